From an optimization exercise on the open Yosys and OpenROAD flow, aimed at small area; shortcuts taken in it are not production practice.
The RTL was checked by simulation tests, not by an equivalence proof against the original design.
The runs stand in the order in which they began. Some may have run side by side, so a run need not build on the results above it, and the first need not be the original design.
The series may have gaps, and a smaller design here may also do less where the tests do not look.
No activity file was given, so power comes from the tool's default toggle rates.

### design/flow/design.v
module AluMux (z,x,y,mux_ctrl);
output reg [31:0] z;
input [31:0] x,y;
input mux_ctrl; 
always@ (x or y or mux_ctrl)
begin
if (mux_ctrl ==0)
begin z=x; end 
else if (mux_ctrl ==1)
begin z=y; end 
else 
begin z= 32'bx; end 
end
endmodule
module RegisterFile ( rd1, rd2, rr1, rr2, wr, wd, we, clk);
output reg [31:0] rd1,rd2;
input [4:0] rr1,rr2,wr;
input we,clk;
input [31:0] wd;
reg [31:0] rf [7:0];
always@ (posedge clk)
begin
if (we && wr[4:3] == 2'b00)
begin
rf[wr[2:0]] <= wd;
end
rd1 <= (rr1[4:3] == 2'b00) ? rf[rr1[2:0]] : 32'd0;
rd2 <= (rr2[4:3] == 2'b00) ? rf[rr2[2:0]] : 32'd0;
end
endmodule
module Alu( Result, A, B, op, shamount,sign);
output wire [31:0] Result;
input wire sign;
input wire [31:0] A,B;
input wire [3:0] op;
input wire [3:0] shamount;
assign Result = 
 (op == 4'b 0000) ? A+B 
:(op == 4'b 0001) ? A-B 
:(op == 4'b 0010) ? A&B
:(op == 4'b 0011) ? A|B
:(op == 4'b 0100) ? A<<shamount
:(op == 4'b 0101) ? A>>shamount
:(op == 4'b 0110) ? $signed($signed(A) >>> shamount)
:(op == 4'b 0111 && sign == 0) ? ((A>B)? 1:0)
:(op == 4'b 0111 && sign == 1) ? ((A>B)? 0:1)
:(op == 4'b 1000 && sign == 0) ? ((A<B)? 1:0)
:(op == 4'b 1000 && sign == 1) ? ((A<B)? 0:1)
: 32'b0000 ;
endmodule
module alu_datapath (
    input  wire        clk,
    input  wire        we,
    input  wire        mux_ctrl,
    input  wire [4:0]  rr1,
    input  wire [4:0]  rr2,
    input  wire [4:0]  wr,
    input  wire [31:0] write_data,
    input  wire [3:0]  op,
    input  wire [3:0]  shamount,
    input  wire        sign,
    output wire [31:0] result
);
wire [31:0] rd1, rd2, wd;
Alu          myAlu (result, rd1, rd2, op, shamount, sign);
AluMux       muxx  (wd, write_data, result, mux_ctrl);
RegisterFile RF    (rd1, rd2, rr1, rr2, wr, wd, we, clk);
endmodule
### design/flow/run.sh
#!/bin/bash
# synth_recipe.tcl (not shown) runs the flow's synth.tcl, then flattens the netlist and writes it again
# the make line also repeats each setting of config.mk as NAME=value (left out here)
make -C /OpenROAD-flow-scripts/flow DESIGN_CONFIG=/design/flow/config.mk WORK_HOME=/design/flow/orfs CLKGATE_MAP_FILE= SYNTH_SCRIPT=/design/flow/synth_recipe.tcl finish
### design/flow/config.mk
export PLATFORM = sky130hd
export DESIGN_NAME = alu_datapath
export DESIGN_NICKNAME = alu_datapath
export VERILOG_FILES = /design/flow/design.v
export SDC_FILE = /design/flow/constraint.sdc
export NUM_CORES = 4
export LEC_CHECK = 0
export CAP_MARGIN = 20
export CORE_MARGIN = 2
export CORE_UTILIZATION = 40
export SLEW_MARGIN = 20
### design/flow/constraint.sdc
create_clock -name core_clock -period 10.0 [get_ports {clk}]
set_input_delay 2.0000 -clock core_clock [delete_from_list [all_inputs] [get_ports {clk}]]
set_output_delay 2.0000 -clock core_clock [all_outputs]
set_load 0.01 [all_outputs]
==> results of run 1 <==
==> cells in the mapped netlist, drive strengths merged, types with 21 or more instances <==
cell type | n | share of area [%]
a211oi | 25 | 0.88
a21o | 21 | 0.72
a21oi | 125 | 2.9
buf | 53 | 1.1
clkbuf | 91 | 1.6
dfxtp | 64 | 5.9
edfxtp | 256 | 35
ha | 96 | 5.5
inv | 107 | 1.8
mux2 | 36 | 1.9
mux2i | 120 | 5.5
mux4 | 164 | 17
nand2 | 93 | 1.6
nand2b | 23 | 0.66
nand3 | 22 | 0.50
nor2 | 211 | 3.6
nor3 | 34 | 0.78
o21ai | 132 | 3.0
==> cell type report <==
cell class | count | area (um2) | share of cell area (%)
Tap cell | 696 | 871 | 3.61
Sequential cell | 320 | 8970 | 37.1
Multi-Input combinational cell | 1370 | 11900 | 49.3
Timing Repair Buffer | 121 | 1080 | 4.47
Clock buffer | 31 | 691 | 2.86
Inverter | 108 | 405 | 1.68
Clock inverter | 18 | 224 | 0.927
==> metal layers <==
layer  vias to the layer above  share of wire (%)  GRT usage (%)
met4                         0                2.7           6.73
li1                       7479                  -              -
met1                      8570                 43           36.0
met3                       121                7.4           2.45
met2                       791                 47           40.3
met5                         -                  0              0
==> cell usage in the layout (no fill, tap or decap), drive strengths merged, types with 9 or more instances in the layout <==
cell type,synthesis,layout
buf,53,42
nor2b,9,9
dfxtp,64,64
a31oi,15,15
clkbuf,91,32
mux4,164,164
mux2,36,36
nand3,22,22
ha,96,96
a22oi,13,13
a221o,15,15
nor4,12,12
clkdlybuf4s50,0,78
nor2,211,211
nand2b,23,23
nand2,93,93
a211o,11,11
o22ai,16,16
o21a,10,10
a211oi,25,25
clkinv,1,10
a21o,21,21
inv,107,108
edfxtp,256,256
or3,10,10
a21oi,125,125
o21bai,13,13
o221ai,14,14
o21ai,132,132
nor3,34,34
a221oi,11,11
o211ai,16,16
mux2i,120,120
==> flip-flops by register name (all words and copies together), names as in the netlist <==
signal / flops
RF.rd2: 32
RF.rd1: 32
RF.rf: 256
==> path summary, 6_finish.rpt <==
path	slack, ns	cells past startpoint	end
worst max-delay path	1.82	11	result[0]
worst min register to register	0.72	3	RF.rd2[23]$_SDFF_PP0_
worst min-delay path	0.72	3	RF.rd2[23]$_SDFF_PP0_
worst max register to register	5.40	12	RF.rf[6][23]$_DFFE_PP_
==> through the flow <==
step / utilization [%] / setup slack, ns / instances / cell area, um2
after floorplan: - / 3.88 / 1942 / 21800
after global placement: 43.2 / 1.69 / 2614 / 23200
after detailed placement: 43.2 / 1.76 / 2614 / 23200
after CTS: 44.9 / 1.74 / 2663 / 24100
after global routing: 44.9 / 1.75 / 2664 / 24200
final: 44.9 / 1.82 / 2664 / 24200
==> worst max-delay path: cells and delay by family <==
family | cells | cell delay (ns)
compound gates | 3 | 0.94
simple gates | 6 | 1.74
buf+inv | 2 | 1.48
==> kinds of logic after synthesis <==
| kind of cell | after synthesis |
|---|---|
| buffers and inverters | 252 |
| and+or+nand+nor | 451 |
| DFF | 320 |
| adders and majority gates | 98 |
| muxes | 320 |
| AOI/OAI and AO/OA | 496 |
| xor gates and xnor gates | 5 |
==> where the power goes <==
group / internal [mW] / switching, mW / total [mW]
logic: 0.277 / 0.427 / 0.704
registers: 1.48 / 0.0315 / 1.51
clock network: 0.626 / 0.465 / 1.09
==> results.ini, run 1 <==
[status]
status = no timing/DRC/antenna violations

[routing]
vias = 17000
drt_first_pass_iters = 7
post_drt_via_cell_ratio = 6.37
drtAntennaViolNets = 0
drtIter0Drc = 2013
drt-total-wl_mm = 71.3
drt-wirelength-per-cell_um = 26.8
drcViolationCount = 0

[synth]
ys_seq_elements = 320
yosys.cell_types.count = 83
ys_async_sr_fraction_pct = 0
syn_avg_cell_area_um2 = 11.2
synth_top_family_by_area = multiplexers
syn-cell-area_um2 = 21800
synth_edf_count = 256
synthMuxAreaShare_pct = 24.3
synth_xor_area_share_pct = 0.201
synth_ff_type = edfxtp_1
yosysWarnings = 2
synthAdderAreaFrac_pct = 5.69
yosys.area_share.simple_pct = 9.26
synth_seq_area_share_pct = 41.1
synthesis.nets = 2099
synth_compound_area_share_pct = 14.8
synthCells = 1942

[finish]
diodes = 0
fillCellCount = 4968
syn2layout_area_growth_pct = 10.8
nets = 2105
drive_gt1_share_pct = 16.3

[cts]
cts_buffer_depth = 3
postCtsSetupRepairBufs = 0
cts-root-buf = clkbuf_16
ctsResizeCount = 0
path_clk_slew_ns = 0.07
clkLatencyLatePin_ns = 0.55
hold_buffers = 0
clock-sinks = 320
cts_tree = built
cts_made_buffers = 27
htreeDepth = 1

[placed_design]
dp_hpwl_mm = 51.1
portBuffers = 90
gp_congestion = 0.969

[critical_path]
worst-path-max-fanout = 20
crit_chain = clkdlybuf4s50_1 > or4b_2 > nor2_1 > nand3_1 > nand2_1 > nor2_1 > nand2_1 > a221oi_1 > a211oi_1 > a2bb2oi_1 > clkdlybuf4s50_1
critPathCaptureType = output pin
critPathLaunchType = primary input
cp_slowest_stage_delay_ns = 1.00
slowest_stage = or4b_2
crit_start = op[1]
crit_arrival_ns = 6.18
reg2reg_from = RF.rd1[10]$_SDFF_PP0_
cp.required_ns = 8.00
worstSetupPathType = in2out

[timing]
slew_headroom_pct = 30.9
fmax_mhz = 122
maxSlewViolCount = 0
hold_viol = 0
finalCriticalPeriod_ns = 8.18
setup_viol = 0
setup_tns_ns = 0
min_period_over_period_pct = 81.8
finClkSkew_ns = 0.0114
grt_setup_unrepaired = false
tightest_slew_ns = 1.03
holdWs_ns = 0.719

[power]
finalPower_mw = 3.30
leakagePower_nw = 8.52
power_per_cell_area_nw_per_um2 = 137
vdd_drop_max_uv = 124

[global_routing]
grtUsageTotal_pct = 24.9
grt-ovfl-total = 0
grt_pass1_vias = 16400
antenna_found_initial = 0
grt_max_degree = 93
grt_pass1_wl_mm = 106

[die]
die_area_um2 = 56400
rows = 85
placeableCoreArea_um2 = 53800
die_h_um = 237
die_x_um = 237
io_pins = 91
start_util_pct = 40.5

[min_path]
min_path_type = reg2reg
min-delay-start = RF.rf[2][23]$_DFFE_PP_

[flow_run]
drv_cap = 0

==> inputs of run 2 (changes only) <==
==> design/flow/design.v (replaced) <==
module AluMux (z, x, y, mux_ctrl);
output wire [31:0] z;
input  wire [31:0] x, y;
input  wire mux_ctrl;
assign z = mux_ctrl ? y : x;
endmodule
module RegisterFile (rd1, rd2, rr1, rr2, wr, wd, we, clk);
output wire [31:0] rd1, rd2;
input  wire [4:0]  rr1, rr2, wr;
input  wire        we, clk;
input  wire [31:0] wd;
reg [31:0] rf [7:0];
reg [7:0]  s1, s2;              
reg [2:0]  wa;                  
reg        wv;                  
reg [31:0] wbuf;                
always @(posedge clk) begin
    if (wv)
        rf[wa] <= wbuf;
    wbuf <= wd;
    wa   <= wr[2:0];
    wv   <= we && wr[4:3] == 2'b00;
    s1   <= (rr1[4:3] == 2'b00) ? (8'd1 << rr1[2:0]) : 8'd0;
    s2   <= (rr2[4:3] == 2'b00) ? (8'd1 << rr2[2:0]) : 8'd0;
end
assign rd1 = ({32{s1[0]}} & rf[0]) | ({32{s1[1]}} & rf[1]) |
             ({32{s1[2]}} & rf[2]) | ({32{s1[3]}} & rf[3]) |
             ({32{s1[4]}} & rf[4]) | ({32{s1[5]}} & rf[5]) |
             ({32{s1[6]}} & rf[6]) | ({32{s1[7]}} & rf[7]);
assign rd2 = ({32{s2[0]}} & rf[0]) | ({32{s2[1]}} & rf[1]) |
             ({32{s2[2]}} & rf[2]) | ({32{s2[3]}} & rf[3]) |
             ({32{s2[4]}} & rf[4]) | ({32{s2[5]}} & rf[5]) |
             ({32{s2[6]}} & rf[6]) | ({32{s2[7]}} & rf[7]);
endmodule
module Alu (Result, A, B, op, shamount, sign);
output wire [31:0] Result; input wire sign; input wire [31:0] A, B; input wire [3:0] op; input wire [3:0] shamount;
wire inv = (op != 4'd0);
wire cin = (op == 4'd1) || (op == 4'd8);
wire [31:0] bx = B ^ {32{inv}};
wire [31:0] p = A ^ bx;
wire [31:0] g = A & bx;
wire n1 = g[0] | (p[0] & cin);
wire n2 = g[1] | (p[1] & n1);
wire n3 = g[3] | (p[3] & g[2]);
wire n4 = p[3] & p[2];
wire n5 = g[5] | (p[5] & g[4]);
wire n6 = p[5] & p[4];
wire n7 = g[7] | (p[7] & g[6]);
wire n8 = p[7] & p[6];
wire n9 = g[9] | (p[9] & g[8]);
wire n10 = p[9] & p[8];
wire n11 = g[11] | (p[11] & g[10]);
wire n12 = p[11] & p[10];
wire n13 = g[13] | (p[13] & g[12]);
wire n14 = p[13] & p[12];
wire n15 = g[15] | (p[15] & g[14]);
wire n16 = p[15] & p[14];
wire n17 = g[17] | (p[17] & g[16]);
wire n18 = p[17] & p[16];
wire n19 = g[19] | (p[19] & g[18]);
wire n20 = p[19] & p[18];
wire n21 = g[21] | (p[21] & g[20]);
wire n22 = p[21] & p[20];
wire n23 = g[23] | (p[23] & g[22]);
wire n24 = p[23] & p[22];
wire n25 = g[25] | (p[25] & g[24]);
wire n26 = p[25] & p[24];
wire n27 = g[27] | (p[27] & g[26]);
wire n28 = p[27] & p[26];
wire n29 = g[29] | (p[29] & g[28]);
wire n30 = p[29] & p[28];
wire n31 = g[31] | (p[31] & g[30]);
wire n32 = p[31] & p[30];
wire n33 = g[2] | (p[2] & n2);
wire n34 = n3 | (n4 & n2);
wire n35 = g[6] | (p[6] & n5);
wire n36 = p[6] & n6;
wire n37 = n7 | (n8 & n5);
wire n38 = n8 & n6;
wire n39 = g[10] | (p[10] & n9);
wire n40 = p[10] & n10;
wire n41 = n11 | (n12 & n9);
wire n42 = n12 & n10;
wire n43 = g[14] | (p[14] & n13);
wire n44 = p[14] & n14;
wire n45 = n15 | (n16 & n13);
wire n46 = n16 & n14;
wire n47 = g[18] | (p[18] & n17);
wire n48 = p[18] & n18;
wire n49 = n19 | (n20 & n17);
wire n50 = n20 & n18;
wire n51 = g[22] | (p[22] & n21);
wire n52 = p[22] & n22;
wire n53 = n23 | (n24 & n21);
wire n54 = n24 & n22;
wire n55 = g[26] | (p[26] & n25);
wire n56 = p[26] & n26;
wire n57 = n27 | (n28 & n25);
wire n58 = n28 & n26;
wire n59 = g[30] | (p[30] & n29);
wire n60 = p[30] & n30;
wire n61 = n31 | (n32 & n29);
wire n62 = n32 & n30;
wire n63 = g[4] | (p[4] & n34);
wire n64 = n5 | (n6 & n34);
wire n65 = n35 | (n36 & n34);
wire n66 = n37 | (n38 & n34);
wire n67 = g[12] | (p[12] & n41);
wire n68 = p[12] & n42;
wire n69 = n13 | (n14 & n41);
wire n70 = n14 & n42;
wire n71 = n43 | (n44 & n41);
wire n72 = n44 & n42;
wire n73 = n45 | (n46 & n41);
wire n74 = n46 & n42;
wire n75 = g[20] | (p[20] & n49);
wire n76 = p[20] & n50;
wire n77 = n21 | (n22 & n49);
wire n78 = n22 & n50;
wire n79 = n51 | (n52 & n49);
wire n80 = n52 & n50;
wire n81 = n53 | (n54 & n49);
wire n82 = n54 & n50;
wire n83 = g[28] | (p[28] & n57);
wire n84 = p[28] & n58;
wire n85 = n29 | (n30 & n57);
wire n86 = n30 & n58;
wire n87 = n59 | (n60 & n57);
wire n88 = n60 & n58;
wire n89 = n61 | (n62 & n57);
wire n90 = n62 & n58;
wire n91 = g[8] | (p[8] & n66);
wire n92 = n9 | (n10 & n66);
wire n93 = n39 | (n40 & n66);
wire n94 = n41 | (n42 & n66);
wire n95 = n67 | (n68 & n66);
wire n96 = n69 | (n70 & n66);
wire n97 = n71 | (n72 & n66);
wire n98 = n73 | (n74 & n66);
wire n99 = g[24] | (p[24] & n81);
wire n100 = p[24] & n82;
wire n101 = n25 | (n26 & n81);
wire n102 = n26 & n82;
wire n103 = n55 | (n56 & n81);
wire n104 = n56 & n82;
wire n105 = n57 | (n58 & n81);
wire n106 = n58 & n82;
wire n107 = n83 | (n84 & n81);
wire n108 = n84 & n82;
wire n109 = n85 | (n86 & n81);
wire n110 = n86 & n82;
wire n111 = n87 | (n88 & n81);
wire n112 = n88 & n82;
wire n113 = n89 | (n90 & n81);
wire n114 = n90 & n82;
wire n115 = g[16] | (p[16] & n98);
wire n116 = n17 | (n18 & n98);
wire n117 = n47 | (n48 & n98);
wire n118 = n49 | (n50 & n98);
wire n119 = n75 | (n76 & n98);
wire n120 = n77 | (n78 & n98);
wire n121 = n79 | (n80 & n98);
wire n122 = n81 | (n82 & n98);
wire n123 = n99 | (n100 & n98);
wire n124 = n101 | (n102 & n98);
wire n125 = n103 | (n104 & n98);
wire n126 = n105 | (n106 & n98);
wire n127 = n107 | (n108 & n98);
wire n128 = n109 | (n110 & n98);
wire n129 = n111 | (n112 & n98);
wire n130 = n113 | (n114 & n98);
wire [32:0] c = {n130, n129, n128, n127, n126, n125, n124, n123, n122, n121, n120, n119, n118, n117, n116, n115, n98, n97, n96, n95, n94, n93, n92, n91, n66, n65, n64, n63, n34, n33, n2, n1, cin};
wire [31:0] sum = p ^ c[31:0];
wire cmp = c[32] ^ sign ^ op[3];
wire        left = (op[1:0] == 2'b00);
wire        fill = op[1] & A[31];
wire [46:0] x = left ? {A, 15'd0} : {{15{fill}}, A};
wire [3:0]  t = shamount ^ {4{left}};
wire [46:0] y = x >> t;
wire [31:0] sh = y[31:0];
wire s_add = (op == 4'd0) || (op == 4'd1);
wire s_and = (op == 4'd2);
wire s_or  = (op == 4'd3);
wire s_sh  = (op == 4'd4) || (op == 4'd5) || (op == 4'd6);
wire s_cmp = (op == 4'd7) || (op == 4'd8);
assign Result = ({32{s_add}} & sum) | ({32{s_and}} & (A & B)) | ({32{s_or}}  & (A | B)) | ({32{s_sh}}  & sh) | {31'd0, s_cmp & cmp};
endmodule
module alu_datapath (
    input  wire        clk,
    input  wire        we,
    input  wire        mux_ctrl,
    input  wire [4:0]  rr1,
    input  wire [4:0]  rr2,
    input  wire [4:0]  wr,
    input  wire [31:0] write_data,
    input  wire [3:0]  op,
    input  wire [3:0]  shamount,
    input  wire        sign,
    output wire [31:0] result
);
wire [31:0] rd1, rd2, wd;
Alu          myAlu (result, rd1, rd2, op, shamount, sign);
AluMux       muxx  (wd, write_data, result, mux_ctrl);
RegisterFile RF    (rd1, rd2, rr1, rr2, wr, wd, we, clk);
endmodule
==> results.ini, run 2 <==
[timing]
slew_headroom_pct = 22.3
maxSlewViolCount = 0
hold_viol = 0
tightest_slew_ns = 1.15
grt_setup_unrepaired = false
setup_viol = 0
finClkSkew_ns = 0.0190
setup_tns_ns = 0
fmax_mhz = 108
finalCriticalPeriod_ns = 9.28
min_period_over_period_pct = 92.8

[die]
placeableCoreArea_um2 = 42100
io_pins = 91
rows = 75
start_util_pct = 40.6
die_area_um2 = 44500
die_h_um = 211
die_x_um = 211

[placed_design]
portBuffers = 90
gp_congestion = 1.03
dp_hpwl_mm = 44.5

[cts]
postCtsSetupRepairBufs = 0
cts_buffer_depth = 3
cts_made_buffers = 34
cts_tree = built
htreeDepth = 2
clkLatencyLatePin_ns = 0.56
hold_buffers = 0
ctsResizeCount = 0
path_clk_slew_ns = 0.06
cts-root-buf = clkbuf_16
clock-sinks = 308

[global_routing]
antenna_found_initial = 3
grtUsageTotal_pct = 29.9
grt-ovfl-total = 0
grt_max_degree = 48
grt_pass1_vias = 14400
grt_pass1_wl_mm = 96.6

[routing]
drtAntennaViolNets = 0
met1_length_mm = 27.6
drt_first_pass_iters = 6
drcViolationCount = 0
post_drt_via_cell_ratio = 6.79
routed-wl-met2_mm = 29.3
drtIter0Drc = 1979
vias = 14600
highest_layer = met4
met3_length_mm = 7.28
drt-wirelength-per-cell_um = 31.0
drt-total-wl_mm = 66.6

[critical_path]
cp.required_ns = 8.00
r2r_slack_ns = 4.93
worst-path-max-fanout = 31
reg2reg_from = RF.s1[3]$_SDFF_PP0_
r2r_end = RF.wbuf[30]$_DFF_P_
critPathCaptureType = output pin
crit_arrival_ns = 7.28
critPathLaunchType = primary input
worstSetupPathType = in2out
r2r_cells = 16

[power]
clkPwrFrac_pct = 40.1
switching_share_pct = 26.8
intPower_mw = 2.47
finalPower_mw = 3.38
p_sw_uw = 906
leakagePower_nw = 6.52
vdd_drop_max_uv = 90.5
power_per_cell_area_nw_per_um2 = 170
p_seq_share_pct = 43.4
p_comb_share_pct = 16.6

[finish]
syn2layout_area_growth_pct = 16.0
layout_common_cells = 258 x a22oi_1, 256 x edfxtp_1, 91 x nor2_1, 87 x clkdlybuf4s50_1, 86 x nand2_1
final_common_cell = a22oi_1
nets = 1680
drive_gt1_share_pct = 11.8
diodes = 0
fillCellCount = 3790
largest_reg_flops = 256

[synth]
synth_ff_type = edfxtp_1
synthCells = 1515
ys_seq_elements = 308
yosys.area.top_type = edfxtp_1
synth_seq_area_share_pct = 51.0
synthTopCellsByCount = 258 x a22oi_1, 256 x edfxtp_1, 99 x nor2_1
yosysWarnings = 1
ys_async_sr_fraction_pct = 0
synth_area_leaders = edfxtp_1 45%, a22oi_1 11%, dfxtp_1 6.1%
synthesis.nets = 1610
syn-cell-area_um2 = 17100
yosys.cell_types.count = 74
synth_top_area_share_pct = 44.9
yosys.cell_count.top_type = a22oi_1
syn_avg_cell_area_um2 = 11.3
synth_edf_count = 256

[min_path]
min_to = RF.rf[0][13]$_DFFE_PP_
worstHoldPathCells = 0
min_path_type = reg2reg
min-delay-start = RF.wbuf[13]$_DFF_P_

[flow_run]
drv_cap = 0

[status]
status = no timing/DRC/antenna violations

run 2: cell count changes after synthesis, sizes merged, moves of 62 or more:
cell / previous run / this run
mux2i: 120 / 20
mux4: 164 / 28
nor2: 211 / 99
ha: 96 / 30
a22oi: 13 / 262
a21oi: 125 / 63
o21ai: 132 / 58
run 2: final cells by class:
type | instances | area, um2 | area share [%]
multi-input combinational | 1056 | 7810 | 39.3
clock inverter | 16 | 254 | 1.28
inverter | 48 | 180 | 0.907
clock buffer | 45 | 983 | 4.95
timing repair buffer | 137 | 1240 | 6.23
tap | 539 | 674 | 3.39
sequential | 308 | 8730 | 43.9
run 2: critical path: stages:
cell and delay, ns:
clkdlybuf4s50_1 0.54, or2_2 0.47, nor2_4 0.16, buf_4 0.49, xor2_1 0.17, fa_1 0.49, nand2b_1 0.19, a21oi_1 0.28
o211ai_1 0.23, o21ai_1 0.21, buf_4 0.17, inv_1 0.18, nor3_1 0.37, o21ai_0 0.41, mux2i_1 0.31, nand2_1 0.10
clkdlybuf4s50_1 0.49
run 2: cell families after synthesis:
family,after synthesis,share of synthesized area [%]
adders and majority gates,61,4.35
xor gates and xnor gates,51,2.61
AOI/OAI and AO/OA,525,21.8
and+or+nand+nor,353,10.4
buffers and inverters,151,3.82
DFF,308,51.0
muxes,66,6.08
run 2: worst max-delay path by stage:
stage,from,to,slack (ns),cells past startpoint
after floorplan,op[1],result[17],1.74,19
final,op[3],result[0],0.72,17
after global routing,op[3],result[0],0.50,17
after CTS,op[3],result[17],0.73,18
after global placement,op[3],result[17],0.80,18
after detailed placement,op[3],result[17],0.74,18
run 2: routing by layer:
layer  GRT usage (%)  vias to the layer above
met2            45.5                     1007
met5               0                        -
met4            10.9                        0
met1            42.5                     7190
li1                -                     6207
met3            5.62                      178
run 2: per-stage QoR:
| step | setup slack [ns] | cells | utilization, % | hold slack [ns] | cell area, um2 |
|---|---|---|---|---|---|
| after floorplan | 1.74 | 1515 | - | 0.507 | 17100 |
| after global placement | 0.801 | 2088 | 44.2 | 0.537 | 18600 |
| after detailed placement | 0.742 | 2088 | 44.2 | 0.541 | 18600 |
| after CTS | 0.733 | 2149 | 47.2 | 0.541 | 19900 |
| after global routing | 0.500 | 2149 | 47.2 | 0.569 | 19900 |
| final | 0.721 | 2149 | 47.2 | 0.539 | 19900 |
run 2: power by group through the flow:
stage,sequential [mW],clock (mW),combinational (mW)
after floorplan,1.48,0,0.333
after global placement,1.49,0,0.544
after detailed placement,1.49,0,0.542
after CTS,1.46,1.37,0.545
after global routing,1.47,1.42,0.593
final,1.46,1.35,0.561
==> inputs of run 3 (changes only) <==
--- a/design/flow/config.mk
+++ b/design/flow/config.mk
@@ -7,5 +7,7 @@
 export LEC_CHECK = 0
 export CAP_MARGIN = 20
 export CORE_MARGIN = 2
-export CORE_UTILIZATION = 40
+export CORE_UTILIZATION = 60
+export CTS_BUF_LIST = sky130_fd_sc_hd__clkbuf_4 sky130_fd_sc_hd__clkbuf_8
+export PLACE_DENSITY = 0.75
 export SLEW_MARGIN = 20
==> results.ini, run 3 <==
[status]
status = no timing/DRC/antenna violations

[critical_path]
cp.required_ns = 8.00
critPathCaptureType = output pin
reg2reg_from = RF.s1[1]$_SDFF_PP0_
crit_chain = clkdlybuf4s50_1 > or2_2 > nor2_4 > buf_4 > xor2_1 > fa_1 > nand2b_1 > a21oi_1 > o211ai_1 > o21ai_1 > inv_1 > fa_1 > xor2_1 > nand2_1 > o21ai_0 > o22ai_2 > clkdlybuf4s50_1
critPathLaunchType = primary input
r2r_end = RF.wbuf[30]$_DFF_P_
r2r_slack_ns = 4.48
cp.depth = 17
crit_buf_inv = 4
worstSetupPathType = in2out
worst-path-max-fanout = 31
crit_arrival_ns = 7.54
cp_slowest_stage_delay_ns = 0.58
slowest_stage = clkdlybuf4s50_1
cpLargestDelayFamily = buffers and inverters
r2r_cells = 15

[timing]
hold_viol = 0
setup_viol = 0
holdWs_ns = 0.536
setup_tns_ns = 0
grt_setup_unrepaired = false
slew_headroom_pct = 27.9
min_period_over_period_pct = 95.4
finalCriticalPeriod_ns = 9.54
tightest_slew_ns = 1.07
finClkSkew_ns = 0.0603
fmax_mhz = 105
maxSlewViolCount = 0

[synth]
synth_seq_area_share_pct = 51.0
synthesis.nets = 1610
ys_async_sr_fraction_pct = 0
syn-cell-area_um2 = 17100
syn_avg_cell_area_um2 = 11.3
yosysWarnings = 1
synthTopCellsByCount = 258 x a22oi_1, 256 x edfxtp_1, 99 x nor2_1
yosys.area.top_type = edfxtp_1
synth_top_area_share_pct = 44.9
yosys.cell_count.top_type = a22oi_1
synth_edf_count = 256
yosys.cell_types.count = 74
synth_ff_type = edfxtp_1
synth_area_leaders = edfxtp_1 45%, a22oi_1 11%, dfxtp_1 6.1%
synthCells = 1515
ys_seq_elements = 308

[die]
die_h_um = 173
rows = 61
placeableCoreArea_um2 = 27900
start_util_pct = 61.3
die_x_um = 173
die_area_um2 = 29900
io_pins = 91

[global_routing]
grt_pass1_vias = 14900
grt_max_degree = 47
grtUsageTotal_pct = 42.5
grt_pass1_wl_mm = 94.8
antenna_found_initial = 2
grt-ovfl-total = 0

[routing]
drt-wirelength-per-cell_um = 32.0
drtAntennaViolNets = 0
vias = 15200
drt-total-wl_mm = 64.3
drcViolationCount = 0
drtIter0Drc = 2734
post_drt_via_cell_ratio = 7.55
drt_first_pass_iters = 7

[finish]
fillCellCount = 2062
drive_gt1_share_pct = 13.1
largest_reg_flops = 256
nets = 1690
final_common_cell = a22oi_1
syn2layout_area_growth_pct = 13.3
layout_common_cells = 258 x a22oi_1, 256 x edfxtp_1, 90 x nor2_1, 87 x clkdlybuf4s50_1, 86 x nand2_1

[placed_design]
gp_congestion = 1.07
portBuffers = 90
dp_hpwl_mm = 42.6

[cts]
postCtsSetupRepairBufs = 0
cts-root-buf = clkbuf_8
clock-sinks = 308
cts_tree = built
cts_made_buffers = 48
ctsResizeCount = 0
path_clk_slew_ns = 0.06
cts_buffer_depth = 3
htreeDepth = 2
clkLatencyLatePin_ns = 0.63
hold_buffers = 0

[power]
vdd_drop_max_uv = 170
leakagePower_nw = 6.42
power_per_cell_area_nw_per_um2 = 161

[min_path]
worstHoldPathCells = 0
min-delay-start = RF.wbuf[13]$_DFF_P_
min_path_type = reg2reg
min_to = RF.rf[2][13]$_DFFE_PP_

[flow_run]
drv_cap = 0

[run 3: cell type report]
type | count | area [um2] | share of cell area (%)
sequential | 308 | 8730 | 45.0
multi-input combinational | 1056 | 7810 | 40.2
timing repair buffer | 133 | 1210 | 6.23
clock buffer | 76 | 896 | 4.62
tap | 378 | 473 | 2.44
inverter | 48 | 180 | 0.928
clock inverter | 12 | 105 | 0.542
antenna | 2 | 5.00 | 0.0258
[run 3: worst max-delay path by stage]
stage	start	end	slack, ns
6_report	op[3]	result[17]	0.46
4_1_cts	op[3]	result[17]	0.61
2_1_floorplan	op[1]	result[17]	1.74
5_1_grt	op[3]	result[17]	0.30
3_5_place_dp	op[3]	result[17]	0.62
3_3_place_gp	op[3]	result[17]	0.67
[run 3: logic make-up (layout without fill, tap and decap cells)]
kind of cell,after synthesis,count (layout),share of synthesized area (%)
mux,66,66,6.08
other cells,0,2,0
compound gates,525,525,21.8
flops,308,308,51.0
xor+xnor,51,51,2.61
buf+inv,151,269,3.82
fa+ha+maj,61,61,4.35
simple gates,353,353,10.4
[run 3: per-layer routing]
metal / global-route usage, % / vias to the layer above / part of all wire (%)
met4: 23.2 / 2 / 5.8
met3: 14.4 / 301 / 17
met5: 0 / - / 0.016
met1: 57.2 / 7221 / 35
met2: 60.9 / 1436 / 42
li1: - / 6240 / -
[run 3: per-stage QoR]
step / setup WS [ns] / cells / power, mW / utilization, % / instance area [um2]
5_1_grt: 0.295 / 2011 / 3.21 / 69.5 / 19400
6_report: 0.460 / 2013 / 3.12 / 69.5 / 19400
4_1_cts: 0.609 / 2011 / 3.09 / 69.5 / 19400
3_3_place_gp: 0.666 / 1923 / 2.01 / 65.9 / 18400
2_1_floorplan: 1.74 / 1515 / 1.81 / - / 17100
3_5_place_dp: 0.623 / 1923 / 2.02 / 65.9 / 18400
[run 3: report_power, final]
group	total, mW	internal [mW]	switching [mW]	leakage (nW)
combinational	0.553	0.207	0.345	3.14
sequential	1.46	1.43	0.0326	2.76
clock	1.10	0.598	0.501	0.528
==> inputs of run 4 (changes only) <==
==> design/flow/config.mk (replaced) <==
export PLATFORM = sky130hd
export DESIGN_NAME = alu_datapath
export DESIGN_NICKNAME = alu_datapath
export VERILOG_FILES = /design/flow/design.v
export SDC_FILE = /design/flow/constraint.sdc
export NUM_CORES = 4
export LEC_CHECK = 0
export CAP_MARGIN = 5
export CORE_MARGIN = 2
export CORE_UTILIZATION = 40
export CTS_BUF_LIST = sky130_fd_sc_hd__clkbuf_8
export CTS_CLUSTER_SIZE = 30
export SLEW_MARGIN = 5
==> results.ini, run 4 <==
[placed_design]
dp_hpwl_mm = 44.5
portBuffers = 90
pre_cts_slack_ns = 0.742
gp_congestion = 1.03

[power]
leakagePower_nw = 6.52
power_per_cell_area_nw_per_um2 = 162
vdd_drop_max_uv = 73.8

[synth]
synth_ff_type = edfxtp_1
yosysWarnings = 1
synth_top_area_share_pct = 44.9
ys_async_sr_fraction_pct = 0
synth_seq_area_share_pct = 51.0
synthCells = 1515
syn-cell-area_um2 = 17100
syn_avg_cell_area_um2 = 11.3
yosys.cell_count.top_type = a22oi_1
synthTopCellsByCount = 258 x a22oi_1, 256 x edfxtp_1, 99 x nor2_1
yosys.cell_types.count = 74
synth_area_leaders = edfxtp_1 45%, a22oi_1 11%, dfxtp_1 6.1%
yosys.area.top_type = edfxtp_1
synthesis.nets = 1610
ys_seq_elements = 308
synth_edf_count = 256

[cts]
htreeDepth = 2
postCtsSetupRepairBufs = 0
path_clk_slew_ns = 0.07
cts_buffer_depth = 3
cts-root-buf = clkbuf_8
clock-sinks = 308
clkLatencyLatePin_ns = 0.64
hold_buffers = 0
cts_made_buffers = 50
cts_tree = built
ctsResizeCount = 0

[min_path]
worstHoldPathCells = 0
min_path_type = reg2reg

[timing]
tightest_slew_ns = 1.09
finalCriticalPeriod_ns = 9.32
min_period_over_period_pct = 93.2
grt_setup_unrepaired = false
setup_slack_ns = 0.680
setup_tns_ns = 0
fmax_mhz = 107
slew_headroom_pct = 26.8
setup_viol = 0
finClkSkew_ns = 0.0341
hold_viol = 0
maxSlewViolCount = 0

[critical_path]
r2r_slack_ns = 4.88
r2r_cells = 15
worst-path-max-fanout = 31
worstSetupPathType = in2out
cp.required_ns = 8.00
critPathLaunchType = primary input
crit_arrival_ns = 7.32
critPathCaptureType = output pin

[routing]
drt_first_pass_iters = 5
drtAntennaViolNets = 0
drtIter0Drc = 1922
drt-wirelength-per-cell_um = 30.4
drcViolationCount = 0
post_drt_via_cell_ratio = 6.71
drt-total-wl_mm = 66.5
vias = 14700

[finish]
drive_gt1_share_pct = 12.7
largest_reg_flops = 256
nets = 1696
final_common_cell = a22oi_1
utilization_pct = 46.8
syn2layout_area_growth_pct = 15.1
layout_common_cells = 258 x a22oi_1, 256 x edfxtp_1, 91 x nor2_1, 87 x clkdlybuf4s50_1, 86 x nand2_1

[global_routing]
grt_pass1_wl_mm = 96.4
grt_pass1_vias = 14400
grtUsageTotal_pct = 29.8
antenna_found_initial = 3
grt_max_degree = 48
grt-ovfl-total = 0

[die]
die_h_um = 211
rows = 75
placeableCoreArea_um2 = 42100
start_util_pct = 40.6
die_area_um2 = 44500
die_x_um = 211
io_pins = 91

[status]
status = no timing/DRC/antenna violations

[flow_run]
drv_cap = 0

## run 4: metal layers
layer | share of wire, % | GRT usage, % | wire length, um
met5 | 0 | 0 | 0
met1 | 41 | 41.6 | 27300
met4 | 3.9 | 12.7 | 2590
met3 | 11 | 6.13 | 7620
met2 | 44 | 45.0 | 29000
## run 4: where the power goes
part | total (mW) | switching, mW | leakage (nW) | internal (mW)
sequential | 1.47 | 0.0329 | 2.76 | 1.43
clock | 1.16 | 0.516 | 0.606 | 0.645
combinational | 0.560 | 0.351 | 3.16 | 0.209
## run 4: final cells by class
type,instances,area [um2]
fillers,3840,22400
flip-flops and latches,308,8730
multi-input cells,1056,7810
repair buffers,137,1240
clock buffers,55,757
well taps,539,674
clock inverters,39,324
inverters,48,180
diodes,1,2.50
## run 4: worst max-delay path, cell delays in order
cell	delay [ns]
clkdlybuf4s50_1	0.54
or2_2	0.48
nor2_4	0.16
buf_4	0.48
xor2_1	0.17
fa_1	0.49
nand2b_1	0.19
a21oi_1	0.29
o211ai_1	0.24
o21ai_1	0.22
buf_4	0.17
inv_1	0.18
nor3_1	0.36
o21ai_0	0.42
mux2i_1	0.32
nand2_1	0.10
clkdlybuf4s50_1	0.50
## run 4: path summary, 6_finish.rpt
kind	from	end
worst max-delay path	op[3]	result[0]
worst min-delay path	RF.wbuf[22]$_DFF_P_	RF.rf[7][22]$_DFFE_PP_
worst max register to register	RF.s1[3]$_SDFF_PP0_	RF.wbuf[30]$_DFF_P_
worst min register to register	RF.wbuf[22]$_DFF_P_	RF.rf[7][22]$_DFFE_PP_
## run 4: logic make-up (layout without fill, tap and decap cells)
kind of cell | Yosys count | after routing | synth area share, %
AO/OA/AOI/OAI | 525 | 525 | 21.8
AND/OR/NAND/NOR | 353 | 353 | 10.4
flip-flops | 308 | 308 | 51.0
buffers and inverters | 151 | 279 | 3.82
multiplexers | 66 | 66 | 6.08
adder cells (fa/ha/maj) | 61 | 61 | 4.35
XOR/XNOR | 51 | 51 | 2.61
other | 0 | 1 | 0
## run 4: through the flow
| stage | cells | hold WS [ns] | area, um2 | power (mW) |
|---|---|---|---|---|
| after floorplan | 1515 | 0.507 | 17100 | 1.81 |
| after global placement | 2088 | 0.537 | 18600 | 2.04 |
| after detailed placement | 2088 | 0.541 | 18600 | 2.03 |
| after CTS | 2182 | 0.540 | 19700 | 3.19 |
| after global routing | 2182 | 0.541 | 19700 | 3.30 |
| final | 2183 | 0.539 | 19700 | 3.19 |
==> inputs of run 5 (changes only) <==
==> design/flow/flow/run.sh (new file) <==
#!/bin/bash
# Standard layout, except that ABC maps the logic with an area-oriented
# script (flow/area.abc) instead of ORFS's speed script. Everything else,
# registers included, comes from the standard synthesis and flow.
set -euo pipefail
W=$(pwd)
cat > "$W/own_synth.tcl" <<EOT
proc own_abc_script {n1 n2 op} {
  global abc_args
  set i [lsearch -exact \$abc_args -script]
  if {\$i >= 0} { lset abc_args [expr {\$i + 1}] {$W/flow/area.abc} }
}
trace add variable ::abc_args write own_abc_script
source {$W/synth_recipe.tcl}
EOT
bash "$W/standard.sh" "SYNTH_SCRIPT=$W/own_synth.tcl" finish > "$W/flow.log" 2>&1
==> design/flow/flow/area.abc (new file) <==
strash
&get -n
&dch -f
&nf -R 1000
&put
==> design/flow/standard.sh (new file) <==
#!/bin/bash
# synth_recipe.tcl (not shown) runs the flow's synth.tcl, then flattens the netlist and writes it again
# the make line also repeats each setting of config.mk as NAME=value (left out here)
make -C /OpenROAD-flow-scripts/flow DESIGN_CONFIG=/design/flow/config.mk WORK_HOME=/design/flow/orfs CLKGATE_MAP_FILE= SYNTH_SCRIPT=/design/flow/synth_recipe.tcl "${@:-finish}"
==> design/flow/config.mk (replaced) <==
export PLATFORM = sky130hd
export DESIGN_NAME = alu_datapath
export DESIGN_NICKNAME = alu_datapath
export VERILOG_FILES = /design/flow/design.v
export SDC_FILE = /design/flow/constraint.sdc
export NUM_CORES = 4
export LEC_CHECK = 0
export CAP_MARGIN = 20
export CORE_MARGIN = 2
export CORE_UTILIZATION = 40
export SLEW_MARGIN = 20
removed: design/flow/run.sh
==> results.ini, run 5 <==
[status]
status = no timing/DRC/antenna violations

[min_path]
worstHoldPathCells = 0
min_path_type = reg2reg
min-delay-start = RF.wbuf[4]$_DFF_P_
min_to = RF.rf[4][4]$_DFFE_PP_

[synth]
synth_edf_count = 256
ys_async_sr_fraction_pct = 0
synthTopCellsByCount = 256 x edfxtp_1, 156 x nand2_1, 125 x o21ai_0
syn_avg_cell_area_um2 = 11.3
yosys.cell_count.top_type = edfxtp_1
synth_ff_type = edfxtp_1
yosysWarnings = 1
ys_seq_elements = 308
synth_seq_area_share_pct = 56.1
yosys.area.top_type = edfxtp_1
synth_area_leaders = edfxtp_1 49%, a222oi_1 7.2%, dfxtp_1 6.7%
synthCells = 1380
yosys.cell_types.count = 48
syn-cell-area_um2 = 15600
synthesis.nets = 1475
synth_top_area_share_pct = 49.4

[critical_path]
reg2reg_from = RF.s2[1]$_SDFF_PP0_
slowest_stage = clkdlybuf4s50_1
worst-path-max-fanout = 31
r2r_slack_ns = 4.25
cp.required_ns = 8.00
cpLargestDelayFamily = compound AO/OA/AOI/OAI gates
critPathLaunchType = primary input
r2r_cells = 22
worstSetupPathType = in2out
cp_slowest_stage_delay_ns = 0.61
crit_arrival_ns = 7.59
crit_chain = clkdlybuf4s50_1 > nor2_2 > nand2_1 > nor2_4 > buf_6 > xnor2_1 > ha_1 > nand2_1 > nor2_1 > a211oi_1 > o21ai_1 > nand3_1 > and3b_1 > o31ai_1 > buf_4 > a21oi_1 > o41ai_1 > buf_4 > and3_1 > a211oi_1 > xor2_1 > o211ai_1 > clkdlybuf4s50_1
crit_buf_inv = 5
critPathCaptureType = output pin
r2r_end = RF.wbuf[28]$_DFF_P_

[routing]
drt_first_pass_iters = 7
drt-total-wl_mm = 54.1
drtAntennaViolNets = 0
drt-wirelength-per-cell_um = 25.7
drtIter0Drc = 2115
post_drt_via_cell_ratio = 6.45
drcViolationCount = 0
vias = 13600

[placed_design]
dpl_cell_area_um2 = 17600
dp_cells = 2043
portBuffers = 90
pre_cts_slack_ns = 0.175
dp_hpwl_mm = 35.8
gp_congestion = 1.00

[cts]
path_clk_slew_ns = 0.06
clkLatencyLatePin_ns = 0.54
cts-root-buf = clkbuf_16
htreeDepth = 2
clock-sinks = 308
postCtsSetupRepairBufs = 0
cts_tree = built
hold_buffers = 0
cts_buffer_depth = 3
cts_made_buffers = 34
ctsResizeCount = 0

[finish]
syn2layout_area_growth_pct = 20.9
layout_common_cells = 256 x edfxtp_1, 156 x nand2_1, 124 x o21ai_0, 113 x a21oi_1, 113 x nor2_1
final_common_cell = edfxtp_1
diodes = 0
fin_area_um2 = 18800
largest_reg_flops = 256
layoutNonFillerInstCount = 2104
nets = 1656
drive_gt1_share_pct = 8.20
utilization_pct = 48.9

[global_routing]
grt-ovfl-total = 0
grt_pass1_vias = 12900
grt_max_degree = 47
antenna_found_initial = 0
grt_pass1_wl_mm = 80.1
grtUsageTotal_pct = 26.2

[die]
die_area_um2 = 40500
die_x_um = 201
die_h_um = 201
start_util_pct = 40.4
io_pins = 91
placeableCoreArea_um2 = 38500
rows = 72

[timing]
setup_tns_ns = 0
hold_viol = 0
finalCriticalPeriod_ns = 9.59
setup_slack_ns = 0.406
holdWs_ns = 0.546
maxSlewViolCount = 0
finClkSkew_ns = 0.0223
fmax_mhz = 104
min_period_over_period_pct = 95.9
grt_setup_unrepaired = false
setup_viol = 0
tightest_slew_ns = 1.10
slew_headroom_pct = 26.5

[power]
power_per_cell_area_nw_per_um2 = 173
leakagePower_nw = 6.34
vdd_drop_max_uv = 117
finalPower_mw = 3.25

[flow_run]
drv_cap = 0

-- run 5: how the worst max path moves through the flow --
stage               startpoint          to  slack (ns)  depth (start not counted)
finish                   op[3]  result[29]        0.41                         23
global route             op[3]  result[28]        0.06                         23
CTS                      op[3]  result[29]        0.17                         23
detailed placement       op[3]  result[29]        0.18                         23
global placement         op[3]  result[29]        0.26                         23
floorplan                op[2]  result[28]        0.23                         19
-- run 5: cells by family (layout without fill, tap and decap cells) --
| family | count (synthesis) | in the layout | share of synthesized area (%) |
|---|---|---|---|
| and+or+nand+nor | 422 | 422 | 11.9 |
| muxes | 50 | 50 | 3.47 |
| buffers and inverters | 21 | 227 | 0.507 |
| xor gates and xnor gates | 53 | 53 | 2.98 |
| adders and majority gates | 36 | 36 | 3.19 |
| AOI/OAI and AO/OA | 490 | 490 | 21.8 |
| DFF | 308 | 308 | 56.1 |
-- run 5: where the power goes --
part / internal (mW) / switching [mW]
logic: 0.192 / 0.298
registers: 1.44 / 0.0345
clock network: 0.780 / 0.506
total: 2.41 / 0.839
-- run 5: metal layers --
layer	vias to the layer above	global-route usage (%)	wire length (um)
li1	6017	-	-
met1	6654	36.7	22500
met2	806	40.8	24700
met3	100	4.37	5380
met4	0	10.1	1530
met5	-	0	0
-- run 5: area by class of cell --
cell class | count | area, um2
well taps | 518 | 648
multi-input cells | 1051 | 6880
repair buffers | 145 | 1310
clock inverters | 22 | 254
flip-flops and latches | 308 | 8730
fillers | 3518 | 19700
clock buffers | 39 | 901
inverters | 21 | 78.8
==> inputs of run 6 (changes only) <==
==> design/flow/design.v (replaced) <==
module AluMux (z, x, y, mux_ctrl);
output wire [31:0] z;
input  wire [31:0] x, y;
input  wire mux_ctrl;
assign z = mux_ctrl ? y : x;
endmodule
module RegisterFile (rd1, rd2, rr1, rr2, wr, wd, we, clk);
output wire [31:0] rd1, rd2;
input  wire [4:0]  rr1, rr2, wr;
input  wire        we, clk;
input  wire [31:0] wd;
reg [31:0] rf [7:0];
reg [2:0]  ra1, ra2, wa;        
reg        rv1, rv2, wv;        
reg [31:0] wbuf;                
always @(posedge clk) begin
    if (wv)
        rf[wa] <= wbuf;
    wbuf <= wd;
    wa   <= wr[2:0];
    wv   <= we && wr[4:3] == 2'b00;
    ra1  <= rr1[2:0];
    rv1  <= rr1[4:3] == 2'b00;
    ra2  <= rr2[2:0];
    rv2  <= rr2[4:3] == 2'b00;
end
wire [7:0] s1 = {8{rv1}} & (8'd1 << ra1);
wire [7:0] s2 = {8{rv2}} & (8'd1 << ra2);
assign rd1 = ({32{s1[0]}} & rf[0]) | ({32{s1[1]}} & rf[1]) |
             ({32{s1[2]}} & rf[2]) | ({32{s1[3]}} & rf[3]) |
             ({32{s1[4]}} & rf[4]) | ({32{s1[5]}} & rf[5]) |
             ({32{s1[6]}} & rf[6]) | ({32{s1[7]}} & rf[7]);
assign rd2 = ({32{s2[0]}} & rf[0]) | ({32{s2[1]}} & rf[1]) |
             ({32{s2[2]}} & rf[2]) | ({32{s2[3]}} & rf[3]) |
             ({32{s2[4]}} & rf[4]) | ({32{s2[5]}} & rf[5]) |
             ({32{s2[6]}} & rf[6]) | ({32{s2[7]}} & rf[7]);
endmodule
module Alu (Result, A, B, op, shamount, sign);
output wire [31:0] Result;
input  wire        sign;
input  wire [31:0] A, B;
input  wire [3:0]  op;
input  wire [3:0]  shamount;
wire        inv = (op == 4'd1) || (op == 4'd7) || (op == 4'd8);
wire        cin = (op == 4'd1) || (op == 4'd8);
wire [31:0] bx  = B ^ {32{inv}};
wire [31:0] p   = A ^ bx;
wire [31:0] g   = A & bx;
wire [31:0] G [0:5];
wire [31:0] P [0:5];
assign G[0] = {g[31:1], g[0] | (p[0] & cin)};
assign P[0] = p;
genvar k, i;
generate
    for (k = 0; k < 5; k = k + 1) begin : g_lvl
        for (i = 0; i < 32; i = i + 1) begin : g_bit
            if ((i >> k) & 1) begin : g_op
                localparam integer J = ((i >> (k + 1)) << (k + 1)) + (1 << k) - 1;
                assign G[k+1][i] = G[k][i] | (P[k][i] & G[k][J]);
                assign P[k+1][i] = P[k][i] & P[k][J];
            end else begin : g_pass
                assign G[k+1][i] = G[k][i];
                assign P[k+1][i] = P[k][i];
            end
        end
    end
endgenerate
wire [32:0] c   = {G[5], cin};
wire [31:0] sum = p ^ c[31:0];
wire        cmp = c[32] ^ sign ^ op[3];
wire        left = (op[1:0] == 2'b00);
wire        fill = op[1] & A[31];
wire [46:0] x  = left ? {A, 15'd0} : {{15{fill}}, A};
wire [3:0]  t  = shamount ^ {4{left}};
wire [38:0] y3 = t[3] ? x[46:8]  : x[38:0];
wire [34:0] y2 = t[2] ? y3[38:4] : y3[34:0];
wire [32:0] y1 = t[1] ? y2[34:2] : y2[32:0];
wire [31:0] sh = t[0] ? y1[32:1] : y1[31:0];
wire s_add = (op == 4'd0) || (op == 4'd1);
wire s_and = (op == 4'd2);
wire s_or  = (op == 4'd3);
wire s_sh  = (op == 4'd4) || (op == 4'd5) || (op == 4'd6);
wire s_cmp = (op == 4'd7) || (op == 4'd8);
assign Result = ({32{s_add}}        & sum) |
                ({32{s_and | s_or}} & g)   |
                ({32{s_or}}         & p)   |
                ({32{s_sh}}         & sh)  |
                {31'd0, s_cmp & cmp};
endmodule
module alu_datapath (
    input  wire        clk,
    input  wire        we,
    input  wire        mux_ctrl,
    input  wire [4:0]  rr1,
    input  wire [4:0]  rr2,
    input  wire [4:0]  wr,
    input  wire [31:0] write_data,
    input  wire [3:0]  op,
    input  wire [3:0]  shamount,
    input  wire        sign,
    output wire [31:0] result
);
wire [31:0] rd1, rd2, wd;
Alu          myAlu (result, rd1, rd2, op, shamount, sign);
AluMux       muxx  (wd, write_data, result, mux_ctrl);
RegisterFile RF    (rd1, rd2, rr1, rr2, wr, wd, we, clk);
endmodule
==> design/flow/flow/run.sh (replaced) <==
#!/bin/bash
# Standard layout (standard.sh) with three changes:
#  - ABC maps the logic with an area-oriented script (flow/area.abc) instead
#    of ORFS's speed script; registers come from the standard synthesis;
#  - every port still gets a buffer, but a sky130_fd_sc_hd__buf_1;
#  - clock tree sinks are clustered in larger groups, without dummy loads.
set -euo pipefail
W=$(pwd)
cat > "$W/own_synth.tcl" <<EOT
proc own_abc_script {n1 n2 op} {
  global abc_args
  set i [lsearch -exact \$abc_args -script]
  if {\$i >= 0} { lset abc_args [expr {\$i + 1}] {$W/flow/area.abc} }
}
trace add variable ::abc_args write own_abc_script
source {$W/synth_recipe.tcl}
EOT
bash "$W/standard.sh" \
  "SYNTH_SCRIPT=$W/own_synth.tcl" \
  "BUFFER_PORTS_ARGS=-buffer_cell sky130_fd_sc_hd__buf_1" \
  "CTS_ARGS=-sink_clustering_enable -repair_clock_nets -sink_clustering_size 16 -sink_clustering_max_diameter 60 -buf_list sky130_fd_sc_hd__clkbuf_8 -dont_use_dummy_load" \
  finish > "$W/flow.log" 2>&1
==> results.ini, run 6 <==
[flow_run]
drv_cap = 0

[die]
io_pins = 91
rows = 71
start_util_pct = 40.4
die_x_um = 198
die_area_um2 = 39300
die_h_um = 198
placeableCoreArea_um2 = 37400

[timing]
slew_headroom_pct = 26.5
setup_tns_ns = 0
finClkSkew_ns = 0.0851
fmax_mhz = 106
maxSlewViolCount = 0
finalCriticalPeriod_ns = 9.45
holdWs_ns = 0.487
hold_viol = 0
setup_viol = 0
min_period_over_period_pct = 94.5
grt_setup_unrepaired = false
tightest_slew_ns = 1.10

[cts]
postCtsSetupRepairBufs = 0
cts_made_buffers = 26
cts-root-buf = clkbuf_8
cts_tree = built
hold_buffers = 0
htreeDepth = 1
clkLatencyLatePin_ns = 0.61
ctsResizeCount = 0
clock-sinks = 300
cts_buffer_depth = 3
path_clk_slew_ns = 0.09

[synth]
syn-cell-area_um2 = 15100
synth_area_leaders = edfxtp_1 51%, a222oi_1 6.0%, dfxtp_1 5.8%
yosysWarnings = 2
ys_async_sr_fraction_pct = 0
syn_avg_cell_area_um2 = 11.7
synthCells = 1292
synthTopCellsByCount = 256 x edfxtp_1, 161 x nand2_1, 104 x a21oi_1
ys_seq_elements = 300
yosys.area.top_type = edfxtp_1
synthesis.nets = 1389
yosys.cell_count.top_type = edfxtp_1
synth_ff_type = edfxtp_1
synth_top_area_share_pct = 50.9
synth_edf_count = 256
yosys.cell_types.count = 46
synth_seq_area_share_pct = 56.8

[placed_design]
dp_cells = 1951
portBuffers = 90
gp_congestion = 0.946
dp_hpwl_mm = 33.4

[critical_path]
cp.required_ns = 8.00
slowest_stage = fa_1
cp_slowest_stage_delay_ns = 0.50
worst-path-max-fanout = 6
crit_buf_inv = 4
crit_arrival_ns = 7.45
cpLargestDelayFamily = simple AND/OR/NAND/NOR gates
critPathCaptureType = output pin
worstSetupPathType = in2out
critPathLaunchType = primary input

[status]
status = no timing/DRC/antenna violations

[power]
intPower_mw = 1.78
switching_share_pct = 27.2
vdd_drop_max_uv = 101
power_per_cell_area_nw_per_um2 = 144
p_seq_share_pct = 58.7
leakagePower_nw = 5.66
p_comb_share_pct = 16.7
clkPwrFrac_pct = 24.6
p_sw_uw = 665

[finish]
nets = 1565
fillCellCount = 3517
final_common_cell = edfxtp_1
diodes = 0
layout_common_cells = 256 x edfxtp_1, 161 x nand2_1, 103 x a21oi_1, 90 x a222oi_1, 88 x buf_1
layoutNonFillerInstCount = 1977
multiInputGateArea_um2 = 6610
syn2layout_area_growth_pct = 12.9
utilization_pct = 45.5
drive_gt1_share_pct = 8.25
seq_area_um2 = 8570
largest_reg_flops = 256

[global_routing]
grt_pass1_vias = 12200
grt_max_degree = 57
grt-ovfl-total = 0
antenna_found_initial = 0
grtUsageTotal_pct = 25.4
grt_pass1_wl_mm = 74.1

[routing]
drt_first_pass_iters = 8
drtAntennaViolNets = 0
post_drt_via_cell_ratio = 6.34
drtIter0Drc = 1830
drcViolationCount = 0
drt-wirelength-per-cell_um = 25.4
drt-total-wl_mm = 50.2
vias = 12500

[min_path]
min_path_type = reg2reg

-- run 6: cell types whose count changed after synthesis, moves of 7 or more --
cell / previous run / this run
a21oi_1: 113 / 104
a221oi_1: 16 / 39
a222oi_1: 112 / 90
a22o_1: 6 / 20
a22oi_1: 56 / 35
and3_1: 15 / 8
dfxtp_1: 52 / 44
mux2i_1: 19 / 28
nand3_1: 66 / 57
nor2_1: 124 / 90
o211ai_1: 10 / 30
o21ai_0: 125 / 77
or3_1: 4 / 11
-- run 6: path summary, 6_finish.rpt --
path | depth (start not counted) | start | to | slack [ns]
setup / recovery | 27 | op[1] | result[0] | 0.55
setup reg to reg | 27 | RF.ra2[1]$_DFF_P_ | RF.wbuf[0]$_DFF_P_ | 3.27
hold / removal | 0 | RF.wbuf[4]$_DFF_P_ | RF.rf[5][4]$_DFFE_PP_ | 0.49
hold reg to reg | 0 | RF.wbuf[4]$_DFF_P_ | RF.rf[5][4]$_DFFE_PP_ | 0.49
-- run 6: per-layer routing --
layer | wire length, um | up-vias | GRT usage, %
met5 | 0 | - | 0
met1 | 20600 | 6105 | 34.6
li1 | - | 5621 | -
met2 | 23000 | 714 | 41.1
met4 | 1290 | 0 | 7.85
met3 | 5290 | 99 | 4.96
-- run 6: cell families (layout without fill, tap and decap cells) --
kind of cell,Yosys count,after routing,share of synthesized area [%]
multiplexers,65,65,4.62
adder cells (fa/ha/maj),38,38,3.45
AND/OR/NAND/NOR,385,385,11.3
AO/OA/AOI/OAI,432,432,20.5
buffers and inverters,23,197,0.572
flip-flops,300,300,56.8
XOR/XNOR,49,49,2.84
-- run 6: cell type report --
cell class                 count  area share, %
clock buffer                  26           2.10
sequential                   300           50.3
tap                          511           3.75
multi-input combinational    969           38.8
timing repair buffer         148           4.55
inverter                      23          0.507
-- run 6: power by group through the flow --
| stage | clock network [mW] | logic, mW | registers [mW] |
|---|---|---|---|
| final | 0.601 | 0.408 | 1.44 |
| after global routing | 0.657 | 0.448 | 1.44 |
| after CTS | 0.615 | 0.402 | 1.44 |
| after detailed placement | 0 | 0.400 | 1.46 |
| after global placement | 0 | 0.397 | 1.46 |
| after floorplan | 0 | 0.268 | 1.45 |
-- run 6: stage by stage --
stage / worst slack (ns) / area (um2) / power, mW
2_1_floorplan: 0.0916 / 15100 / 1.72
3_3_place_gp: 0.289 / 16700 / 1.86
3_5_place_dp: 0.184 / 16700 / 1.86
4_1_cts: 0.174 / 17000 / 2.45
5_1_grt: 0.0732 / 17000 / 2.55
6_report: 0.554 / 17000 / 2.44
==> inputs of run 7 (changes only) <==
--- a/design/flow/design.v
+++ b/design/flow/design.v
@@ -26,14 +26,41 @@
 end
 wire [7:0] s1 = {8{rv1}} & (8'd1 << ra1);
 wire [7:0] s2 = {8{rv2}} & (8'd1 << ra2);
-assign rd1 = ({32{s1[0]}} & rf[0]) | ({32{s1[1]}} & rf[1]) |
-             ({32{s1[2]}} & rf[2]) | ({32{s1[3]}} & rf[3]) |
-             ({32{s1[4]}} & rf[4]) | ({32{s1[5]}} & rf[5]) |
-             ({32{s1[6]}} & rf[6]) | ({32{s1[7]}} & rf[7]);
-assign rd2 = ({32{s2[0]}} & rf[0]) | ({32{s2[1]}} & rf[1]) |
-             ({32{s2[2]}} & rf[2]) | ({32{s2[3]}} & rf[3]) |
-             ({32{s2[4]}} & rf[4]) | ({32{s2[5]}} & rf[5]) |
-             ({32{s2[6]}} & rf[6]) | ({32{s2[7]}} & rf[7]);
+ReadPort port1 (rd1, s1, rf[0], rf[1], rf[2], rf[3], rf[4], rf[5], rf[6], rf[7]);
+ReadPort port2 (rd2, s2, rf[0], rf[1], rf[2], rf[3], rf[4], rf[5], rf[6], rf[7]);
+endmodule
+module ReadPort (y, sel, r0, r1, r2, r3, r4, r5, r6, r7);
+output wire [31:0] y;
+input  wire [7:0]  sel;
+input  wire [31:0] r0, r1, r2, r3, r4, r5, r6, r7;
+assign y = ({32{sel[0]}} & r0) | ({32{sel[1]}} & r1) |
+           ({32{sel[2]}} & r2) | ({32{sel[3]}} & r3) |
+           ({32{sel[4]}} & r4) | ({32{sel[5]}} & r5) |
+           ({32{sel[6]}} & r6) | ({32{sel[7]}} & r7);
+endmodule
+module ShiftCore (sh, a, fill, left, amt, en);
+output wire [31:0] sh;
+input  wire [31:0] a;
+input  wire        fill, left, en;
+input  wire [3:0]  amt;
+wire [31:0] s [0:4];
+assign s[0] = a;
+genvar m, n;
+generate
+    for (m = 0; m < 4; m = m + 1) begin : g_st
+        for (n = 0; n < 32; n = n + 1) begin : g_b
+            wire up = (n + (1 << m) > 31) ? fill : s[m][(n + (1 << m)) % 32];
+            wire dn = (n < (1 << m)) ? 1'b0 : s[m][(n + 32 - (1 << m)) % 32];
+            wire v = amt[m] ? (left ? dn : up) : s[m][n];
+            if (m == 0) begin : g_en
+                assign s[m+1][n] = en & v;
+            end else begin : g_pass
+                assign s[m+1][n] = v;
+            end
+        end
+    end
+endgenerate
+assign sh = s[4];
 endmodule
 module Alu (Result, A, B, op, shamount, sign);
 output wire [31:0] Result;
@@ -69,22 +96,18 @@
 wire [31:0] sum = p ^ c[31:0];
 wire        cmp = c[32] ^ sign ^ op[3];
 wire        left = (op[1:0] == 2'b00);
-wire        fill = op[1] & A[31];
-wire [46:0] x  = left ? {A, 15'd0} : {{15{fill}}, A};
-wire [3:0]  t  = shamount ^ {4{left}};
-wire [38:0] y3 = t[3] ? x[46:8]  : x[38:0];
-wire [34:0] y2 = t[2] ? y3[38:4] : y3[34:0];
-wire [32:0] y1 = t[1] ? y2[34:2] : y2[32:0];
-wire [31:0] sh = t[0] ? y1[32:1] : y1[31:0];
+wire        fill = (op == 4'd6) & A[31];
+wire        s_sh = (op == 4'd4) || (op == 4'd5) || (op == 4'd6);
+wire [31:0] sh;
+ShiftCore shifter (sh, A, fill, left, shamount, s_sh);
 wire s_add = (op == 4'd0) || (op == 4'd1);
 wire s_and = (op == 4'd2);
 wire s_or  = (op == 4'd3);
-wire s_sh  = (op == 4'd4) || (op == 4'd5) || (op == 4'd6);
 wire s_cmp = (op == 4'd7) || (op == 4'd8);
 assign Result = ({32{s_add}}        & sum) |
                 ({32{s_and | s_or}} & g)   |
                 ({32{s_or}}         & p)   |
-                ({32{s_sh}}         & sh)  |
+                sh                         |
                 {31'd0, s_cmp & cmp};
 endmodule
 module alu_datapath (
==> design/flow/flow/run.sh (replaced) <==
#!/bin/bash
# Standard layout (standard.sh) with these changes:
#  - the modules that flow/mapped.v defines (ReadPort, ShiftCore) are taken
#    from there, built directly from library cells, instead of from design.v;
#    flow/mapped.v is written by gen/gen_mapped.py and does what the RTL
#    modules of the same names do;
#  - ABC maps the rest of the logic with an area-oriented script
#    (flow/area.abc) instead of ORFS's speed script; the registers come from
#    the standard synthesis unchanged;
#  - every port still gets a buffer, but a sky130_fd_sc_hd__buf_1;
#  - clock tree sinks are clustered in larger groups, without dummy loads.
set -euo pipefail
W=$(pwd)
mods=$(sed -n 's/^module \([A-Za-z_][A-Za-z0-9_]*\).*/\1/p' "$W/flow/mapped.v" | paste -sd'|')
awk -v mods="^module ($mods)[ (]" '
  $0 ~ mods { skip = 1 }
  !skip { print }
  skip && /^endmodule/ { skip = 0 }
' "$W/design.v" > "$W/design_own.v"
cat "$W/flow/mapped.v" >> "$W/design_own.v"
cat > "$W/own_synth.tcl" <<EOT
proc own_abc_script {n1 n2 op} {
  global abc_args
  set i [lsearch -exact \$abc_args -script]
  if {\$i >= 0} { lset abc_args [expr {\$i + 1}] {$W/flow/area.abc} }
}
trace add variable ::abc_args write own_abc_script
source {$W/synth_recipe.tcl}
EOT
bash "$W/standard.sh" \
  "VERILOG_FILES=$W/design_own.v" \
  "SYNTH_SCRIPT=$W/own_synth.tcl" \
  "BUFFER_PORTS_ARGS=-buffer_cell sky130_fd_sc_hd__buf_1" \
  "CTS_ARGS=-sink_clustering_enable -repair_clock_nets -sink_clustering_size 16 -sink_clustering_max_diameter 60 -buf_list sky130_fd_sc_hd__clkbuf_8 -dont_use_dummy_load" \
  finish > "$W/flow.log" 2>&1
==> design/flow/flow/mapped.v (new file) <==
module ReadPort (y, sel, r0, r1, r2, r3, r4, r5, r6, r7);
  output wire [31:0] y;
  input  wire [7:0]  sel;
  input  wire [31:0] r0, r1, r2, r3, r4, r5, r6, r7;
  wire [31:0] n0, n1, n2;
  sky130_fd_sc_hd__a222oi_1 g1 (.A1(sel[0]), .A2(r0[0]), .B1(sel[1]), .B2(r1[0]), .C1(sel[2]), .C2(r2[0]), .Y(n0[0]));
  sky130_fd_sc_hd__a222oi_1 g2 (.A1(sel[3]), .A2(r3[0]), .B1(sel[4]), .B2(r4[0]), .C1(sel[5]), .C2(r5[0]), .Y(n1[0]));
  sky130_fd_sc_hd__a22oi_1 g3 (.A1(sel[6]), .A2(r6[0]), .B1(sel[7]), .B2(r7[0]), .Y(n2[0]));
  sky130_fd_sc_hd__nand3_1 g4 (.A(n0[0]), .B(n1[0]), .C(n2[0]), .Y(y[0]));
  sky130_fd_sc_hd__a222oi_1 g5 (.A1(sel[0]), .A2(r0[1]), .B1(sel[1]), .B2(r1[1]), .C1(sel[2]), .C2(r2[1]), .Y(n0[1]));
  sky130_fd_sc_hd__a222oi_1 g6 (.A1(sel[3]), .A2(r3[1]), .B1(sel[4]), .B2(r4[1]), .C1(sel[5]), .C2(r5[1]), .Y(n1[1]));
  sky130_fd_sc_hd__a22oi_1 g7 (.A1(sel[6]), .A2(r6[1]), .B1(sel[7]), .B2(r7[1]), .Y(n2[1]));
  sky130_fd_sc_hd__nand3_1 g8 (.A(n0[1]), .B(n1[1]), .C(n2[1]), .Y(y[1]));
  sky130_fd_sc_hd__a222oi_1 g9 (.A1(sel[0]), .A2(r0[2]), .B1(sel[1]), .B2(r1[2]), .C1(sel[2]), .C2(r2[2]), .Y(n0[2]));
  sky130_fd_sc_hd__a222oi_1 g10 (.A1(sel[3]), .A2(r3[2]), .B1(sel[4]), .B2(r4[2]), .C1(sel[5]), .C2(r5[2]), .Y(n1[2]));
  sky130_fd_sc_hd__a22oi_1 g11 (.A1(sel[6]), .A2(r6[2]), .B1(sel[7]), .B2(r7[2]), .Y(n2[2]));
  sky130_fd_sc_hd__nand3_1 g12 (.A(n0[2]), .B(n1[2]), .C(n2[2]), .Y(y[2]));
  sky130_fd_sc_hd__a222oi_1 g13 (.A1(sel[0]), .A2(r0[3]), .B1(sel[1]), .B2(r1[3]), .C1(sel[2]), .C2(r2[3]), .Y(n0[3]));
  sky130_fd_sc_hd__a222oi_1 g14 (.A1(sel[3]), .A2(r3[3]), .B1(sel[4]), .B2(r4[3]), .C1(sel[5]), .C2(r5[3]), .Y(n1[3]));
  sky130_fd_sc_hd__a22oi_1 g15 (.A1(sel[6]), .A2(r6[3]), .B1(sel[7]), .B2(r7[3]), .Y(n2[3]));
  sky130_fd_sc_hd__nand3_1 g16 (.A(n0[3]), .B(n1[3]), .C(n2[3]), .Y(y[3]));
  sky130_fd_sc_hd__a222oi_1 g17 (.A1(sel[0]), .A2(r0[4]), .B1(sel[1]), .B2(r1[4]), .C1(sel[2]), .C2(r2[4]), .Y(n0[4]));
  sky130_fd_sc_hd__a222oi_1 g18 (.A1(sel[3]), .A2(r3[4]), .B1(sel[4]), .B2(r4[4]), .C1(sel[5]), .C2(r5[4]), .Y(n1[4]));
  sky130_fd_sc_hd__a22oi_1 g19 (.A1(sel[6]), .A2(r6[4]), .B1(sel[7]), .B2(r7[4]), .Y(n2[4]));
  sky130_fd_sc_hd__nand3_1 g20 (.A(n0[4]), .B(n1[4]), .C(n2[4]), .Y(y[4]));
  sky130_fd_sc_hd__a222oi_1 g21 (.A1(sel[0]), .A2(r0[5]), .B1(sel[1]), .B2(r1[5]), .C1(sel[2]), .C2(r2[5]), .Y(n0[5]));
  sky130_fd_sc_hd__a222oi_1 g22 (.A1(sel[3]), .A2(r3[5]), .B1(sel[4]), .B2(r4[5]), .C1(sel[5]), .C2(r5[5]), .Y(n1[5]));
  sky130_fd_sc_hd__a22oi_1 g23 (.A1(sel[6]), .A2(r6[5]), .B1(sel[7]), .B2(r7[5]), .Y(n2[5]));
  sky130_fd_sc_hd__nand3_1 g24 (.A(n0[5]), .B(n1[5]), .C(n2[5]), .Y(y[5]));
  sky130_fd_sc_hd__a222oi_1 g25 (.A1(sel[0]), .A2(r0[6]), .B1(sel[1]), .B2(r1[6]), .C1(sel[2]), .C2(r2[6]), .Y(n0[6]));
  sky130_fd_sc_hd__a222oi_1 g26 (.A1(sel[3]), .A2(r3[6]), .B1(sel[4]), .B2(r4[6]), .C1(sel[5]), .C2(r5[6]), .Y(n1[6]));
  sky130_fd_sc_hd__a22oi_1 g27 (.A1(sel[6]), .A2(r6[6]), .B1(sel[7]), .B2(r7[6]), .Y(n2[6]));
  sky130_fd_sc_hd__nand3_1 g28 (.A(n0[6]), .B(n1[6]), .C(n2[6]), .Y(y[6]));
  sky130_fd_sc_hd__a222oi_1 g29 (.A1(sel[0]), .A2(r0[7]), .B1(sel[1]), .B2(r1[7]), .C1(sel[2]), .C2(r2[7]), .Y(n0[7]));
  sky130_fd_sc_hd__a222oi_1 g30 (.A1(sel[3]), .A2(r3[7]), .B1(sel[4]), .B2(r4[7]), .C1(sel[5]), .C2(r5[7]), .Y(n1[7]));
  sky130_fd_sc_hd__a22oi_1 g31 (.A1(sel[6]), .A2(r6[7]), .B1(sel[7]), .B2(r7[7]), .Y(n2[7]));
  sky130_fd_sc_hd__nand3_1 g32 (.A(n0[7]), .B(n1[7]), .C(n2[7]), .Y(y[7]));
  sky130_fd_sc_hd__a222oi_1 g33 (.A1(sel[0]), .A2(r0[8]), .B1(sel[1]), .B2(r1[8]), .C1(sel[2]), .C2(r2[8]), .Y(n0[8]));
  sky130_fd_sc_hd__a222oi_1 g34 (.A1(sel[3]), .A2(r3[8]), .B1(sel[4]), .B2(r4[8]), .C1(sel[5]), .C2(r5[8]), .Y(n1[8]));
  sky130_fd_sc_hd__a22oi_1 g35 (.A1(sel[6]), .A2(r6[8]), .B1(sel[7]), .B2(r7[8]), .Y(n2[8]));
  sky130_fd_sc_hd__nand3_1 g36 (.A(n0[8]), .B(n1[8]), .C(n2[8]), .Y(y[8]));
  sky130_fd_sc_hd__a222oi_1 g37 (.A1(sel[0]), .A2(r0[9]), .B1(sel[1]), .B2(r1[9]), .C1(sel[2]), .C2(r2[9]), .Y(n0[9]));
  sky130_fd_sc_hd__a222oi_1 g38 (.A1(sel[3]), .A2(r3[9]), .B1(sel[4]), .B2(r4[9]), .C1(sel[5]), .C2(r5[9]), .Y(n1[9]));
  sky130_fd_sc_hd__a22oi_1 g39 (.A1(sel[6]), .A2(r6[9]), .B1(sel[7]), .B2(r7[9]), .Y(n2[9]));
  sky130_fd_sc_hd__nand3_1 g40 (.A(n0[9]), .B(n1[9]), .C(n2[9]), .Y(y[9]));
  sky130_fd_sc_hd__a222oi_1 g41 (.A1(sel[0]), .A2(r0[10]), .B1(sel[1]), .B2(r1[10]), .C1(sel[2]), .C2(r2[10]), .Y(n0[10]));
  sky130_fd_sc_hd__a222oi_1 g42 (.A1(sel[3]), .A2(r3[10]), .B1(sel[4]), .B2(r4[10]), .C1(sel[5]), .C2(r5[10]), .Y(n1[10]));
  sky130_fd_sc_hd__a22oi_1 g43 (.A1(sel[6]), .A2(r6[10]), .B1(sel[7]), .B2(r7[10]), .Y(n2[10]));
  sky130_fd_sc_hd__nand3_1 g44 (.A(n0[10]), .B(n1[10]), .C(n2[10]), .Y(y[10]));
  sky130_fd_sc_hd__a222oi_1 g45 (.A1(sel[0]), .A2(r0[11]), .B1(sel[1]), .B2(r1[11]), .C1(sel[2]), .C2(r2[11]), .Y(n0[11]));
  sky130_fd_sc_hd__a222oi_1 g46 (.A1(sel[3]), .A2(r3[11]), .B1(sel[4]), .B2(r4[11]), .C1(sel[5]), .C2(r5[11]), .Y(n1[11]));
  sky130_fd_sc_hd__a22oi_1 g47 (.A1(sel[6]), .A2(r6[11]), .B1(sel[7]), .B2(r7[11]), .Y(n2[11]));
  sky130_fd_sc_hd__nand3_1 g48 (.A(n0[11]), .B(n1[11]), .C(n2[11]), .Y(y[11]));
  sky130_fd_sc_hd__a222oi_1 g49 (.A1(sel[0]), .A2(r0[12]), .B1(sel[1]), .B2(r1[12]), .C1(sel[2]), .C2(r2[12]), .Y(n0[12]));
  sky130_fd_sc_hd__a222oi_1 g50 (.A1(sel[3]), .A2(r3[12]), .B1(sel[4]), .B2(r4[12]), .C1(sel[5]), .C2(r5[12]), .Y(n1[12]));
  sky130_fd_sc_hd__a22oi_1 g51 (.A1(sel[6]), .A2(r6[12]), .B1(sel[7]), .B2(r7[12]), .Y(n2[12]));
  sky130_fd_sc_hd__nand3_1 g52 (.A(n0[12]), .B(n1[12]), .C(n2[12]), .Y(y[12]));
  sky130_fd_sc_hd__a222oi_1 g53 (.A1(sel[0]), .A2(r0[13]), .B1(sel[1]), .B2(r1[13]), .C1(sel[2]), .C2(r2[13]), .Y(n0[13]));
  sky130_fd_sc_hd__a222oi_1 g54 (.A1(sel[3]), .A2(r3[13]), .B1(sel[4]), .B2(r4[13]), .C1(sel[5]), .C2(r5[13]), .Y(n1[13]));
  sky130_fd_sc_hd__a22oi_1 g55 (.A1(sel[6]), .A2(r6[13]), .B1(sel[7]), .B2(r7[13]), .Y(n2[13]));
  sky130_fd_sc_hd__nand3_1 g56 (.A(n0[13]), .B(n1[13]), .C(n2[13]), .Y(y[13]));
  sky130_fd_sc_hd__a222oi_1 g57 (.A1(sel[0]), .A2(r0[14]), .B1(sel[1]), .B2(r1[14]), .C1(sel[2]), .C2(r2[14]), .Y(n0[14]));
  sky130_fd_sc_hd__a222oi_1 g58 (.A1(sel[3]), .A2(r3[14]), .B1(sel[4]), .B2(r4[14]), .C1(sel[5]), .C2(r5[14]), .Y(n1[14]));
  sky130_fd_sc_hd__a22oi_1 g59 (.A1(sel[6]), .A2(r6[14]), .B1(sel[7]), .B2(r7[14]), .Y(n2[14]));
  sky130_fd_sc_hd__nand3_1 g60 (.A(n0[14]), .B(n1[14]), .C(n2[14]), .Y(y[14]));
  sky130_fd_sc_hd__a222oi_1 g61 (.A1(sel[0]), .A2(r0[15]), .B1(sel[1]), .B2(r1[15]), .C1(sel[2]), .C2(r2[15]), .Y(n0[15]));
  sky130_fd_sc_hd__a222oi_1 g62 (.A1(sel[3]), .A2(r3[15]), .B1(sel[4]), .B2(r4[15]), .C1(sel[5]), .C2(r5[15]), .Y(n1[15]));
  sky130_fd_sc_hd__a22oi_1 g63 (.A1(sel[6]), .A2(r6[15]), .B1(sel[7]), .B2(r7[15]), .Y(n2[15]));
  sky130_fd_sc_hd__nand3_1 g64 (.A(n0[15]), .B(n1[15]), .C(n2[15]), .Y(y[15]));
  sky130_fd_sc_hd__a222oi_1 g65 (.A1(sel[0]), .A2(r0[16]), .B1(sel[1]), .B2(r1[16]), .C1(sel[2]), .C2(r2[16]), .Y(n0[16]));
  sky130_fd_sc_hd__a222oi_1 g66 (.A1(sel[3]), .A2(r3[16]), .B1(sel[4]), .B2(r4[16]), .C1(sel[5]), .C2(r5[16]), .Y(n1[16]));
  sky130_fd_sc_hd__a22oi_1 g67 (.A1(sel[6]), .A2(r6[16]), .B1(sel[7]), .B2(r7[16]), .Y(n2[16]));
  sky130_fd_sc_hd__nand3_1 g68 (.A(n0[16]), .B(n1[16]), .C(n2[16]), .Y(y[16]));
  sky130_fd_sc_hd__a222oi_1 g69 (.A1(sel[0]), .A2(r0[17]), .B1(sel[1]), .B2(r1[17]), .C1(sel[2]), .C2(r2[17]), .Y(n0[17]));
  sky130_fd_sc_hd__a222oi_1 g70 (.A1(sel[3]), .A2(r3[17]), .B1(sel[4]), .B2(r4[17]), .C1(sel[5]), .C2(r5[17]), .Y(n1[17]));
  sky130_fd_sc_hd__a22oi_1 g71 (.A1(sel[6]), .A2(r6[17]), .B1(sel[7]), .B2(r7[17]), .Y(n2[17]));
  sky130_fd_sc_hd__nand3_1 g72 (.A(n0[17]), .B(n1[17]), .C(n2[17]), .Y(y[17]));
  sky130_fd_sc_hd__a222oi_1 g73 (.A1(sel[0]), .A2(r0[18]), .B1(sel[1]), .B2(r1[18]), .C1(sel[2]), .C2(r2[18]), .Y(n0[18]));
  sky130_fd_sc_hd__a222oi_1 g74 (.A1(sel[3]), .A2(r3[18]), .B1(sel[4]), .B2(r4[18]), .C1(sel[5]), .C2(r5[18]), .Y(n1[18]));
  sky130_fd_sc_hd__a22oi_1 g75 (.A1(sel[6]), .A2(r6[18]), .B1(sel[7]), .B2(r7[18]), .Y(n2[18]));
  sky130_fd_sc_hd__nand3_1 g76 (.A(n0[18]), .B(n1[18]), .C(n2[18]), .Y(y[18]));
  sky130_fd_sc_hd__a222oi_1 g77 (.A1(sel[0]), .A2(r0[19]), .B1(sel[1]), .B2(r1[19]), .C1(sel[2]), .C2(r2[19]), .Y(n0[19]));
  sky130_fd_sc_hd__a222oi_1 g78 (.A1(sel[3]), .A2(r3[19]), .B1(sel[4]), .B2(r4[19]), .C1(sel[5]), .C2(r5[19]), .Y(n1[19]));
  sky130_fd_sc_hd__a22oi_1 g79 (.A1(sel[6]), .A2(r6[19]), .B1(sel[7]), .B2(r7[19]), .Y(n2[19]));
  sky130_fd_sc_hd__nand3_1 g80 (.A(n0[19]), .B(n1[19]), .C(n2[19]), .Y(y[19]));
  sky130_fd_sc_hd__a222oi_1 g81 (.A1(sel[0]), .A2(r0[20]), .B1(sel[1]), .B2(r1[20]), .C1(sel[2]), .C2(r2[20]), .Y(n0[20]));
  sky130_fd_sc_hd__a222oi_1 g82 (.A1(sel[3]), .A2(r3[20]), .B1(sel[4]), .B2(r4[20]), .C1(sel[5]), .C2(r5[20]), .Y(n1[20]));
  sky130_fd_sc_hd__a22oi_1 g83 (.A1(sel[6]), .A2(r6[20]), .B1(sel[7]), .B2(r7[20]), .Y(n2[20]));
  sky130_fd_sc_hd__nand3_1 g84 (.A(n0[20]), .B(n1[20]), .C(n2[20]), .Y(y[20]));
  sky130_fd_sc_hd__a222oi_1 g85 (.A1(sel[0]), .A2(r0[21]), .B1(sel[1]), .B2(r1[21]), .C1(sel[2]), .C2(r2[21]), .Y(n0[21]));
  sky130_fd_sc_hd__a222oi_1 g86 (.A1(sel[3]), .A2(r3[21]), .B1(sel[4]), .B2(r4[21]), .C1(sel[5]), .C2(r5[21]), .Y(n1[21]));
  sky130_fd_sc_hd__a22oi_1 g87 (.A1(sel[6]), .A2(r6[21]), .B1(sel[7]), .B2(r7[21]), .Y(n2[21]));
  sky130_fd_sc_hd__nand3_1 g88 (.A(n0[21]), .B(n1[21]), .C(n2[21]), .Y(y[21]));
  sky130_fd_sc_hd__a222oi_1 g89 (.A1(sel[0]), .A2(r0[22]), .B1(sel[1]), .B2(r1[22]), .C1(sel[2]), .C2(r2[22]), .Y(n0[22]));
  sky130_fd_sc_hd__a222oi_1 g90 (.A1(sel[3]), .A2(r3[22]), .B1(sel[4]), .B2(r4[22]), .C1(sel[5]), .C2(r5[22]), .Y(n1[22]));
  sky130_fd_sc_hd__a22oi_1 g91 (.A1(sel[6]), .A2(r6[22]), .B1(sel[7]), .B2(r7[22]), .Y(n2[22]));
  sky130_fd_sc_hd__nand3_1 g92 (.A(n0[22]), .B(n1[22]), .C(n2[22]), .Y(y[22]));
  sky130_fd_sc_hd__a222oi_1 g93 (.A1(sel[0]), .A2(r0[23]), .B1(sel[1]), .B2(r1[23]), .C1(sel[2]), .C2(r2[23]), .Y(n0[23]));
  sky130_fd_sc_hd__a222oi_1 g94 (.A1(sel[3]), .A2(r3[23]), .B1(sel[4]), .B2(r4[23]), .C1(sel[5]), .C2(r5[23]), .Y(n1[23]));
  sky130_fd_sc_hd__a22oi_1 g95 (.A1(sel[6]), .A2(r6[23]), .B1(sel[7]), .B2(r7[23]), .Y(n2[23]));
  sky130_fd_sc_hd__nand3_1 g96 (.A(n0[23]), .B(n1[23]), .C(n2[23]), .Y(y[23]));
  sky130_fd_sc_hd__a222oi_1 g97 (.A1(sel[0]), .A2(r0[24]), .B1(sel[1]), .B2(r1[24]), .C1(sel[2]), .C2(r2[24]), .Y(n0[24]));
  sky130_fd_sc_hd__a222oi_1 g98 (.A1(sel[3]), .A2(r3[24]), .B1(sel[4]), .B2(r4[24]), .C1(sel[5]), .C2(r5[24]), .Y(n1[24]));
  sky130_fd_sc_hd__a22oi_1 g99 (.A1(sel[6]), .A2(r6[24]), .B1(sel[7]), .B2(r7[24]), .Y(n2[24]));
  sky130_fd_sc_hd__nand3_1 g100 (.A(n0[24]), .B(n1[24]), .C(n2[24]), .Y(y[24]));
  sky130_fd_sc_hd__a222oi_1 g101 (.A1(sel[0]), .A2(r0[25]), .B1(sel[1]), .B2(r1[25]), .C1(sel[2]), .C2(r2[25]), .Y(n0[25]));
  sky130_fd_sc_hd__a222oi_1 g102 (.A1(sel[3]), .A2(r3[25]), .B1(sel[4]), .B2(r4[25]), .C1(sel[5]), .C2(r5[25]), .Y(n1[25]));
  sky130_fd_sc_hd__a22oi_1 g103 (.A1(sel[6]), .A2(r6[25]), .B1(sel[7]), .B2(r7[25]), .Y(n2[25]));
  sky130_fd_sc_hd__nand3_1 g104 (.A(n0[25]), .B(n1[25]), .C(n2[25]), .Y(y[25]));
  sky130_fd_sc_hd__a222oi_1 g105 (.A1(sel[0]), .A2(r0[26]), .B1(sel[1]), .B2(r1[26]), .C1(sel[2]), .C2(r2[26]), .Y(n0[26]));
  sky130_fd_sc_hd__a222oi_1 g106 (.A1(sel[3]), .A2(r3[26]), .B1(sel[4]), .B2(r4[26]), .C1(sel[5]), .C2(r5[26]), .Y(n1[26]));
  sky130_fd_sc_hd__a22oi_1 g107 (.A1(sel[6]), .A2(r6[26]), .B1(sel[7]), .B2(r7[26]), .Y(n2[26]));
  sky130_fd_sc_hd__nand3_1 g108 (.A(n0[26]), .B(n1[26]), .C(n2[26]), .Y(y[26]));
  sky130_fd_sc_hd__a222oi_1 g109 (.A1(sel[0]), .A2(r0[27]), .B1(sel[1]), .B2(r1[27]), .C1(sel[2]), .C2(r2[27]), .Y(n0[27]));
  sky130_fd_sc_hd__a222oi_1 g110 (.A1(sel[3]), .A2(r3[27]), .B1(sel[4]), .B2(r4[27]), .C1(sel[5]), .C2(r5[27]), .Y(n1[27]));
  sky130_fd_sc_hd__a22oi_1 g111 (.A1(sel[6]), .A2(r6[27]), .B1(sel[7]), .B2(r7[27]), .Y(n2[27]));
  sky130_fd_sc_hd__nand3_1 g112 (.A(n0[27]), .B(n1[27]), .C(n2[27]), .Y(y[27]));
  sky130_fd_sc_hd__a222oi_1 g113 (.A1(sel[0]), .A2(r0[28]), .B1(sel[1]), .B2(r1[28]), .C1(sel[2]), .C2(r2[28]), .Y(n0[28]));
  sky130_fd_sc_hd__a222oi_1 g114 (.A1(sel[3]), .A2(r3[28]), .B1(sel[4]), .B2(r4[28]), .C1(sel[5]), .C2(r5[28]), .Y(n1[28]));
  sky130_fd_sc_hd__a22oi_1 g115 (.A1(sel[6]), .A2(r6[28]), .B1(sel[7]), .B2(r7[28]), .Y(n2[28]));
  sky130_fd_sc_hd__nand3_1 g116 (.A(n0[28]), .B(n1[28]), .C(n2[28]), .Y(y[28]));
  sky130_fd_sc_hd__a222oi_1 g117 (.A1(sel[0]), .A2(r0[29]), .B1(sel[1]), .B2(r1[29]), .C1(sel[2]), .C2(r2[29]), .Y(n0[29]));
  sky130_fd_sc_hd__a222oi_1 g118 (.A1(sel[3]), .A2(r3[29]), .B1(sel[4]), .B2(r4[29]), .C1(sel[5]), .C2(r5[29]), .Y(n1[29]));
  sky130_fd_sc_hd__a22oi_1 g119 (.A1(sel[6]), .A2(r6[29]), .B1(sel[7]), .B2(r7[29]), .Y(n2[29]));
  sky130_fd_sc_hd__nand3_1 g120 (.A(n0[29]), .B(n1[29]), .C(n2[29]), .Y(y[29]));
  sky130_fd_sc_hd__a222oi_1 g121 (.A1(sel[0]), .A2(r0[30]), .B1(sel[1]), .B2(r1[30]), .C1(sel[2]), .C2(r2[30]), .Y(n0[30]));
  sky130_fd_sc_hd__a222oi_1 g122 (.A1(sel[3]), .A2(r3[30]), .B1(sel[4]), .B2(r4[30]), .C1(sel[5]), .C2(r5[30]), .Y(n1[30]));
  sky130_fd_sc_hd__a22oi_1 g123 (.A1(sel[6]), .A2(r6[30]), .B1(sel[7]), .B2(r7[30]), .Y(n2[30]));
  sky130_fd_sc_hd__nand3_1 g124 (.A(n0[30]), .B(n1[30]), .C(n2[30]), .Y(y[30]));
  sky130_fd_sc_hd__a222oi_1 g125 (.A1(sel[0]), .A2(r0[31]), .B1(sel[1]), .B2(r1[31]), .C1(sel[2]), .C2(r2[31]), .Y(n0[31]));
  sky130_fd_sc_hd__a222oi_1 g126 (.A1(sel[3]), .A2(r3[31]), .B1(sel[4]), .B2(r4[31]), .C1(sel[5]), .C2(r5[31]), .Y(n1[31]));
  sky130_fd_sc_hd__a22oi_1 g127 (.A1(sel[6]), .A2(r6[31]), .B1(sel[7]), .B2(r7[31]), .Y(n2[31]));
  sky130_fd_sc_hd__nand3_1 g128 (.A(n0[31]), .B(n1[31]), .C(n2[31]), .Y(y[31]));
endmodule

module ShiftCore (sh, a, fill, left, amt, en);
  output wire [31:0] sh;
  input  wire [31:0] a;
  input  wire        fill, left, en;
  input  wire [3:0]  amt;
  wire [3:0] sl, sr, sn;
  wire nfill;
  wire [31:0] s1, s2, s3;
  sky130_fd_sc_hd__inv_1 g129 (.A(fill), .Y(nfill));
  sky130_fd_sc_hd__and3_1 g130 (.A(en), .B(left), .C(amt[0]), .X(sl[0]));
  sky130_fd_sc_hd__and3b_1 g131 (.A_N(left), .B(en), .C(amt[0]), .X(sr[0]));
  sky130_fd_sc_hd__nor2b_1 g132 (.A(amt[0]), .B_N(en), .Y(sn[0]));
  sky130_fd_sc_hd__and2_1 g133 (.A(left), .B(amt[1]), .X(sl[1]));
  sky130_fd_sc_hd__nor2b_1 g134 (.A(left), .B_N(amt[1]), .Y(sr[1]));
  sky130_fd_sc_hd__inv_1 g135 (.A(amt[1]), .Y(sn[1]));
  sky130_fd_sc_hd__and2_1 g136 (.A(left), .B(amt[2]), .X(sl[2]));
  sky130_fd_sc_hd__nor2b_1 g137 (.A(left), .B_N(amt[2]), .Y(sr[2]));
  sky130_fd_sc_hd__inv_1 g138 (.A(amt[2]), .Y(sn[2]));
  sky130_fd_sc_hd__and2_1 g139 (.A(left), .B(amt[3]), .X(sl[3]));
  sky130_fd_sc_hd__nor2b_1 g140 (.A(left), .B_N(amt[3]), .Y(sr[3]));
  sky130_fd_sc_hd__inv_1 g141 (.A(amt[3]), .Y(sn[3]));
  sky130_fd_sc_hd__a22oi_1 g142 (.A1(sr[0]), .A2(a[1]), .B1(sn[0]), .B2(a[0]), .Y(s1[0]));
  sky130_fd_sc_hd__a222oi_1 g143 (.A1(sl[0]), .A2(a[0]), .B1(sr[0]), .B2(a[2]), .C1(sn[0]), .C2(a[1]), .Y(s1[1]));
  sky130_fd_sc_hd__a222oi_1 g144 (.A1(sl[0]), .A2(a[1]), .B1(sr[0]), .B2(a[3]), .C1(sn[0]), .C2(a[2]), .Y(s1[2]));
  sky130_fd_sc_hd__a222oi_1 g145 (.A1(sl[0]), .A2(a[2]), .B1(sr[0]), .B2(a[4]), .C1(sn[0]), .C2(a[3]), .Y(s1[3]));
  sky130_fd_sc_hd__a222oi_1 g146 (.A1(sl[0]), .A2(a[3]), .B1(sr[0]), .B2(a[5]), .C1(sn[0]), .C2(a[4]), .Y(s1[4]));
  sky130_fd_sc_hd__a222oi_1 g147 (.A1(sl[0]), .A2(a[4]), .B1(sr[0]), .B2(a[6]), .C1(sn[0]), .C2(a[5]), .Y(s1[5]));
  sky130_fd_sc_hd__a222oi_1 g148 (.A1(sl[0]), .A2(a[5]), .B1(sr[0]), .B2(a[7]), .C1(sn[0]), .C2(a[6]), .Y(s1[6]));
  sky130_fd_sc_hd__a222oi_1 g149 (.A1(sl[0]), .A2(a[6]), .B1(sr[0]), .B2(a[8]), .C1(sn[0]), .C2(a[7]), .Y(s1[7]));
  sky130_fd_sc_hd__a222oi_1 g150 (.A1(sl[0]), .A2(a[7]), .B1(sr[0]), .B2(a[9]), .C1(sn[0]), .C2(a[8]), .Y(s1[8]));
  sky130_fd_sc_hd__a222oi_1 g151 (.A1(sl[0]), .A2(a[8]), .B1(sr[0]), .B2(a[10]), .C1(sn[0]), .C2(a[9]), .Y(s1[9]));
  sky130_fd_sc_hd__a222oi_1 g152 (.A1(sl[0]), .A2(a[9]), .B1(sr[0]), .B2(a[11]), .C1(sn[0]), .C2(a[10]), .Y(s1[10]));
  sky130_fd_sc_hd__a222oi_1 g153 (.A1(sl[0]), .A2(a[10]), .B1(sr[0]), .B2(a[12]), .C1(sn[0]), .C2(a[11]), .Y(s1[11]));
  sky130_fd_sc_hd__a222oi_1 g154 (.A1(sl[0]), .A2(a[11]), .B1(sr[0]), .B2(a[13]), .C1(sn[0]), .C2(a[12]), .Y(s1[12]));
  sky130_fd_sc_hd__a222oi_1 g155 (.A1(sl[0]), .A2(a[12]), .B1(sr[0]), .B2(a[14]), .C1(sn[0]), .C2(a[13]), .Y(s1[13]));
  sky130_fd_sc_hd__a222oi_1 g156 (.A1(sl[0]), .A2(a[13]), .B1(sr[0]), .B2(a[15]), .C1(sn[0]), .C2(a[14]), .Y(s1[14]));
  sky130_fd_sc_hd__a222oi_1 g157 (.A1(sl[0]), .A2(a[14]), .B1(sr[0]), .B2(a[16]), .C1(sn[0]), .C2(a[15]), .Y(s1[15]));
  sky130_fd_sc_hd__a222oi_1 g158 (.A1(sl[0]), .A2(a[15]), .B1(sr[0]), .B2(a[17]), .C1(sn[0]), .C2(a[16]), .Y(s1[16]));
  sky130_fd_sc_hd__a222oi_1 g159 (.A1(sl[0]), .A2(a[16]), .B1(sr[0]), .B2(a[18]), .C1(sn[0]), .C2(a[17]), .Y(s1[17]));
  sky130_fd_sc_hd__a222oi_1 g160 (.A1(sl[0]), .A2(a[17]), .B1(sr[0]), .B2(a[19]), .C1(sn[0]), .C2(a[18]), .Y(s1[18]));
  sky130_fd_sc_hd__a222oi_1 g161 (.A1(sl[0]), .A2(a[18]), .B1(sr[0]), .B2(a[20]), .C1(sn[0]), .C2(a[19]), .Y(s1[19]));
  sky130_fd_sc_hd__a222oi_1 g162 (.A1(sl[0]), .A2(a[19]), .B1(sr[0]), .B2(a[21]), .C1(sn[0]), .C2(a[20]), .Y(s1[20]));
  sky130_fd_sc_hd__a222oi_1 g163 (.A1(sl[0]), .A2(a[20]), .B1(sr[0]), .B2(a[22]), .C1(sn[0]), .C2(a[21]), .Y(s1[21]));
  sky130_fd_sc_hd__a222oi_1 g164 (.A1(sl[0]), .A2(a[21]), .B1(sr[0]), .B2(a[23]), .C1(sn[0]), .C2(a[22]), .Y(s1[22]));
  sky130_fd_sc_hd__a222oi_1 g165 (.A1(sl[0]), .A2(a[22]), .B1(sr[0]), .B2(a[24]), .C1(sn[0]), .C2(a[23]), .Y(s1[23]));
  sky130_fd_sc_hd__a222oi_1 g166 (.A1(sl[0]), .A2(a[23]), .B1(sr[0]), .B2(a[25]), .C1(sn[0]), .C2(a[24]), .Y(s1[24]));
  sky130_fd_sc_hd__a222oi_1 g167 (.A1(sl[0]), .A2(a[24]), .B1(sr[0]), .B2(a[26]), .C1(sn[0]), .C2(a[25]), .Y(s1[25]));
  sky130_fd_sc_hd__a222oi_1 g168 (.A1(sl[0]), .A2(a[25]), .B1(sr[0]), .B2(a[27]), .C1(sn[0]), .C2(a[26]), .Y(s1[26]));
  sky130_fd_sc_hd__a222oi_1 g169 (.A1(sl[0]), .A2(a[26]), .B1(sr[0]), .B2(a[28]), .C1(sn[0]), .C2(a[27]), .Y(s1[27]));
  sky130_fd_sc_hd__a222oi_1 g170 (.A1(sl[0]), .A2(a[27]), .B1(sr[0]), .B2(a[29]), .C1(sn[0]), .C2(a[28]), .Y(s1[28]));
  sky130_fd_sc_hd__a222oi_1 g171 (.A1(sl[0]), .A2(a[28]), .B1(sr[0]), .B2(a[30]), .C1(sn[0]), .C2(a[29]), .Y(s1[29]));
  sky130_fd_sc_hd__a222oi_1 g172 (.A1(sl[0]), .A2(a[29]), .B1(sr[0]), .B2(a[31]), .C1(sn[0]), .C2(a[30]), .Y(s1[30]));
  sky130_fd_sc_hd__a222oi_1 g173 (.A1(sl[0]), .A2(a[30]), .B1(sr[0]), .B2(fill), .C1(sn[0]), .C2(a[31]), .Y(s1[31]));
  sky130_fd_sc_hd__a221oi_1 g174 (.A1(sr[1]), .A2(s1[2]), .B1(sn[1]), .B2(s1[0]), .C1(sl[1]), .Y(s2[0]));
  sky130_fd_sc_hd__a221oi_1 g175 (.A1(sr[1]), .A2(s1[3]), .B1(sn[1]), .B2(s1[1]), .C1(sl[1]), .Y(s2[1]));
  sky130_fd_sc_hd__a222oi_1 g176 (.A1(sl[1]), .A2(s1[0]), .B1(sr[1]), .B2(s1[4]), .C1(sn[1]), .C2(s1[2]), .Y(s2[2]));
  sky130_fd_sc_hd__a222oi_1 g177 (.A1(sl[1]), .A2(s1[1]), .B1(sr[1]), .B2(s1[5]), .C1(sn[1]), .C2(s1[3]), .Y(s2[3]));
  sky130_fd_sc_hd__a222oi_1 g178 (.A1(sl[1]), .A2(s1[2]), .B1(sr[1]), .B2(s1[6]), .C1(sn[1]), .C2(s1[4]), .Y(s2[4]));
  sky130_fd_sc_hd__a222oi_1 g179 (.A1(sl[1]), .A2(s1[3]), .B1(sr[1]), .B2(s1[7]), .C1(sn[1]), .C2(s1[5]), .Y(s2[5]));
  sky130_fd_sc_hd__a222oi_1 g180 (.A1(sl[1]), .A2(s1[4]), .B1(sr[1]), .B2(s1[8]), .C1(sn[1]), .C2(s1[6]), .Y(s2[6]));
  sky130_fd_sc_hd__a222oi_1 g181 (.A1(sl[1]), .A2(s1[5]), .B1(sr[1]), .B2(s1[9]), .C1(sn[1]), .C2(s1[7]), .Y(s2[7]));
  sky130_fd_sc_hd__a222oi_1 g182 (.A1(sl[1]), .A2(s1[6]), .B1(sr[1]), .B2(s1[10]), .C1(sn[1]), .C2(s1[8]), .Y(s2[8]));
  sky130_fd_sc_hd__a222oi_1 g183 (.A1(sl[1]), .A2(s1[7]), .B1(sr[1]), .B2(s1[11]), .C1(sn[1]), .C2(s1[9]), .Y(s2[9]));
  sky130_fd_sc_hd__a222oi_1 g184 (.A1(sl[1]), .A2(s1[8]), .B1(sr[1]), .B2(s1[12]), .C1(sn[1]), .C2(s1[10]), .Y(s2[10]));
  sky130_fd_sc_hd__a222oi_1 g185 (.A1(sl[1]), .A2(s1[9]), .B1(sr[1]), .B2(s1[13]), .C1(sn[1]), .C2(s1[11]), .Y(s2[11]));
  sky130_fd_sc_hd__a222oi_1 g186 (.A1(sl[1]), .A2(s1[10]), .B1(sr[1]), .B2(s1[14]), .C1(sn[1]), .C2(s1[12]), .Y(s2[12]));
  sky130_fd_sc_hd__a222oi_1 g187 (.A1(sl[1]), .A2(s1[11]), .B1(sr[1]), .B2(s1[15]), .C1(sn[1]), .C2(s1[13]), .Y(s2[13]));
  sky130_fd_sc_hd__a222oi_1 g188 (.A1(sl[1]), .A2(s1[12]), .B1(sr[1]), .B2(s1[16]), .C1(sn[1]), .C2(s1[14]), .Y(s2[14]));
  sky130_fd_sc_hd__a222oi_1 g189 (.A1(sl[1]), .A2(s1[13]), .B1(sr[1]), .B2(s1[17]), .C1(sn[1]), .C2(s1[15]), .Y(s2[15]));
  sky130_fd_sc_hd__a222oi_1 g190 (.A1(sl[1]), .A2(s1[14]), .B1(sr[1]), .B2(s1[18]), .C1(sn[1]), .C2(s1[16]), .Y(s2[16]));
  sky130_fd_sc_hd__a222oi_1 g191 (.A1(sl[1]), .A2(s1[15]), .B1(sr[1]), .B2(s1[19]), .C1(sn[1]), .C2(s1[17]), .Y(s2[17]));
  sky130_fd_sc_hd__a222oi_1 g192 (.A1(sl[1]), .A2(s1[16]), .B1(sr[1]), .B2(s1[20]), .C1(sn[1]), .C2(s1[18]), .Y(s2[18]));
  sky130_fd_sc_hd__a222oi_1 g193 (.A1(sl[1]), .A2(s1[17]), .B1(sr[1]), .B2(s1[21]), .C1(sn[1]), .C2(s1[19]), .Y(s2[19]));
  sky130_fd_sc_hd__a222oi_1 g194 (.A1(sl[1]), .A2(s1[18]), .B1(sr[1]), .B2(s1[22]), .C1(sn[1]), .C2(s1[20]), .Y(s2[20]));
  sky130_fd_sc_hd__a222oi_1 g195 (.A1(sl[1]), .A2(s1[19]), .B1(sr[1]), .B2(s1[23]), .C1(sn[1]), .C2(s1[21]), .Y(s2[21]));
  sky130_fd_sc_hd__a222oi_1 g196 (.A1(sl[1]), .A2(s1[20]), .B1(sr[1]), .B2(s1[24]), .C1(sn[1]), .C2(s1[22]), .Y(s2[22]));
  sky130_fd_sc_hd__a222oi_1 g197 (.A1(sl[1]), .A2(s1[21]), .B1(sr[1]), .B2(s1[25]), .C1(sn[1]), .C2(s1[23]), .Y(s2[23]));
  sky130_fd_sc_hd__a222oi_1 g198 (.A1(sl[1]), .A2(s1[22]), .B1(sr[1]), .B2(s1[26]), .C1(sn[1]), .C2(s1[24]), .Y(s2[24]));
  sky130_fd_sc_hd__a222oi_1 g199 (.A1(sl[1]), .A2(s1[23]), .B1(sr[1]), .B2(s1[27]), .C1(sn[1]), .C2(s1[25]), .Y(s2[25]));
  sky130_fd_sc_hd__a222oi_1 g200 (.A1(sl[1]), .A2(s1[24]), .B1(sr[1]), .B2(s1[28]), .C1(sn[1]), .C2(s1[26]), .Y(s2[26]));
  sky130_fd_sc_hd__a222oi_1 g201 (.A1(sl[1]), .A2(s1[25]), .B1(sr[1]), .B2(s1[29]), .C1(sn[1]), .C2(s1[27]), .Y(s2[27]));
  sky130_fd_sc_hd__a222oi_1 g202 (.A1(sl[1]), .A2(s1[26]), .B1(sr[1]), .B2(s1[30]), .C1(sn[1]), .C2(s1[28]), .Y(s2[28]));
  sky130_fd_sc_hd__a222oi_1 g203 (.A1(sl[1]), .A2(s1[27]), .B1(sr[1]), .B2(s1[31]), .C1(sn[1]), .C2(s1[29]), .Y(s2[29]));
  sky130_fd_sc_hd__a222oi_1 g204 (.A1(sl[1]), .A2(s1[28]), .B1(sr[1]), .B2(nfill), .C1(sn[1]), .C2(s1[30]), .Y(s2[30]));
  sky130_fd_sc_hd__a222oi_1 g205 (.A1(sl[1]), .A2(s1[29]), .B1(sr[1]), .B2(nfill), .C1(sn[1]), .C2(s1[31]), .Y(s2[31]));
  sky130_fd_sc_hd__a22oi_1 g206 (.A1(sr[2]), .A2(s2[4]), .B1(sn[2]), .B2(s2[0]), .Y(s3[0]));
  sky130_fd_sc_hd__a22oi_1 g207 (.A1(sr[2]), .A2(s2[5]), .B1(sn[2]), .B2(s2[1]), .Y(s3[1]));
  sky130_fd_sc_hd__a22oi_1 g208 (.A1(sr[2]), .A2(s2[6]), .B1(sn[2]), .B2(s2[2]), .Y(s3[2]));
  sky130_fd_sc_hd__a22oi_1 g209 (.A1(sr[2]), .A2(s2[7]), .B1(sn[2]), .B2(s2[3]), .Y(s3[3]));
  sky130_fd_sc_hd__a222oi_1 g210 (.A1(sl[2]), .A2(s2[0]), .B1(sr[2]), .B2(s2[8]), .C1(sn[2]), .C2(s2[4]), .Y(s3[4]));
  sky130_fd_sc_hd__a222oi_1 g211 (.A1(sl[2]), .A2(s2[1]), .B1(sr[2]), .B2(s2[9]), .C1(sn[2]), .C2(s2[5]), .Y(s3[5]));
  sky130_fd_sc_hd__a222oi_1 g212 (.A1(sl[2]), .A2(s2[2]), .B1(sr[2]), .B2(s2[10]), .C1(sn[2]), .C2(s2[6]), .Y(s3[6]));
  sky130_fd_sc_hd__a222oi_1 g213 (.A1(sl[2]), .A2(s2[3]), .B1(sr[2]), .B2(s2[11]), .C1(sn[2]), .C2(s2[7]), .Y(s3[7]));
  sky130_fd_sc_hd__a222oi_1 g214 (.A1(sl[2]), .A2(s2[4]), .B1(sr[2]), .B2(s2[12]), .C1(sn[2]), .C2(s2[8]), .Y(s3[8]));
  sky130_fd_sc_hd__a222oi_1 g215 (.A1(sl[2]), .A2(s2[5]), .B1(sr[2]), .B2(s2[13]), .C1(sn[2]), .C2(s2[9]), .Y(s3[9]));
  sky130_fd_sc_hd__a222oi_1 g216 (.A1(sl[2]), .A2(s2[6]), .B1(sr[2]), .B2(s2[14]), .C1(sn[2]), .C2(s2[10]), .Y(s3[10]));
  sky130_fd_sc_hd__a222oi_1 g217 (.A1(sl[2]), .A2(s2[7]), .B1(sr[2]), .B2(s2[15]), .C1(sn[2]), .C2(s2[11]), .Y(s3[11]));
  sky130_fd_sc_hd__a222oi_1 g218 (.A1(sl[2]), .A2(s2[8]), .B1(sr[2]), .B2(s2[16]), .C1(sn[2]), .C2(s2[12]), .Y(s3[12]));
  sky130_fd_sc_hd__a222oi_1 g219 (.A1(sl[2]), .A2(s2[9]), .B1(sr[2]), .B2(s2[17]), .C1(sn[2]), .C2(s2[13]), .Y(s3[13]));
  sky130_fd_sc_hd__a222oi_1 g220 (.A1(sl[2]), .A2(s2[10]), .B1(sr[2]), .B2(s2[18]), .C1(sn[2]), .C2(s2[14]), .Y(s3[14]));
  sky130_fd_sc_hd__a222oi_1 g221 (.A1(sl[2]), .A2(s2[11]), .B1(sr[2]), .B2(s2[19]), .C1(sn[2]), .C2(s2[15]), .Y(s3[15]));
  sky130_fd_sc_hd__a222oi_1 g222 (.A1(sl[2]), .A2(s2[12]), .B1(sr[2]), .B2(s2[20]), .C1(sn[2]), .C2(s2[16]), .Y(s3[16]));
  sky130_fd_sc_hd__a222oi_1 g223 (.A1(sl[2]), .A2(s2[13]), .B1(sr[2]), .B2(s2[21]), .C1(sn[2]), .C2(s2[17]), .Y(s3[17]));
  sky130_fd_sc_hd__a222oi_1 g224 (.A1(sl[2]), .A2(s2[14]), .B1(sr[2]), .B2(s2[22]), .C1(sn[2]), .C2(s2[18]), .Y(s3[18]));
  sky130_fd_sc_hd__a222oi_1 g225 (.A1(sl[2]), .A2(s2[15]), .B1(sr[2]), .B2(s2[23]), .C1(sn[2]), .C2(s2[19]), .Y(s3[19]));
  sky130_fd_sc_hd__a222oi_1 g226 (.A1(sl[2]), .A2(s2[16]), .B1(sr[2]), .B2(s2[24]), .C1(sn[2]), .C2(s2[20]), .Y(s3[20]));
  sky130_fd_sc_hd__a222oi_1 g227 (.A1(sl[2]), .A2(s2[17]), .B1(sr[2]), .B2(s2[25]), .C1(sn[2]), .C2(s2[21]), .Y(s3[21]));
  sky130_fd_sc_hd__a222oi_1 g228 (.A1(sl[2]), .A2(s2[18]), .B1(sr[2]), .B2(s2[26]), .C1(sn[2]), .C2(s2[22]), .Y(s3[22]));
  sky130_fd_sc_hd__a222oi_1 g229 (.A1(sl[2]), .A2(s2[19]), .B1(sr[2]), .B2(s2[27]), .C1(sn[2]), .C2(s2[23]), .Y(s3[23]));
  sky130_fd_sc_hd__a222oi_1 g230 (.A1(sl[2]), .A2(s2[20]), .B1(sr[2]), .B2(s2[28]), .C1(sn[2]), .C2(s2[24]), .Y(s3[24]));
  sky130_fd_sc_hd__a222oi_1 g231 (.A1(sl[2]), .A2(s2[21]), .B1(sr[2]), .B2(s2[29]), .C1(sn[2]), .C2(s2[25]), .Y(s3[25]));
  sky130_fd_sc_hd__a222oi_1 g232 (.A1(sl[2]), .A2(s2[22]), .B1(sr[2]), .B2(s2[30]), .C1(sn[2]), .C2(s2[26]), .Y(s3[26]));
  sky130_fd_sc_hd__a222oi_1 g233 (.A1(sl[2]), .A2(s2[23]), .B1(sr[2]), .B2(s2[31]), .C1(sn[2]), .C2(s2[27]), .Y(s3[27]));
  sky130_fd_sc_hd__a222oi_1 g234 (.A1(sl[2]), .A2(s2[24]), .B1(sr[2]), .B2(fill), .C1(sn[2]), .C2(s2[28]), .Y(s3[28]));
  sky130_fd_sc_hd__a222oi_1 g235 (.A1(sl[2]), .A2(s2[25]), .B1(sr[2]), .B2(fill), .C1(sn[2]), .C2(s2[29]), .Y(s3[29]));
  sky130_fd_sc_hd__a222oi_1 g236 (.A1(sl[2]), .A2(s2[26]), .B1(sr[2]), .B2(fill), .C1(sn[2]), .C2(s2[30]), .Y(s3[30]));
  sky130_fd_sc_hd__a222oi_1 g237 (.A1(sl[2]), .A2(s2[27]), .B1(sr[2]), .B2(fill), .C1(sn[2]), .C2(s2[31]), .Y(s3[31]));
  sky130_fd_sc_hd__a221oi_1 g238 (.A1(sr[3]), .A2(s3[8]), .B1(sn[3]), .B2(s3[0]), .C1(sl[3]), .Y(sh[0]));
  sky130_fd_sc_hd__a221oi_1 g239 (.A1(sr[3]), .A2(s3[9]), .B1(sn[3]), .B2(s3[1]), .C1(sl[3]), .Y(sh[1]));
  sky130_fd_sc_hd__a221oi_1 g240 (.A1(sr[3]), .A2(s3[10]), .B1(sn[3]), .B2(s3[2]), .C1(sl[3]), .Y(sh[2]));
  sky130_fd_sc_hd__a221oi_1 g241 (.A1(sr[3]), .A2(s3[11]), .B1(sn[3]), .B2(s3[3]), .C1(sl[3]), .Y(sh[3]));
  sky130_fd_sc_hd__a221oi_1 g242 (.A1(sr[3]), .A2(s3[12]), .B1(sn[3]), .B2(s3[4]), .C1(sl[3]), .Y(sh[4]));
  sky130_fd_sc_hd__a221oi_1 g243 (.A1(sr[3]), .A2(s3[13]), .B1(sn[3]), .B2(s3[5]), .C1(sl[3]), .Y(sh[5]));
  sky130_fd_sc_hd__a221oi_1 g244 (.A1(sr[3]), .A2(s3[14]), .B1(sn[3]), .B2(s3[6]), .C1(sl[3]), .Y(sh[6]));
  sky130_fd_sc_hd__a221oi_1 g245 (.A1(sr[3]), .A2(s3[15]), .B1(sn[3]), .B2(s3[7]), .C1(sl[3]), .Y(sh[7]));
  sky130_fd_sc_hd__a222oi_1 g246 (.A1(sl[3]), .A2(s3[0]), .B1(sr[3]), .B2(s3[16]), .C1(sn[3]), .C2(s3[8]), .Y(sh[8]));
  sky130_fd_sc_hd__a222oi_1 g247 (.A1(sl[3]), .A2(s3[1]), .B1(sr[3]), .B2(s3[17]), .C1(sn[3]), .C2(s3[9]), .Y(sh[9]));
  sky130_fd_sc_hd__a222oi_1 g248 (.A1(sl[3]), .A2(s3[2]), .B1(sr[3]), .B2(s3[18]), .C1(sn[3]), .C2(s3[10]), .Y(sh[10]));
  sky130_fd_sc_hd__a222oi_1 g249 (.A1(sl[3]), .A2(s3[3]), .B1(sr[3]), .B2(s3[19]), .C1(sn[3]), .C2(s3[11]), .Y(sh[11]));
  sky130_fd_sc_hd__a222oi_1 g250 (.A1(sl[3]), .A2(s3[4]), .B1(sr[3]), .B2(s3[20]), .C1(sn[3]), .C2(s3[12]), .Y(sh[12]));
  sky130_fd_sc_hd__a222oi_1 g251 (.A1(sl[3]), .A2(s3[5]), .B1(sr[3]), .B2(s3[21]), .C1(sn[3]), .C2(s3[13]), .Y(sh[13]));
  sky130_fd_sc_hd__a222oi_1 g252 (.A1(sl[3]), .A2(s3[6]), .B1(sr[3]), .B2(s3[22]), .C1(sn[3]), .C2(s3[14]), .Y(sh[14]));
  sky130_fd_sc_hd__a222oi_1 g253 (.A1(sl[3]), .A2(s3[7]), .B1(sr[3]), .B2(s3[23]), .C1(sn[3]), .C2(s3[15]), .Y(sh[15]));
  sky130_fd_sc_hd__a222oi_1 g254 (.A1(sl[3]), .A2(s3[8]), .B1(sr[3]), .B2(s3[24]), .C1(sn[3]), .C2(s3[16]), .Y(sh[16]));
  sky130_fd_sc_hd__a222oi_1 g255 (.A1(sl[3]), .A2(s3[9]), .B1(sr[3]), .B2(s3[25]), .C1(sn[3]), .C2(s3[17]), .Y(sh[17]));
  sky130_fd_sc_hd__a222oi_1 g256 (.A1(sl[3]), .A2(s3[10]), .B1(sr[3]), .B2(s3[26]), .C1(sn[3]), .C2(s3[18]), .Y(sh[18]));
  sky130_fd_sc_hd__a222oi_1 g257 (.A1(sl[3]), .A2(s3[11]), .B1(sr[3]), .B2(s3[27]), .C1(sn[3]), .C2(s3[19]), .Y(sh[19]));
  sky130_fd_sc_hd__a222oi_1 g258 (.A1(sl[3]), .A2(s3[12]), .B1(sr[3]), .B2(s3[28]), .C1(sn[3]), .C2(s3[20]), .Y(sh[20]));
  sky130_fd_sc_hd__a222oi_1 g259 (.A1(sl[3]), .A2(s3[13]), .B1(sr[3]), .B2(s3[29]), .C1(sn[3]), .C2(s3[21]), .Y(sh[21]));
  sky130_fd_sc_hd__a222oi_1 g260 (.A1(sl[3]), .A2(s3[14]), .B1(sr[3]), .B2(s3[30]), .C1(sn[3]), .C2(s3[22]), .Y(sh[22]));
  sky130_fd_sc_hd__a222oi_1 g261 (.A1(sl[3]), .A2(s3[15]), .B1(sr[3]), .B2(s3[31]), .C1(sn[3]), .C2(s3[23]), .Y(sh[23]));
  sky130_fd_sc_hd__a222oi_1 g262 (.A1(sl[3]), .A2(s3[16]), .B1(sr[3]), .B2(nfill), .C1(sn[3]), .C2(s3[24]), .Y(sh[24]));
  sky130_fd_sc_hd__a222oi_1 g263 (.A1(sl[3]), .A2(s3[17]), .B1(sr[3]), .B2(nfill), .C1(sn[3]), .C2(s3[25]), .Y(sh[25]));
  sky130_fd_sc_hd__a222oi_1 g264 (.A1(sl[3]), .A2(s3[18]), .B1(sr[3]), .B2(nfill), .C1(sn[3]), .C2(s3[26]), .Y(sh[26]));
  sky130_fd_sc_hd__a222oi_1 g265 (.A1(sl[3]), .A2(s3[19]), .B1(sr[3]), .B2(nfill), .C1(sn[3]), .C2(s3[27]), .Y(sh[27]));
  sky130_fd_sc_hd__a222oi_1 g266 (.A1(sl[3]), .A2(s3[20]), .B1(sr[3]), .B2(nfill), .C1(sn[3]), .C2(s3[28]), .Y(sh[28]));
  sky130_fd_sc_hd__a222oi_1 g267 (.A1(sl[3]), .A2(s3[21]), .B1(sr[3]), .B2(nfill), .C1(sn[3]), .C2(s3[29]), .Y(sh[29]));
  sky130_fd_sc_hd__a222oi_1 g268 (.A1(sl[3]), .A2(s3[22]), .B1(sr[3]), .B2(nfill), .C1(sn[3]), .C2(s3[30]), .Y(sh[30]));
  sky130_fd_sc_hd__a222oi_1 g269 (.A1(sl[3]), .A2(s3[23]), .B1(sr[3]), .B2(nfill), .C1(sn[3]), .C2(s3[31]), .Y(sh[31]));
endmodule
--- a/design/flow/config.mk
+++ b/design/flow/config.mk
@@ -6,6 +6,8 @@
 export NUM_CORES = 4
 export LEC_CHECK = 0
 export CAP_MARGIN = 20
+export CELL_PAD_IN_SITES_DETAIL_PLACEMENT = 1
+export CELL_PAD_IN_SITES_GLOBAL_PLACEMENT = 1
 export CORE_MARGIN = 2
 export CORE_UTILIZATION = 40
 export SLEW_MARGIN = 20
==> results.ini, run 7 <==
[cts]
clock-sinks = 300
clkLatencyLatePin_ns = 0.65
hold_buffers = 0
cts-root-buf = clkbuf_8
ctsResizeCount = 0
cts_made_buffers = 29
postCtsSetupRepairBufs = 0
htreeDepth = 1
path_clk_slew_ns = 0.10
cts_tree = built
cts_buffer_depth = 3

[timing]
slew_headroom_pct = 23.9
finalCriticalPeriod_ns = 8.87
maxSlewViolCount = 0
setup_viol = 0
grt_setup_unrepaired = false
fmax_mhz = 113
hold_viol = 0
min_period_over_period_pct = 88.7
tightest_slew_ns = 1.14
finClkSkew_ns = 0.0769
setup_tns_ns = 0

[critical_path]
endpoint = result[25]
reg2reg_from = RF.ra1[1]$_DFF_P_
r2r_cells = 19
crit_arrival_ns = 6.87
worst-path-max-fanout = 9
r2r_slack_ns = 4.62
cp.required_ns = 8.00
critPathLaunchType = primary input
r2r_end = RF.wbuf[0]$_DFF_P_
worstSetupPathType = in2out
critPathCaptureType = output pin
crit_start = op[0]

[die]
placeableCoreArea_um2 = 35700
io_pins = 91
rows = 69
die_area_um2 = 38000
die_h_um = 195
start_util_pct = 40.8
die_x_um = 195

[synth]
ys_seq_elements = 300
synthTopCellsByCount = 256 x edfxtp_1, 241 x a222oi_1, 73 x a22oi_1
syn-cell-area_um2 = 14600
yosysWarnings = 2
synthesis.nets = 1160
synthCells = 1063
yosys.cell_types.count = 39
synth_ff_type = edfxtp_1
synth_seq_area_share_pct = 58.7
syn_avg_cell_area_um2 = 13.7
synth_top_area_share_pct = 52.7
synth_area_leaders = edfxtp_1 53%, a222oi_1 17%, dfxtp_1 6.0%
yosys.cell_count.top_type = edfxtp_1
synth_edf_count = 256
yosys.area.top_type = edfxtp_1
ys_async_sr_fraction_pct = 0

[routing]
drcViolationCount = 0
drt_first_pass_iters = 11
drt-wirelength-per-cell_um = 32.4
drtAntennaViolNets = 0
drtIter0Drc = 2124
drt-total-wl_mm = 54.6
vias = 12300
post_drt_via_cell_ratio = 7.29

[status]
status = no timing/DRC/antenna violations

[placed_design]
gp_congestion = 0.872
portBuffers = 90
dp_hpwl_mm = 33.0

[finish]
largest_reg_flops = 256
drive_gt1_share_pct = 8.44
syn2layout_area_growth_pct = 12.1
utilization_pct = 45.8
layout_common_cells = 256 x edfxtp_1, 241 x a222oi_1, 89 x buf_1, 73 x a22oi_1, 72 x nand3_1
diodes = 0
nets = 1320
final_common_cell = edfxtp_1

[global_routing]
grtUsageMet3_pct = 3.47
grt_max_degree = 38
grt_pass1_wl_mm = 80.0
grt_pass1_vias = 12300
grt_use_met2_pct = 47.9
met1_usage_pct = 37.8
grt.busiest_layer = met2
antenna_found_initial = 0
grtUsageTotal_pct = 28.0
grt-ovfl-total = 0

[power]
vdd_drop_max_uv = 108
power_per_cell_area_nw_per_um2 = 150
leakagePower_nw = 5.20

[min_path]
min_path_type = reg2reg

[flow_run]
drv_cap = 0

[run 7: cell count changes in the layout (fill, tap and decap cells not counted), moves of 10 or more]
cell	previous run	this run
a21oi_1	103	35
a22oi_1	35	73
mux2i_1	28	0
nand4_1	18	2
o211ai_1	30	1
a222oi_1	90	241
nand3_1	57	72
buf_4	58	39
a22o_1	20	0
mux2_1	37	27
nand2_1	161	39
clkinv_1	23	6
o21ai_0	74	33
nor2_1	71	21
[run 7: cell type report]
cell class	count	area (um2)
Fill cell	3694	19400
Sequential cell	300	8570
Multi-Input combinational cell	753	6150
Timing Repair Buffer	129	632
Clock buffer	29	399
Inverter	10	37.5
Tap cell	461	577
[run 7: power by group]
part | leakage (nW) | internal (mW) | total, mW | switching, mW
clock network | 0.209 | 0.256 | 0.647 | 0.391
registers | 2.68 | 1.41 | 1.45 | 0.0389
logic | 2.31 | 0.123 | 0.358 | 0.235
[run 7: routing by layer]
| metal | share of wire (%) | vias to the layer above |
|---|---|---|
| met2 | 49 | 585 |
| li1 | - | 5254 |
| met1 | 41 | 6332 |
| met5 | 0 | - |
| met4 | 2.3 | 0 |
| met3 | 7.2 | 87 |
[run 7: cell families after synthesis]
group	Yosys count	synth area share [%]
AO/OA/AOI/OAI	436	25.7
XOR/XNOR	53	3.18
multiplexers	27	2.08
buffers and inverters	10	0.257
adder cells (fa/ha/maj)	38	3.57
flip-flops	300	58.7
AND/OR/NAND/NOR	199	6.51
[run 7: worst min path at each step]
stage	start	to	slack [ns]	depth (start not counted)
floorplan	RF.wbuf[0]$_DFF_P_	RF.rf[0][0]$_DFFE_PP_	0.51	0
global placement	RF.wbuf[13]$_DFF_P_	RF.rf[0][13]$_DFFE_PP_	0.54	0
detailed placement	RF.wbuf[8]$_DFF_P_	RF.rf[0][8]$_DFFE_PP_	0.54	0
CTS	RF.wbuf[19]$_DFF_P_	RF.rf[7][19]$_DFFE_PP_	0.51	0
global route	RF.wbuf[14]$_DFF_P_	RF.rf[4][14]$_DFFE_PP_	0.54	0
finish	RF.wbuf[19]$_DFF_P_	RF.rf[7][19]$_DFFE_PP_	0.51	0
[run 7: metrics by stage]
step / power, mW / hold WS, ns / std cells / instance area [um2] / setup slack, ns
finish: 2.45 / 0.512 / 1682 / 16400 / 1.13
CTS: 2.47 / 0.514 / 1682 / 16400 / 1.23
global route: 2.55 / 0.543 / 1682 / 16400 / 0.750
floorplan: 1.69 / 0.507 / 1063 / 14600 / 0.116
detailed placement: 1.83 / 0.542 / 1653 / 16000 / 1.28
global placement: 1.82 / 0.541 / 1653 / 16000 / 1.30
[run 7: critical path, cell delays in order]
cell and delay [ns]:
buf_1 0.16, nor2_1 0.60, nand3b_1 0.18, o21ai_0 0.23
a21oi_4 0.05, xnor2_1 0.19, fa_1 0.48, fa_1 0.46
nand3_1 0.13, nand2_1 0.11, a21oi_1 0.35, nor3_1 0.11
a311oi_1 0.23, buf_4 0.21, o21ai_0 0.39, a21oi_1 0.31
xor2_1 0.08, o21ai_0 0.37, buf_1 0.20
==> inputs of run 8 (changes only) <==
--- a/design/flow/flow/run.sh
+++ b/design/flow/flow/run.sh
@@ -31,5 +31,5 @@
   "VERILOG_FILES=$W/design_own.v" \
   "SYNTH_SCRIPT=$W/own_synth.tcl" \
   "BUFFER_PORTS_ARGS=-buffer_cell sky130_fd_sc_hd__buf_1" \
-  "CTS_ARGS=-sink_clustering_enable -repair_clock_nets -sink_clustering_size 16 -sink_clustering_max_diameter 60 -buf_list sky130_fd_sc_hd__clkbuf_8 -dont_use_dummy_load" \
+  "CTS_ARGS=-sink_clustering_enable -repair_clock_nets -sink_clustering_size 18 -sink_clustering_max_diameter 70 -buf_list sky130_fd_sc_hd__clkbuf_8 -dont_use_dummy_load" \
   finish > "$W/flow.log" 2>&1
==> results.ini, run 8 <==
[synth]
yosys.area.top_type = edfxtp_1
yosysWarnings = 2
synthTopCellsByCount = 256 x edfxtp_1, 241 x a222oi_1, 73 x a22oi_1
synth_area_leaders = edfxtp_1 53%, a222oi_1 17%, dfxtp_1 6.0%
synth_edf_count = 256
ys_async_sr_fraction_pct = 0
synthCells = 1063
yosys.cell_types.count = 39
ys_seq_elements = 300
syn-cell-area_um2 = 14600
synth_ff_type = edfxtp_1
synth_top_area_share_pct = 52.7
syn_avg_cell_area_um2 = 13.7
synthesis.nets = 1160
yosys.cell_count.top_type = edfxtp_1
synth_seq_area_share_pct = 58.7

[routing]
drt-total-wl_mm = 54.5
drtIter0Drc = 2078
routed-wl-met2_mm = 26.7
met3_length_mm = 4.20
vias = 12200
highest_layer = met4
drtAntennaViolNets = 0
met1_length_mm = 22.3
drcViolationCount = 0
drt-wirelength-per-cell_um = 32.5
post_drt_via_cell_ratio = 7.26
drt_first_pass_iters = 14

[critical_path]
critPathLaunchType = primary input
crit_buf_inv = 3
cp.required_ns = 8.00
crit_arrival_ns = 6.90
cp_slowest_stage_delay_ns = 0.60
critPathCaptureType = output pin
cpLargestDelayFamily = compound AO/OA/AOI/OAI gates
crit_chain = buf_1 > nor2_1 > nand3b_1 > o21ai_0 > a21oi_4 > xnor2_1 > fa_1 > fa_1 > nand3_1 > nand2_1 > a21oi_1 > nor3_1 > a311oi_1 > buf_4 > o21ai_0 > a21oi_1 > xor2_1 > o21ai_0 > buf_1
worst-path-max-fanout = 9
path_common_cell = o21ai_0
slowest_stage = nor2_1
worstSetupPathType = in2out

[cts]
ctsResizeCount = 0
cts_tree = built
clock-sinks = 300
hold_buffers = 0
htreeDepth = 1
clkLatencyLatePin_ns = 0.62
cts_buffer_depth = 3
cts_made_buffers = 26
postCtsSetupRepairBufs = 0
cts-root-buf = clkbuf_8
path_clk_slew_ns = 0.11

[global_routing]
antenna_found_initial = 0
grt-ovfl-total = 0
grtUsageTotal_pct = 28.0
grt_pass1_vias = 12200
grt_max_degree = 38
grt_pass1_wl_mm = 79.8

[placed_design]
gp_congestion = 0.872
portBuffers = 90
dp_hpwl_mm = 33.0
pre_cts_slack_ns = 1.28

[timing]
hold_viol = 0
setup_tns_ns = 0
min_period_over_period_pct = 89.0
finClkSkew_ns = 0.0552
grt_setup_unrepaired = false
holdWs_ns = 0.508
slew_headroom_pct = 25.8
setup_viol = 0
fmax_mhz = 112
finalCriticalPeriod_ns = 8.90
tightest_slew_ns = 1.11
setup_slack_ns = 1.10
maxSlewViolCount = 0

[flow_run]
drv_cap = 0

[finish]
nets = 1317
largest_reg_flops = 256
multiInputGateArea_um2 = 6150
final_common_cell = edfxtp_1
fillCellCount = 3696
layout_common_cells = 256 x edfxtp_1, 241 x a222oi_1, 89 x buf_1, 73 x a22oi_1, 72 x nand3_1
diodes = 0
syn2layout_area_growth_pct = 11.8
seq_area_um2 = 8570
drive_gt1_share_pct = 8.21

[die]
placeableCoreArea_um2 = 35700
start_util_pct = 40.8
io_pins = 91
rows = 69
die_area_um2 = 38000
die_h_um = 195
die_x_um = 195

[status]
status = no timing/DRC/antenna violations

[power]
vdd_drop_max_uv = 110
power_per_cell_area_nw_per_um2 = 149
leakagePower_nw = 5.18

[min_path]
min_path_type = reg2reg

run 8: logic make-up after synthesis:
kind of cell | after synthesis | share of synthesized area [%]
AND/OR/NAND/NOR | 199 | 6.51
buffers and inverters | 10 | 0.257
AO/OA/AOI/OAI | 436 | 25.7
adder cells (fa/ha/maj) | 38 | 3.57
flip-flops | 300 | 58.7
multiplexers | 27 | 2.08
XOR/XNOR | 53 | 3.18
run 8: metrics by stage:
stage	total power [mW]	util [%]	cells	area [um2]
floorplan	1.69	-	1063	14600
global placement	1.82	44.6	1653	16000
detailed placement	1.83	44.6	1653	16000
CTS	2.44	45.6	1679	16300
global route	2.52	45.7	1679	16300
finish	2.43	45.7	1679	16300
run 8: final cells by class:
cell class              instances  share of cell area [%]
flip-flops and latches        300                    52.5
multi-input cells             753                    37.7
repair buffers                129                    3.87
well taps                     461                    3.53
clock buffers                  26                    2.19
inverters                      10                   0.230
run 8: path summary, 6_finish.rpt:
path	start	endpoint	slack (ns)	depth (start not counted)
max reg2reg	RF.ra2[2]$_DFF_P_	RF.wbuf[0]$_DFF_P_	4.58	20
max	op[0]	result[25]	1.10	19
min	RF.wbuf[8]$_DFF_P_	RF.rf[5][8]$_DFFE_PP_	0.51	0
min reg2reg	RF.wbuf[8]$_DFF_P_	RF.rf[5][8]$_DFFE_PP_	0.51	0
run 8: power breakdown:
group          switching (mW)  internal, mW
logic                   0.235         0.123
registers              0.0388          1.41
clock network           0.392         0.231
total                   0.665          1.76
run 8: layer usage:
| layer | vias up | global-route usage [%] |
|---|---|---|
| met5 | - | 0 |
| met4 | 0 | 7.58 |
| met3 | 83 | 3.26 |
| met2 | 619 | 47.8 |
| met1 | 6245 | 37.9 |
| li1 | 5250 | - |

afterwards: timing with drivers on the ports:
The flow's constraints put no driver on any port. The routed layouts listed below were extracted and timed again, unchanged, in two steps.
Step 1 assumes that a clkbuf_16 drives the clock port and a buf_2 every other input.
Step 2 times the ports against the registers' clock, not the clock port: input delays grow and output delays shrink by t, the midpoint of the rising clock arrivals with the driver on.
Three values: ideal, step 1, step 2; two values: the first two.
run | t, ns | setup WS [ns] | worst setup path at the end | clock arrival spread, ns | worst data-port slew with drivers (ns)
run 1 | 0.605 | 1.815 / 1.790 / 1.790 | input to output | 0.012 / 0.011 | 0.04
run 2 | 0.601 | 0.721 / 0.699 / 0.699 | input to output | 0.020 / 0.020 | 0.05
run 3 | 0.648 | 0.460 / 0.433 / 0.433 | input to output | 0.061 / 0.060 | 0.04
run 4 | 0.671 | 0.680 / 0.658 / 0.658 | input to output | 0.034 / 0.034 | 0.05
run 5 | 0.585 | 0.406 / 0.379 / 0.379 | input to output | 0.024 / 0.023 | 0.04
run 6 | 0.622 | 0.554 / 0.523 / 0.523 | input to output | 0.086 / 0.086 | 0.07
run 7 | 0.658 | 1.128 / 1.107 / 1.107 | input to output | 0.077 / 0.077 | 0.06
run 8 | 0.651 | 1.101 / 1.080 / 1.080 | input to output | 0.059 / 0.059 | 0.06
After both steps setup and hold are still met in every run listed. The setup slack of run 6, which loses most, moves by -0.031 ns with the drivers and by -0.031 ns with both steps.
